This design comes from an exercise in tuning for small area, a short achievable clock period and few clock cycles per item on the open sky130 flow, not from production work.
Function was checked by simulation only, so behaviour that the tests miss may differ from the original.
The runs stand in the order in which they began. Some may have run side by side, so a run need not build on the results above it, and the first need not be the original design.
Not every run is shown, and edits may drop behaviour that the tests do not exercise.

==> design.v <==
`timescale 1ns / 1ps
module evaluate(input wire [2:0]state,output reg [31:0]score);
integer i;
always @ (*)
begin
	for(i=0;i<32;i=i+1)
	begin
		if(state==7&&i==25)score[i]<=1;
		else if(state==6&&i==20)score[i]<=1;
		else if(state==5&&i==17)score[i]<=1;
		else if(state==4&&(i==16||i==17))score[i]<=1;
		else if(state==3&&i==15)score[i]<=1;
		else if(state==2&&i==13)score[i]<=1;
		else if(state==1&&i==12)score[i]<=1;
		else score[i]<=0;
	end
end
endmodule
`timescale 1ns / 1ps
module judgeChessForm(input wire clk,input wire	[8:0]A,input wire [8:0]B,output wire [2:0]typeOut);
integer cnt,addLeft,addRight,zeroLeft,zeroRight,zeroComplementLeft,zeroComplementRight,mark;
integer i;
reg [2:0] form;
reg [2:0] realType;
assign typeOut=realType;
always @ (*)
begin
	form=0;
	cnt=1;
	addLeft=0;
	addRight=0;
	zeroLeft=0;
	zeroRight=0;
	zeroComplementLeft=0;
	zeroComplementRight=0;
	mark=0;
	for(i=3;i>=0;i=i-1)
	begin
		if(mark==0)
			begin
				if(A[i]==0)
					begin
						if(B[i]==0)
							begin
								mark=1;
								zeroLeft=1;
							end
						else mark=3;
					end
				else cnt=cnt+1;
			end
		else if(mark==1)
			begin
				if(A[i]==0&&B[i]==0)zeroLeft=zeroLeft+1;
				else if(A[i]==1)
					begin
						addLeft=1;
						mark=2;
					end
				else mark=3;
			end
		else if(mark==2)
			begin
				if(A[i]==1)addLeft=addLeft+1;				
				else 
					begin
						if(B[i]==0)
							begin
								zeroComplementLeft=1;
								mark=4;
							end
						else mark=3;
					end
			end
		else if(mark==4)
			begin
				if(A[i]==0&&B[i]==0)zeroComplementLeft=zeroComplementLeft+1;
				else mark=3;
			end
	end
	mark=0;
	for(i=5;i<=8;i=i+1)
	begin
		if(mark==0)
			begin
				if(A[i]==0)
					begin
						if(B[i]==0)
							begin
								mark=1;
								zeroRight=1;
							end
						else mark=3;
					end
				else cnt=cnt+1;
			end
		else if(mark==1)
			begin
				if(A[i]==0&&B[i]==0)zeroRight=zeroRight+1;
				else if(A[i]==1)
					begin
						addRight=1;
						mark=2;
					end
				else mark=3;
			end
		else if(mark==2)
			begin
				if(A[i]==1)addRight=addRight+1;				
				else 
					begin
						if(B[i]==0)
							begin
								zeroComplementRight=1;
								mark=4;
							end
						else mark=3;
					end
			end
		else if(mark==4)
			begin
				if(A[i]==0&&B[i]==0)zeroComplementRight=zeroComplementRight+1;
				else mark=3;
			end
	end
	if(cnt>=5)form=7;
	else if(cnt==4)
		begin
			if(zeroLeft>=1&&zeroRight>=1)form=6;
			else if(zeroLeft+zeroRight>=1)form=5;
			else form=0;
		end	
	else if(cnt==3)
		begin
			if((zeroLeft==1&&addLeft>=1)||(zeroRight==1&&addRight>=1))form=5;
			else if(zeroLeft+zeroRight<=1)form=0;
			else if(zeroLeft==0||zeroRight==0)form=3;
			else if(zeroLeft+zeroRight==2)form=3;
			else if(zeroLeft+zeroRight>=3)form=4;
		end
	else if(cnt==2)
		begin
			if((zeroLeft==1&&addLeft>=2)||(zeroRight==1&&addRight>=2))form=5;
			else if(zeroLeft==1&&addLeft==1)
				begin
					if(zeroRight+zeroComplementLeft==0)form=0;
					else if(zeroRight==0||zeroComplementLeft==0)form=3;
					else if(zeroRight+zeroComplementLeft>=2)form=4;
				end
			else if(zeroRight==1&&addRight==1)
				begin
					if(zeroLeft+zeroComplementRight==0)form=0;
					else if(zeroLeft==0||zeroComplementRight==0)form=3;
					else if(zeroLeft+zeroComplementRight>=2)form=4;
				end
			else if((zeroLeft==2&&addLeft>=1)||(zeroRight==2&&addRight>=1))form=3;
			else if(zeroLeft==0||zeroRight==0)form=1;
			else if(zeroLeft+zeroRight>=4)form=2;
			else if(zeroLeft+zeroRight<3)form=0;
			else if(zeroLeft+zeroRight==3)form=1;
		end
	else if(cnt==1)
		begin
			if((zeroLeft==1&&addLeft>=3)||(zeroRight==1&&addRight>=3))form=5;
			else if(zeroLeft==1&&addLeft>=2)
				begin
					if(zeroRight+zeroComplementLeft==0)form=0;
					else if(zeroRight==0||zeroComplementLeft==0)form=3;
					else form=4;
				end
			else if(zeroRight==1&&addRight>=2)
				begin
					if(zeroLeft+zeroComplementRight==0)form=0;
					else if(zeroLeft==0||zeroComplementRight==0)form=3;
					else form=4;
				end
			else if((zeroLeft==2&&addLeft>=2)||(zeroRight==2&&addRight>=2))form=3;
			else if(zeroLeft==1&&zeroRight==1&&addLeft>=1&&addRight>=1)form=3;
			else if((A[4:0]==21&&B[4:0]==0)||(A[8:4]==21&&B[8:4]==0))form=3;
			else if(zeroLeft==1&&addLeft==1)
				begin
					if(zeroComplementLeft+zeroRight<2)form=0;
					else if(zeroComplementLeft==0||zeroRight==0)form=1;
					else if(zeroComplementLeft+zeroRight==2)form=1;
					else form=2;
				end
			else if(zeroRight==1&&addRight==1)
				begin
					if(zeroComplementRight+zeroLeft<2)form=0;
					else if(zeroComplementRight==0||zeroLeft==0)form=1;
					else if(zeroComplementRight+zeroLeft==2)form=1;
					else form=2;
				end
			else if(zeroLeft==2&&addLeft==1)
				begin
					if(zeroComplementLeft+zeroRight==0)form=0;
					else if(zeroComplementLeft==0||zeroRight==0)form=1;
					else form=2;
				end
			else if(zeroRight==2&&addRight==1)
				begin
					if(zeroComplementRight+zeroLeft==0)form=0;
					else if(zeroComplementRight==0||zeroLeft==0)form=1;
					else form=2;
				end
			else if((zeroLeft==3&&addLeft==1)||(zeroRight==3&&addRight==1))form=1;
			else form=0;
		end
	realType=form;
end
endmodule
`timescale 1ns / 1ps
module aiGo(reset,clk,humanIn,enable,AIOut,finish,x,y); 
input wire clk,enable;
input wire reset;
input wire [224:0] humanIn; 
output wire [224:0] AIOut;
output wire finish;
output reg[3:0]x,y;
reg isFinished;
reg [224:0]AI;
reg [9:0] target;
reg empty;
reg [9:0] humanPos;
reg [9:0] aiPos;
reg state;
reg [31:0] maxAi,maxHm,maxHmForAi,maxAiForHm;
reg [31:0] sumAi,sumHm;
reg [8:0] aAi,aHm,bAi,bHm,cAi,cHm,dAi,dHm,aAit,aHmt,bAit,bHmt,cAit,cHmt,dAit,dHmt;
wire [2:0] aTypeAi,aTypeHm,bTypeAi,bTypeHm,cTypeAi,cTypeHm,dTypeAi,dTypeHm;
wire [31:0] aValueAi,aValueHm,bValueAi,bValueHm,cValueAi,cValueHm,dValueAi,dValueHm;
reg firstIn;
reg firstValid;
reg jgClk;
assign AIOut[224:0]=AI[224:0];
assign finish=isFinished;
judgeChessForm aAiJudge(jgClk,aAi,aHmt,aTypeAi);
judgeChessForm aHmJudge(jgClk,aHm,aAit,aTypeHm);
judgeChessForm bAiJudge(jgClk,bAi,bHmt,bTypeAi);
judgeChessForm bHmJudge(jgClk,bHm,bAit,bTypeHm);
judgeChessForm cAiJudge(jgClk,cAi,cHmt,cTypeAi);
judgeChessForm cHmJudge(jgClk,cHm,cAit,cTypeHm);
judgeChessForm dAiJudge(jgClk,dAi,dHmt,dTypeAi);
judgeChessForm dHmJudge(jgClk,dHm,dAit,dTypeHm);
evaluate aAiEva(aTypeAi,aValueAi);
evaluate aHmEva(aTypeHm,aValueHm);
evaluate bAiEva(bTypeAi,bValueAi);
evaluate bHmEva(bTypeHm,bValueHm);
evaluate cAiEva(cTypeAi,cValueAi);
evaluate cHmEva(cTypeHm,cValueHm);
evaluate dAiEva(dTypeAi,dValueAi);
evaluate dHmEva(dTypeHm,dValueHm);
integer row,col;
integer i,j,k;
always @(posedge clk or negedge reset)
begin
	if(!reset)
		begin 
			firstIn<=1;
			AI<=0;
			AI[112]<=1;
			isFinished<=0;
		end 
	else if(enable)
		begin 
			if(firstIn==1)
				begin 
					x<=7;
					y<=7;
					isFinished<=1;
					firstIn<=0;
				end 
			else
				begin 
					if(isFinished)
						begin
							target<=0;
							isFinished<=0;
							state<=0;
							firstValid<=1;
							jgClk<=0;
						end
					else
						begin 
							if(state==0)
								begin 
									if(target==225)
										begin
											if(maxAi>maxHm)
												begin
													AI[aiPos]<=1;
													x<=aiPos/15;
													y<=aiPos%15;
												end
											else
												begin
													AI[humanPos]<=1;
													x<=humanPos/15;
													y<=humanPos%15;
												end
											 isFinished<=1;
											 target<=0;
										end
									else 
										begin 
											empty<=0;
											if(humanIn[target]==0&&AI[target]==0)
												begin 
													empty<=1;
													row=target/15;
													col=target%15;
														for(i=-4;i<=4;i=i+1)
														if(col+i<0||col+i>14)
															begin
																aHmt[i+4]<=1;
																aAit[i+4]<=1;
																aHm[i+4]<=0;
																aAi[i+4]<=0;
															end
														else 
															begin
																if(i==0)
																	begin
																		aHm[i+4]<=1;
																		aAi[i+4]<=1;
																		aHmt[i+4]<=0;
																		aAit[i+4]<=0;
																	end
																else
																	begin
																		aHm[i+4]<=humanIn[target+i];
																		aHmt[i+4]<=humanIn[target+i];
																		aAi[i+4]<=AI[target+i];
																		aAit[i+4]<=AI[target+i];
																	end
															end
														for(i=-4;i<=4;i=i+1)
														if(row+i<0||row+i>14)
															begin
																bHmt[i+4]<=1;
																bAit[i+4]<=1;
																bHm[i+4]<=0;
																bAi[i+4]<=0;
															end
														else 
															begin
																if(i==0)
																	begin
																		bHm[i+4]<=1;
																		bAi[i+4]<=1;
																		bHmt[i+4]<=0;
																		bAit[i+4]<=0;
																	end
																else
																	begin
																		bHm[i+4]<=humanIn[target+i*15];
																		bHmt[i+4]<=humanIn[target+i*15];
																		bAi[i+4]<=AI[target+i*15];
																		bAit[i+4]<=AI[target+i*15];
																	end
															end
														for(i=-4;i<=4;i=i+1)
														if(row+i<0||row+i>14||col+i<0||col+i>14)
															begin
																cHmt[i+4]<=1;
																cAit[i+4]<=1;
																cHm[i+4]<=0;
																cAi[i+4]<=0;
															end
														else 
															begin
																if(i==0)
																	begin
																		cHm[i+4]<=1;
																		cAi[i+4]<=1;
																		cHmt[i+4]<=0;
																		cAit[i+4]<=0;
																	end
																else
																	begin
																		cHm[i+4]<=humanIn[target+i*15+i];
																		cHmt[i+4]<=humanIn[target+i*15+i];
																		cAi[i+4]<=AI[target+i*15+i];
																		cAit[i+4]<=AI[target+i*15+i];
																	end
															end
														for(i=-4;i<=4;i=i+1)
														if(row+i<0||row+i>14||col-i<0||col-i>14)
															begin
																dHmt[i+4]<=1;
																dAit[i+4]<=1;
																dHm[i+4]<=0;
																dAi[i+4]<=0;
															end
														else 
															begin
																if(i==0)
																	begin
																		dHm[i+4]<=1;
																		dAi[i+4]<=1;
																		dHmt[i+4]<=0;
																		dAit[i+4]<=0;
																	end
																else
																	begin
																		dHm[i+4]<=humanIn[target+i*15-i];
																		dHmt[i+4]<=humanIn[target+i*15-i];
																		dAi[i+4]<=AI[target+i*15-i];
																		dAit[i+4]<=AI[target+i*15-i];
																	end
															end
														jgClk<=1;
												end 
												state<=~state;
												target<=target+1;
										end 
									end 
								else 
									begin 
										if(empty==1)
												begin
													sumAi=aValueAi+bValueAi+cValueAi+dValueAi;
													sumHm=aValueHm+bValueHm+cValueHm+dValueHm;
													if(firstValid)
														begin
															maxAi<=sumAi;
															maxAiForHm<=sumAi;
															maxHm<=sumHm;
															maxHmForAi<=sumHm;
															aiPos<=target-1;
															humanPos<=target-1;
															firstValid<=0;
														end
													else 
														begin
															if(sumAi>maxAi||(sumAi==maxAi&&sumHm>maxHmForAi))
																begin
																	maxAi<=sumAi;
																	maxHmForAi<=sumHm;
																	aiPos<=target-1;
																end
															if(sumHm>maxHm||(sumHm==maxHm&&sumAi>maxAiForHm))
																begin
																	maxHm<=sumHm;
																	maxAiForHm<=sumAi;
																	humanPos<=target-1;
																end
														end
												end
												jgClk<=0;
												state<=~state;
									end 
						end 
				end 
		end 
end
endmodule 
==> run.sh <==
#!/bin/bash
# synth_recipe.tcl (not shown) runs the flow's synth.tcl, then flattens the netlist and writes it again
# the make line also repeats each setting of config.mk as NAME=value (left out here)
make -C /OpenROAD-flow-scripts/flow DESIGN_CONFIG=/design/flow/config.mk WORK_HOME=/design/flow/orfs CLKGATE_MAP_FILE= SYNTH_SCRIPT=/design/flow/synth_recipe.tcl finish
==> config.mk <==
export PLATFORM = sky130hd
export DESIGN_NAME = aiGo
export DESIGN_NICKNAME = aiGo
export VERILOG_FILES = /design/flow/design.v
export SDC_FILE = /design/flow/constraint.sdc
export NUM_CORES = 4
export LEC_CHECK = 0
export CAP_MARGIN = 20
export CORE_MARGIN = 2
export CORE_UTILIZATION = 22
export PLACE_DENSITY = 0.45
export SLEW_MARGIN = 20
==> constraint.sdc <==
create_clock -name core_clock -period 14.0 [get_ports {clk}]
set_input_delay 2.8000 -clock core_clock [delete_from_list [all_inputs] [get_ports {clk}]]
set_output_delay 2.8000 -clock core_clock [all_outputs]
set_load 0.01 [all_outputs]
==> qor.yml, run 1 <==
synth.avg_cell_area_um2: 8.32
period_needed_ns: 11.61
crit_path_start: "target[2]"
slowest_stage: "o311ai_2"
worst_slack_ns: 2.39
critPathMaxFanout: 45
synth_top_cell_area_share_pct: 22.2
drcViolationCount: 0
gp_congestion: 1.05
yosysTopAreaCell: "mux4_2"
portBuffers: 461
io_pins: 462
cp_slowest_stage_delay_ns: 0.91
status: "no timing/DRC/antenna violations"
start_util_pct: 22.1
nNetsFinal: 12700
worst_r2r_startpoint: "target[2]"
synth.most_common_cell: "nand2_1"
grt_pass1_vias: 101000
rsz0062_at_grt: "no"
cts_tree: "built"
gr-total-overflow: 0
cts_root_buf: "clkbuf_16"
worstPathRequired_ns: 14.37
slew_viol_final: 0
yosys-top-cells-count: "nand2_1, nor2_1, mux4_2, a21oi_1, clkbuf_1"
rows: 245
hpwl_mm: 480
path_class: "flip-flop to flip-flop"
relSlewSlack_pct: 10.9
layout-drive-gt1-share_pct: 17.4
grt.total_usage_pct: 25.8
netlist_area_um2: 98500
firstDrtPassIters: 7
timing.fmax_ghz: 0.0861
hp-start: "AI[224]"
ys_warn_count: 3
setup_viol: 0
grt_max_degree: 144
ys_seq_area_share_pct: 12.8
min_path_type: "flip-flop to flip-flop"
worstPathArrival_ns: 11.98
initialDrtViolationCount: 15700
clock-sinks: 458
period_share_pct: 83.0
synth_flop_cell: "edfxtp_1"
place_ws_ns: 2.52
start_kind: "flip-flop"
grt_pass1_wl_mm: 835
fp.dieArea_um2: 453000
cts_resized: 0
area_growth_pct: 15.9
insertion_delay_ns: 0.74
synthDistinctLibCells: 141
clkTransAtPathRegs_ns: 0.07
die_x_um: 673
vias_per_cell: 6.11
cts_hold_buf: 0
crit_path_end_kind: "flip-flop"
post-cts-setup-buffers: 0
synth-seq-cells: 458
antenna_found_initial: 99
vias: 110000
async_reset_ff_share_pct: 49.6
totalWireLength_mm: 612
synth_edf_count: 231
cts_made_buffers: 57
r2r_setup_slack_ns: 2.39
coreArea_um2: 445000
fin_skew_ns: 0.0346
maxCapViolations: 0
tightest_slew_ns: 1.34
wl_per_cell_um: 33.9
timing.setup.tns_ns: 0
cts_max_path_buffers: 3
finalHoldViolations: 0
fp.dieH_um: 673
netlist_instances: 11800
synthTopCellsByArea: "mux4_2, edfxtp_1, mux2i_1"
detail-route-antenna-nets: 0
crit_top_cell: "nand2_1"
h-tree-depth: 2
[registers in the layout (all words and copies together) (netlist names), 10 cells and up]
signal	count
humanPos	10
maxHmForAi	14
target	10
AI	225
maxAiForHm	14
maxHm	14
maxAi	14
aiPos	10
[layout by cell type (no fill, tap or decap), types with 231 or more instances in the layout]
cell and instances:
o21ai_0 611, nor3_1 294, and2_1 244, a21oi_1 813, mux4_2 969, inv_1 355
clkdlybuf4s50_1 460, a211oi_1 303, nor2_1 1078, ha_1 418, mux2i_1 551, buf_4 485
edfxtp_1 231, nand2_1 1372, nand3_1 313
[cells by family after synthesis]
group / Yosys count / share of synthesized area (%)
mux: 1721 / 30.1
fa+ha+maj: 469 / 6.31
buf+inv: 1247 / 4.86
flops: 458 / 12.8
compound gates: 3312 / 22.1
other cells: 1 / 0.00381
simple gates: 4257 / 20.6
xor+xnor: 367 / 3.31
[critical path, delay by kind of cell, from the launching register on]
family | cells | cell delay [ns]
AOI/OAI and AO/OA | 6 | 2.67
and+or+nand+nor | 18 | 4.63
xor gates and xnor gates | 3 | 0.54
adders and majority gates | 4 | 1.56
buffers and inverters | 7 | 1.33
DFF | 1 | 0.47
[layout make-up]
| class | instances | area [um2] |
|---|---|---|
| sequential | 458 | 12600 |
| fill | 48500 | 331000 |
| timing repair buffer | 957 | 8450 |
| inverter | 368 | 1410 |
| antenna | 63 | 158 |
| tap | 5928 | 7420 |
| clock buffer | 70 | 1540 |
| clock inverter | 32 | 397 |
| multi-input combinational | 10200 | 82100 |
[worst paths after layout]
check                           to  depth (start not counted)
hold / removal             AI[224]                          1
setup reg to reg           cAit[3]                         38
setup / recovery           cAit[3]                         38
min in group asynchronous   AI[28]                          1
hold reg to reg            AI[224]                          1
max in group asynchronous  AI[217]                          3
[routing by layer]
layer | part of all wire (%) | vias to the layer above | GRT usage, %
met5 | 0.051 | - | 0.0638
met4 | 7.5 | 44 | 15.8
met3 | 12 | 1673 | 8.70
met2 | 42 | 7369 | 37.7
met1 | 39 | 55200 | 32.6
li1 | - | 45900 | -
[per-stage QoR]
step	std cells	hold WS (ns)	cell area [um2]	util, %
floorplan	11900	0.536	98600	-
finish	18000	0.480	114000	25.6
CTS	18000	0.480	114000	25.5
detailed placement	17900	0.463	112000	25.1
global route	18000	0.494	114000	25.6
global placement	17900	0.462	112000	25.1
Testbench counts, summed over its fixed seeds: cycles 650,912, moves 1,472.
Power of run 1 is not shown: the default activity estimate is doubtful for this run.
## Run 2: large edit since run 1, in outline
design.v: 457 -> 3104 lines; modules unchanged: 0
  evaluate: edited, 17 -> 138 lines
  judgeChessForm: edited, 192 -> 192 lines
  aiGo: edited, 245 -> 2774 lines, shown in part
  code outside the modules changed too, not shown
==> module evaluate as of run 2 <==
module evaluate(input [2:0] f0, input [2:0] f1, input [2:0] f2, input [2:0] f3, output [13:0] s);
  wire new_n27, new_n28, new_n29, new_n30, new_n31, new_n32, new_n33, new_n34, new_n35, new_n36, new_n37, new_n38, new_n39, new_n40, new_n41, new_n42, new_n44, new_n45, new_n46, new_n47, new_n48, new_n49, new_n50, new_n51, new_n52, new_n53, new_n54, new_n55, new_n56, new_n57, new_n58, new_n59, new_n60, new_n61, new_n62, new_n64, new_n65, new_n66, new_n68, new_n69, new_n70, new_n71, new_n72, new_n73, new_n74, new_n75, new_n76, new_n77, new_n78, new_n79, new_n80, new_n82, new_n83, new_n84, new_n85, new_n86, new_n87, new_n88, new_n89, new_n90, new_n91, new_n92, new_n93, new_n94, new_n95, new_n96, new_n97, new_n98, new_n99, new_n100, new_n102, new_n103, new_n104, new_n105, new_n106, new_n107, new_n108, new_n109, new_n110, new_n111, new_n112, new_n113, new_n114, new_n115, new_n116, new_n118, new_n119, new_n120, new_n122, new_n124, new_n125, new_n126, new_n127, new_n128, new_n129, new_n130, new_n131, new_n132, new_n133, new_n134, new_n135, new_n136, new_n137, new_n140, new_n141, new_n143, new_n144, new_n145, new_n146, new_n147, new_n148, new_n149, new_n150, new_n151, new_n152, new_n153, new_n154, new_n155, new_n156, new_n159, new_n160;
  assign new_n27 = f0[0] & ~f0[2];
  assign new_n28 = ~f0[1] & new_n27;
  assign new_n29 = f2[0] & ~f2[1];
  assign new_n30 = ~f2[2] & new_n29;
  assign new_n31 = f1[0] & ~f1[2];
  assign new_n32 = ~f1[1] & new_n31;
  assign new_n33 = new_n30 & new_n32;
  assign new_n34 = ~new_n30 & ~new_n32;
  assign new_n35 = ~new_n33 & ~new_n34;
  assign new_n36 = new_n28 & new_n35;
  assign new_n37 = ~new_n28 & ~new_n35;
  assign new_n38 = ~new_n36 & ~new_n37;
  assign new_n39 = f3[0] & ~f3[2];
  assign new_n40 = ~f3[1] & new_n39;
  assign new_n41 = new_n38 & new_n40;
  assign new_n42 = ~new_n38 & ~new_n40;
  assign s[0] = ~new_n41 & ~new_n42;
  assign new_n44 = ~f3[0] & f3[1];
  assign new_n45 = ~f3[2] & new_n44;
  assign new_n46 = ~new_n41 & ~new_n45;
  assign new_n47 = f2[1] & ~f2[2];
  assign new_n48 = ~f2[0] & new_n47;
  assign new_n49 = ~f1[0] & f1[1];
  assign new_n50 = ~f1[2] & new_n49;
  assign new_n51 = new_n48 & new_n50;
  assign new_n52 = ~new_n48 & ~new_n50;
  assign new_n53 = ~new_n51 & ~new_n52;
  assign new_n54 = ~new_n33 & ~new_n53;
  assign new_n55 = ~f0[0] & f0[1];
  assign new_n56 = ~f0[2] & new_n55;
  assign new_n57 = ~new_n36 & ~new_n56;
  assign new_n58 = new_n54 & new_n57;
  assign new_n59 = ~new_n54 & ~new_n57;
  assign new_n60 = ~new_n58 & ~new_n59;
  assign new_n61 = new_n46 & ~new_n60;
  assign new_n62 = ~new_n46 & new_n60;
  assign s[1] = ~new_n61 & ~new_n62;
  assign new_n64 = ~new_n59 & ~new_n62;
  assign new_n65 = new_n51 & ~new_n64;
  assign new_n66 = ~new_n51 & new_n64;
  assign s[2] = ~new_n65 & ~new_n66;
  assign new_n68 = f2[0] & new_n47;
  assign new_n69 = f0[1] & new_n27;
  assign new_n70 = f1[1] & new_n31;
  assign new_n71 = new_n69 & new_n70;
  assign new_n72 = ~new_n69 & ~new_n70;
  assign new_n73 = ~new_n71 & ~new_n72;
  assign new_n74 = new_n68 & new_n73;
  assign new_n75 = ~new_n68 & ~new_n73;
  assign new_n76 = ~new_n74 & ~new_n75;
  assign new_n77 = f3[1] & new_n39;
  assign new_n78 = new_n76 & new_n77;
  assign new_n79 = ~new_n76 & ~new_n77;
  assign new_n80 = ~new_n78 & ~new_n79;
  assign s[3] = ~(~new_n65 & ~new_n80);
  assign new_n82 = ~f3[1] & f3[2];
  assign new_n83 = ~f3[0] & new_n82;
  assign new_n84 = ~new_n78 & ~new_n83;
  assign new_n85 = ~f0[1] & f0[2];
  assign new_n86 = ~f0[0] & new_n85;
  assign new_n87 = ~f1[1] & f1[2];
  assign new_n88 = ~f1[0] & new_n87;
  assign new_n89 = new_n86 & new_n88;
  assign new_n90 = ~new_n86 & ~new_n88;
  assign new_n91 = ~new_n89 & ~new_n90;
  assign new_n92 = ~new_n71 & ~new_n91;
  assign new_n93 = ~f2[1] & f2[2];
  assign new_n94 = ~f2[0] & new_n93;
  assign new_n95 = ~new_n74 & ~new_n94;
  assign new_n96 = ~new_n92 & ~new_n95;
  assign new_n97 = new_n92 & new_n95;
  assign new_n98 = ~new_n96 & ~new_n97;
  assign new_n99 = ~new_n84 & new_n98;
  assign new_n100 = new_n84 & ~new_n98;
  assign s[4] = ~new_n99 & ~new_n100;
  assign new_n102 = new_n89 & new_n99;
  assign new_n103 = ~new_n89 & ~new_n96;
  assign new_n104 = ~new_n99 & new_n103;
  assign new_n105 = ~new_n102 & ~new_n104;
  assign new_n106 = new_n87 & new_n93;
  assign new_n107 = ~new_n87 & ~new_n93;
  assign new_n108 = ~new_n106 & ~new_n107;
  assign new_n109 = new_n85 & ~new_n108;
  assign new_n110 = ~new_n85 & new_n108;
  assign new_n111 = ~new_n109 & ~new_n110;
  assign new_n112 = new_n82 & ~new_n111;
  assign new_n113 = ~new_n82 & new_n111;
  assign new_n114 = ~new_n112 & ~new_n113;
  assign new_n115 = new_n105 & new_n114;
  assign new_n116 = ~new_n105 & ~new_n114;
  assign s[5] = ~new_n115 & ~new_n116;
  assign new_n118 = ~new_n107 & ~new_n110;
  assign new_n119 = ~new_n112 & ~new_n115;
  assign new_n120 = ~new_n118 & new_n119;
  assign s[7] = new_n118 & ~new_n119;
  assign new_n122 = ~new_n102 & s[7];
  assign s[6] = ~new_n120 & ~new_n122;
  assign new_n124 = f2[1] & f2[2];
  assign new_n125 = ~f2[0] & new_n124;
  assign new_n126 = f1[2] & new_n49;
  assign new_n127 = new_n125 & new_n126;
  assign new_n128 = ~new_n125 & ~new_n126;
  assign new_n129 = ~new_n127 & ~new_n128;
  assign new_n130 = f3[2] & new_n44;
  assign new_n131 = f0[1] & f0[2];
  assign new_n132 = ~f0[0] & new_n131;
  assign new_n133 = new_n130 & new_n132;
  assign new_n134 = ~new_n130 & ~new_n132;
  assign new_n135 = ~new_n133 & ~new_n134;
  assign new_n136 = new_n129 & ~new_n135;
  assign new_n137 = ~new_n129 & new_n135;
  assign s[8] = ~(~new_n136 & ~new_n137);
  assign s[10] = new_n127 & new_n133;
  assign new_n140 = ~new_n134 & ~new_n137;
  assign new_n141 = ~new_n127 & ~new_n140;
  assign s[9] = ~s[10] & ~new_n141;
  assign new_n143 = f2[0] & new_n124;
  assign new_n144 = f3[0] & f3[1];
  assign new_n145 = f3[2] & new_n144;
  assign new_n146 = new_n143 & new_n145;
  assign new_n147 = ~new_n143 & ~new_n145;
  assign new_n148 = ~new_n146 & ~new_n147;
  assign new_n149 = f1[0] & f1[1];
  assign new_n150 = f1[2] & new_n149;
  assign new_n151 = f0[0] & new_n131;
  assign new_n152 = new_n150 & new_n151;
  assign new_n153 = ~new_n150 & ~new_n151;
  assign new_n154 = ~new_n152 & ~new_n153;
  assign new_n155 = new_n148 & ~new_n154;
  assign new_n156 = ~new_n148 & new_n154;
  assign s[11] = ~(~new_n155 & ~new_n156);
  assign s[13] = new_n146 & new_n152;
  assign new_n159 = ~new_n153 & ~new_n156;
  assign new_n160 = ~new_n146 & ~new_n159;
  assign s[12] = ~s[13] & ~new_n160;
endmodule
==> module judgeChessForm as of run 2 <==
module judgeChessForm(input [7:0] o, input [7:0] e, output [2:0] t);
  wire new_n20, new_n21, new_n22, new_n23, new_n24, new_n25, new_n26, new_n27, new_n28, new_n29, new_n30, new_n31, new_n32, new_n33, new_n34, new_n35, new_n36, new_n37, new_n38, new_n39, new_n40, new_n41, new_n42, new_n43, new_n44, new_n45, new_n46, new_n47, new_n48, new_n49, new_n50, new_n51, new_n52, new_n53, new_n54, new_n55, new_n56, new_n57, new_n58, new_n59, new_n60, new_n61, new_n62, new_n63, new_n64, new_n65, new_n66, new_n67, new_n68, new_n69, new_n70, new_n71, new_n72, new_n73, new_n74, new_n75, new_n76, new_n77, new_n78, new_n79, new_n80, new_n81, new_n82, new_n83, new_n84, new_n85, new_n86, new_n87, new_n88, new_n89, new_n90, new_n91, new_n92, new_n93, new_n94, new_n95, new_n96, new_n97, new_n98, new_n99, new_n100, new_n101, new_n102, new_n103, new_n104, new_n105, new_n106, new_n107, new_n108, new_n109, new_n110, new_n111, new_n112, new_n113, new_n114, new_n115, new_n116, new_n117, new_n118, new_n119, new_n120, new_n121, new_n122, new_n123, new_n124, new_n125, new_n126, new_n127, new_n128, new_n129, new_n130, new_n131, new_n132, new_n133, new_n134, new_n135, new_n136, new_n137, new_n138, new_n139, new_n140, new_n141, new_n142, new_n143, new_n144, new_n145, new_n146, new_n147, new_n148, new_n149, new_n150, new_n151, new_n152, new_n153, new_n154, new_n155, new_n156, new_n157, new_n158, new_n159, new_n160, new_n161, new_n162, new_n163, new_n164, new_n165, new_n166, new_n167, new_n168, new_n169, new_n170, new_n171, new_n172, new_n173, new_n174, new_n175, new_n176, new_n177, new_n178, new_n179, new_n180, new_n181, new_n183, new_n184, new_n185, new_n186, new_n187, new_n188, new_n189, new_n190, new_n191, new_n192, new_n193, new_n194, new_n196, new_n197, new_n198, new_n199, new_n200, new_n201, new_n202, new_n203, new_n204, new_n205, new_n206, new_n207;
  assign new_n20 = ~o[3] & ~o[4];
  assign new_n21 = ~o[1] & e[1];
  assign new_n22 = ~o[3] & e[2];
  assign new_n23 = ~new_n21 & ~new_n22;
  assign new_n24 = ~o[2] & ~new_n23;
  assign new_n25 = ~o[3] & ~e[3];
  assign new_n26 = ~o[2] & ~e[2];
  assign new_n27 = ~new_n25 & ~new_n26;
  assign new_n28 = o[0] & e[1];
  assign new_n29 = o[2] & ~o[3];
  assign new_n30 = ~o[1] & ~new_n29;
  assign new_n31 = ~new_n28 & new_n30;
  assign new_n32 = new_n27 & ~new_n31;
  assign new_n33 = ~new_n24 & new_n32;
  assign new_n34 = o[7] & e[6];
  assign new_n35 = ~o[6] & ~new_n34;
  assign new_n36 = o[4] & o[5];
  assign new_n37 = ~new_n35 & new_n36;
  assign new_n38 = o[4] & e[5];
  assign new_n39 = o[6] & new_n38;
  assign new_n40 = ~o[4] & e[4];
  assign new_n41 = o[5] & new_n40;
  assign new_n42 = ~new_n39 & ~new_n41;
  assign new_n43 = ~new_n37 & new_n42;
  assign new_n44 = ~new_n28 & new_n43;
  assign new_n45 = new_n33 & ~new_n44;
  assign new_n46 = e[4] & e[5];
  assign new_n47 = o[6] & new_n46;
  assign new_n48 = o[7] & new_n47;
  assign new_n49 = o[5] & e[4];
  assign new_n50 = ~new_n35 & new_n49;
  assign new_n51 = o[0] & e[2];
  assign new_n52 = ~o[2] & ~new_n51;
  assign new_n53 = o[1] & e[3];
  assign new_n54 = ~new_n52 & new_n53;
  assign new_n55 = ~new_n50 & ~new_n54;
  assign new_n56 = ~new_n48 & new_n55;
  assign new_n57 = ~new_n45 & new_n56;
  assign new_n58 = o[1] & e[0];
  assign new_n59 = ~new_n21 & ~new_n58;
  assign new_n60 = ~new_n36 & ~new_n38;
  assign new_n61 = o[6] & e[7];
  assign new_n62 = ~o[6] & e[6];
  assign new_n63 = ~new_n61 & ~new_n62;
  assign new_n64 = o[5] & new_n63;
  assign new_n65 = ~new_n60 & ~new_n64;
  assign new_n66 = ~new_n40 & ~new_n65;
  assign new_n67 = ~new_n59 & ~new_n66;
  assign new_n68 = new_n59 & new_n66;
  assign new_n69 = ~new_n67 & ~new_n68;
  assign new_n70 = o[2] & new_n53;
  assign new_n71 = ~new_n69 & new_n70;
  assign new_n72 = o[2] & o[3];
  assign new_n73 = new_n59 & new_n72;
  assign new_n74 = ~o[3] & e[3];
  assign new_n75 = ~new_n27 & ~new_n74;
  assign new_n76 = ~new_n73 & ~new_n75;
  assign new_n77 = ~new_n63 & new_n76;
  assign new_n78 = new_n63 & ~new_n76;
  assign new_n79 = ~new_n77 & ~new_n78;
  assign new_n80 = ~new_n43 & ~new_n79;
  assign new_n81 = o[6] & ~new_n70;
  assign new_n82 = new_n80 & new_n81;
  assign new_n83 = ~new_n71 & ~new_n82;
  assign new_n84 = ~new_n57 & new_n83;
  assign new_n85 = e[7] & ~new_n76;
  assign new_n86 = ~e[7] & new_n76;
  assign new_n87 = ~new_n85 & ~new_n86;
  assign new_n88 = o[6] & ~new_n87;
  assign new_n89 = ~new_n27 & ~new_n87;
  assign new_n90 = e[6] & ~new_n89;
  assign new_n91 = ~e[6] & ~new_n27;
  assign new_n92 = ~new_n90 & ~new_n91;
  assign new_n93 = ~new_n43 & ~new_n92;
  assign new_n94 = ~o[3] & new_n21;
  assign new_n95 = new_n24 & ~new_n94;
  assign new_n96 = new_n76 & ~new_n95;
  assign new_n97 = new_n32 & ~new_n96;
  assign new_n98 = ~new_n33 & new_n47;
  assign new_n99 = ~new_n97 & new_n98;
  assign new_n100 = ~new_n93 & ~new_n99;
  assign new_n101 = ~new_n88 & ~new_n100;
  assign new_n102 = new_n43 & new_n97;
  assign new_n103 = e[0] & e[1];
  assign new_n104 = ~new_n46 & ~new_n103;
  assign new_n105 = ~o[4] & ~new_n104;
  assign new_n106 = o[5] & ~e[7];
  assign new_n107 = e[6] & ~new_n106;
  assign new_n108 = ~new_n60 & new_n107;
  assign new_n109 = ~new_n105 & ~new_n108;
  assign new_n110 = new_n33 & ~new_n109;
  assign new_n111 = ~new_n102 & ~new_n110;
  assign new_n112 = ~new_n69 & ~new_n111;
  assign new_n113 = ~new_n101 & ~new_n112;
  assign new_n114 = new_n33 & ~new_n67;
  assign new_n115 = new_n111 & new_n114;
  assign new_n116 = ~new_n35 & new_n46;
  assign new_n117 = ~new_n49 & ~new_n116;
  assign new_n118 = ~new_n32 & new_n117;
  assign new_n119 = new_n57 & ~new_n118;
  assign new_n120 = ~new_n115 & new_n119;
  assign new_n121 = new_n113 & new_n120;
  assign new_n122 = ~new_n84 & ~new_n121;
  assign new_n123 = new_n20 & ~new_n122;
  assign new_n124 = o[3] & ~e[1];
  assign new_n125 = e[2] & ~new_n25;
  assign new_n126 = ~new_n124 & new_n125;
  assign new_n127 = ~new_n109 & new_n126;
  assign new_n128 = new_n92 & ~new_n109;
  assign new_n129 = new_n96 & ~new_n128;
  assign new_n130 = ~new_n127 & ~new_n129;
  assign new_n131 = ~new_n38 & ~new_n40;
  assign new_n132 = ~new_n130 & ~new_n131;
  assign new_n133 = ~new_n35 & new_n38;
  assign new_n134 = ~new_n47 & ~new_n133;
  assign new_n135 = ~new_n97 & new_n134;
  assign new_n136 = ~o[5] & new_n135;
  assign new_n137 = new_n132 & new_n136;
  assign new_n138 = ~o[3] & ~o[5];
  assign new_n139 = o[4] & ~new_n138;
  assign new_n140 = ~new_n72 & ~new_n139;
  assign new_n141 = ~new_n20 & new_n140;
  assign new_n142 = ~new_n80 & new_n141;
  assign new_n143 = ~new_n33 & new_n142;
  assign new_n144 = ~new_n137 & new_n143;
  assign new_n145 = ~new_n66 & new_n76;
  assign new_n146 = ~o[2] & new_n126;
  assign new_n147 = new_n109 & ~new_n146;
  assign new_n148 = ~new_n145 & new_n147;
  assign new_n149 = ~o[1] & ~o[4];
  assign new_n150 = new_n72 & ~new_n149;
  assign new_n151 = ~o[3] & ~o[6];
  assign new_n152 = new_n36 & ~new_n151;
  assign new_n153 = ~new_n150 & ~new_n152;
  assign new_n154 = ~new_n140 & new_n153;
  assign new_n155 = new_n145 & ~new_n147;
  assign new_n156 = new_n154 & ~new_n155;
  assign new_n157 = ~new_n148 & new_n156;
  assign new_n158 = ~new_n20 & ~new_n36;
  assign new_n159 = ~new_n68 & new_n158;
  assign new_n160 = new_n114 & new_n159;
  assign new_n161 = ~new_n157 & ~new_n160;
  assign new_n162 = new_n66 & ~new_n76;
  assign new_n163 = ~new_n153 & ~new_n162;
  assign new_n164 = ~new_n145 & new_n163;
  assign new_n165 = ~o[3] & ~o[7];
  assign new_n166 = o[6] & ~new_n72;
  assign new_n167 = ~new_n165 & new_n166;
  assign new_n168 = ~new_n154 & ~new_n167;
  assign new_n169 = ~new_n43 & ~new_n168;
  assign new_n170 = ~o[0] & ~o[4];
  assign new_n171 = o[1] & ~new_n170;
  assign new_n172 = ~new_n36 & ~new_n171;
  assign new_n173 = new_n72 & ~new_n172;
  assign new_n174 = ~new_n169 & ~new_n173;
  assign new_n175 = ~new_n72 & new_n172;
  assign new_n176 = new_n153 & ~new_n175;
  assign new_n177 = new_n33 & new_n176;
  assign new_n178 = new_n174 & ~new_n177;
  assign new_n179 = ~new_n164 & new_n178;
  assign new_n180 = new_n161 & new_n179;
  assign new_n181 = ~new_n144 & new_n180;
  assign t[0] = ~(~new_n123 & new_n181);
  assign new_n183 = ~new_n145 & new_n174;
  assign new_n184 = ~new_n153 & ~new_n183;
  assign new_n185 = new_n40 & new_n76;
  assign new_n186 = ~new_n83 & new_n185;
  assign new_n187 = ~new_n43 & new_n77;
  assign new_n188 = ~new_n33 & ~new_n187;
  assign new_n189 = ~new_n20 & ~new_n114;
  assign new_n190 = ~new_n188 & new_n189;
  assign new_n191 = ~new_n140 & new_n155;
  assign new_n192 = ~new_n163 & new_n178;
  assign new_n193 = ~new_n191 & new_n192;
  assign new_n194 = ~new_n190 & new_n193;
  assign t[2] = ~(~new_n186 & new_n194);
  assign new_n196 = new_n132 & ~new_n147;
  assign new_n197 = ~new_n49 & new_n135;
  assign new_n198 = ~new_n196 & new_n197;
  assign new_n199 = new_n142 & ~new_n198;
  assign new_n200 = ~new_n66 & ~new_n111;
  assign new_n201 = ~new_n113 & new_n200;
  assign new_n202 = new_n77 & ~new_n100;
  assign new_n203 = ~new_n84 & new_n161;
  assign new_n204 = ~new_n202 & new_n203;
  assign new_n205 = ~new_n201 & new_n204;
  assign new_n206 = ~new_n199 & new_n205;
  assign new_n207 = ~t[2] & ~new_n206;
  assign t[1] = ~(~new_n184 & ~new_n207);
endmodule
==> module aiGo as of run 2, first 41 of 2774 lines <==
module aiGo(reset,clk,humanIn,enable,AIOut,finish,x,y);
input wire clk,enable;
input wire reset;
input wire [224:0] humanIn;
output wire [224:0] AIOut;
output wire finish;
output reg [3:0] x,y;
reg [224:0] AI;
reg fin, firstIn;
reg [4:0] ph;             
assign AIOut = AI;
assign finish = fin;
reg [134:0] Wh, Wa;       
reg [8:0] Wv;             
reg [14:0] nh, na;
integer k;
always @* begin
  nh = 15'd0; na = 15'd0;
  for (k = 5; k < 15; k = k + 1)
    if (ph + 5'd4 == k) begin
      nh = humanIn[k*15 +: 15];
      na = AI[k*15 +: 15];
    end
end
wire nv = (ph <= 5'd10);
reg [3:0] krow;
wire [134:0] E;
genvar gj;
generate for (gj = 0; gj < 135; gj = gj + 1) begin : gE
  assign E[gj] = ~Wh[gj] & ~Wa[gj] & Wv[gj/15];
end endgenerate
wire [2:0] fAa0, fHa0;
judgeChessForm jAa0(.o({Wa[64], Wa[63], Wa[62], Wa[61], 1'b0, 1'b0, 1'b0, 1'b0}), .e({E[64], E[63], E[62], E[61], 1'b0, 1'b0, 1'b0, 1'b0}), .t(fAa0));
judgeChessForm jHa0(.o({Wh[64], Wh[63], Wh[62], Wh[61], 1'b0, 1'b0, 1'b0, 1'b0}), .e({E[64], E[63], E[62], E[61], 1'b0, 1'b0, 1'b0, 1'b0}), .t(fHa0));
wire [2:0] fAb0, fHb0;
judgeChessForm jAb0(.o({Wa[120], Wa[105], Wa[90], Wa[75], Wa[45], Wa[30], Wa[15], Wa[0]}), .e({E[120], E[105], E[90], E[75], E[45], E[30], E[15], E[0]}), .t(fAb0));
judgeChessForm jHb0(.o({Wh[120], Wh[105], Wh[90], Wh[75], Wh[45], Wh[30], Wh[15], Wh[0]}), .e({E[120], E[105], E[90], E[75], E[45], E[30], E[15], E[0]}), .t(fHb0));
wire [2:0] fAc0, fHc0;
judgeChessForm jAc0(.o({Wa[124], Wa[108], Wa[92], Wa[76], 1'b0, 1'b0, 1'b0, 1'b0}), .e({E[124], E[108], E[92], E[76], 1'b0, 1'b0, 1'b0, 1'b0}), .t(fAc0));
judgeChessForm jHc0(.o({Wh[124], Wh[108], Wh[92], Wh[76], 1'b0, 1'b0, 1'b0, 1'b0}), .e({E[124], E[108], E[92], E[76], 1'b0, 1'b0, 1'b0, 1'b0}), .t(fHc0));
wire [2:0] fAd0, fHd0;
removed: run.sh
==> flow/run.sh (new file) <==
#!/bin/bash
# Layout flow: the standard ORFS flow (standard.sh) with two changes.
#  1. Synthesis is the standard flow's synthesis script unchanged, except that Yosys's final
#     technology mapping call (abc) uses flow/abc.script, an area-oriented ABC
#     script, in place of ORFS's. Registers are untouched: abc maps only the
#     combinational logic, after dfflibmap.
#  2. Timing repair (repair_timing, in floorplan, CTS and global routing) aims
#     for SETUP_SLACK_MARGIN ns of setup slack at the design's clock period.
# The SDC, the clock period and every other setting are the standard flow's.
# Each tool's full output: orfs/logs/... (per ORFS step) and flow_make.log here.
set -euo pipefail
W=$(pwd)
MARGIN=$(cat "$W/flow/margin.txt")
{
  echo 'proc abc {args} {'
  echo '  set i [lsearch -exact $args -script]'
  echo "  if {\$i >= 0} { lset args [expr {\$i + 1}] {$W/flow/abc.script} }"
  echo '  yosys abc {*}$args'
  echo '}'
  cat "$W/synth_recipe.tcl"
} > "$W/flow_synth.tcl"
bash "$W/standard.sh" SYNTH_SCRIPT="$W/flow_synth.tcl" SETUP_SLACK_MARGIN="$MARGIN" finish > "$W/flow_make.log" 2>&1
==> flow/abc.script (new file) <==
strash
dch -f
amap
topo
==> flow/margin.txt (new file) <==
8
==> standard.sh (new file) <==
#!/bin/bash
# synth_recipe.tcl (not shown) runs the flow's synth.tcl, then flattens the netlist and writes it again
# the make line also repeats each setting of config.mk as NAME=value (left out here)
make -C /OpenROAD-flow-scripts/flow DESIGN_CONFIG=/design/flow/config.mk WORK_HOME=/design/flow/orfs CLKGATE_MAP_FILE= SYNTH_SCRIPT=/design/flow/synth_recipe.tcl "${@:-finish}"
--- a/config.mk
+++ b/config.mk
@@ -7,6 +7,6 @@
 export LEC_CHECK = 0
 export CAP_MARGIN = 20
 export CORE_MARGIN = 2
-export CORE_UTILIZATION = 22
-export PLACE_DENSITY = 0.45
+export CORE_UTILIZATION = 35
+export PLACE_DENSITY = 0.55
 export SLEW_MARGIN = 20
==> qor.yml, run 2 <==
status: "no timing/DRC/antenna violations"  # unchanged
insertion_delay_ns: 1.02  # was 0.74 ns
async_reset_ff_share_pct: 18.5  # was 49.6%
cts_made_buffers: 170  # was 57
rsz0062_at_grt: "yes"  # was no
synth_top_cell_area_share_pct: 20.5  # was 22.2%
synthTopCellsByArea: "edfxtp_1, nor2_1, clkinv_1"  # was mux4_2, edfxtp_1, mux2i_1
yosys-top-cells-count: "nor2_1, clkinv_1, o21ai_0, nor3_1, nand2_1"  # was nand2_1, nor2_1, mux4_2, a21oi_1, clkbuf_1
start_kind: "flip-flop"  # unchanged
start_util_pct: 35.1  # was 22.1%
grt_max_degree: 159  # was 144
die_x_um: 650  # was 673 um
reg_top3: "AI: 225 flops, kfA: 180 flops, kfH: 180 flops"
vias: 193000  # was 110000
netlist_area_um2: 146000  # was 98500 um2
synth_compound_area_share_pct: 35.8  # was 22.1%
layout-drive-gt1-share_pct: 5.78  # was 17.4%
crit_path_end_kind: "flip-flop"  # unchanged
worstPathArrival_ns: 6.93  # was 11.98 ns
clkTransAtPathRegs_ns: 0.06  # was 0.07 ns
cp_slowest_stage_delay_ns: 0.79  # was 0.91 ns
path_buf_inv: 8  # was 7
firstDrtPassIters: 11  # was 7
cts_tree: "built"  # unchanged
synth_top_family_by_area: "compound AO/OA/AOI/OAI gates"  # was multiplexers
vias_per_cell: 6.76  # was 6.11
synth.avg_cell_area_um2: 6.89  # was 8.32 um2
synth_xor_area_share_pct: 0  # was 3.31%
muxShareOfSynthArea_pct: 0  # was 30.1%
fin_skew_ns: 0.112  # was 0.0346 ns
antenna_found_initial: 214  # was 99
worstPathRequired_ns: 14.62  # was 14.37 ns
synth_flop_cell: "edfxtp_1"  # unchanged
period_needed_ns: 6.31  # was 11.61 ns
grt.total_usage_pct: 47.8  # was 25.8%
clock-sinks: 1224  # was 458
cts_hold_buf: 0  # unchanged
nNetsFinal: 23700  # was 12700
synth_simple_gate_area_share_pct: 23.2  # was 20.6%
drcViolationCount: 0  # unchanged
path_class: "flip-flop to flip-flop"  # unchanged
setup_viol: 0  # unchanged
synth.most_common_cell: "nor2_1"  # was nand2_1
hpwl_mm: 849  # was 480 mm
fp.dieH_um: 650  # was 673 um
detail-route-antenna-nets: 0  # unchanged
relSlewSlack_pct: 6.80  # was 10.9%
h-tree-depth: 4  # was 2
regMostFlops: "AI"  # unchanged
yosysTopAreaCell: "edfxtp_1"  # was mux4_2
ys_warn_count: 1  # was 3
slowest_stage: "o21ai_4"  # was o311ai_2
netlist_instances: 21200  # was 11800
synthDistinctLibCells: 64  # was 141
timing.fmax_ghz: 0.158  # was 0.0861 GHz
io_pins: 462  # unchanged
finalHoldViolations: 0  # unchanged
area_growth_pct: 17.7  # was 15.9%
synth-seq-cells: 1224  # was 458
crit_family: "buffers and inverters"  # was simple AND/OR/NAND/NOR gates
cts_max_path_buffers: 4  # was 3
gr-total-overflow: 0  # unchanged
wl_per_cell_um: 37.2  # was 33.9 um
coreArea_um2: 416000  # was 445000 um2
rows: 237  # was 245
tightest_slew_ns: 1.38  # was 1.34 ns
layout_commonest_cell: "nor2_1"  # was nand2_1
slew_viol_final: 0  # unchanged
critPathMaxFanout: 29  # was 45
grt_pass1_vias: 174000  # was 101000
synth_edf_count: 997  # was 231
crit_chain: "buf_4 -> clkinv_1 -> buf_4 -> o21ai_0 -> clkinv_1 -> nor2_2 -> clkinv_1 -> buf_4 -> nor2_1 -> buf_4 -> clkinv_1 -> a21oi_1 -> o21ai_0 -> o21a_1 -> o211a_1 -> o21ai_4"
fp.dieArea_um2: 422000  # was 453000 um2
period_share_pct: 45.1  # was 83.0%
grt_pass1_wl_mm: 1420  # was 835 mm
ys_seq_area_share_pct: 24.4  # was 12.8%
initialDrtViolationCount: 29800  # was 15700
largest_register_ffs: 225  # unchanged
synth_fa_ha_area_share_pct: 8.43  # was 6.31%
min_path_type: "flip-flop to flip-flop"  # unchanged
maxCapViolations: 0  # unchanged
portBuffers: 461  # unchanged
gp_congestion: 1.13  # was 1.05
totalWireLength_mm: 1060  # was 612 mm
cts_root_buf: "clkbuf_16"  # unchanged
timing.setup.tns_ns: 0  # unchanged
final_cell_mix: "nor2_1, clkinv_1, o21ai_0"  # was nand2_1, nor2_1, mux4_2
[run 2: changes by cell type after synthesis, moves of 442 or more]
cell | previous run | this run
clkbuf_1 | 651 | 0
clkinv_1 | 3 | 3135
edfxtp_1 | 231 | 997
mux2i_1 | 567 | 0
mux4_2 | 969 | 0
nor2_1 | 1092 | 4372
nor3_1 | 297 | 1485
o21a_1 | 43 | 485
o21ai_0 | 625 | 2035
o22ai_1 | 196 | 919
[run 2: kinds of logic (layout without fill, tap and decap cells)]
logic type,after synthesis,count (layout)
simple gates,7964,7966
compound gates,7945,7945
buf+inv,3158,4652
flops,1224,1224
fa+ha+maj,893,893
other cells,0,353
[run 2: repair_timing]
action	CTS	global route
setup endpoints to repair	193	465
buffers inserted	15	27
pin swaps	2	9
gates resized for setup	25	136
cloned	0	3
[run 2: final timing paths]
path                          from        to  slack (ns)  depth (start not counted)
min in group asynchronous    reset   AI[180]        1.94                          1
max                         Wh[71]  kfA[157]        7.69                         16
max in group asynchronous    reset       fin       10.70                          2
max reg2reg                 Wh[71]  kfA[157]        7.69                         16
min                        krow[2]   prow[2]        0.42                          0
min reg2reg                krow[2]   prow[2]        0.42                          0
[run 2: metal layers]
| layer | part of all wire [%] | global-route usage (%) | up-vias |
|---|---|---|---|
| met2 | 38 | 64.1 | 14900 |
| met1 | 37 | 57.2 | 92100 |
| li1 | - | - | 82300 |
| met4 | 11 | 41.7 | 110 |
| met3 | 14 | 21.2 | 3508 |
| met5 | 0.11 | 0.521 | - |
[run 2: layout make-up]
class	count	area [um2]
tap	5497	6880
antenna	353	883
clock inverter	110	1350
timing repair buffer	1204	10600
fill	44300	244000
sequential	1224	35600
timing repair inverter	1	5.00
multi-input combinational	16800	100000
clock buffer	202	4480
inverter	3135	11900
[run 2: stage by stage]
stage / utilization [%] / setup WS [ns] / area (um2) / instances / hold slack, ns
6_report: 41.3 / 7.69 / 172000 / 28500 / 0.423
5_1_grt: 41.2 / 7.81 / 171000 / 28400 / 0.425
4_1_cts: 40.8 / 7.98 / 170000 / 28100 / 0.421
3_5_place_dp: 39.3 / 6.95 / 164000 / 27800 / 0.407
3_3_place_gp: 39.3 / 6.77 / 164000 / 27800 / 0.406
2_1_floorplan: - / 0.394 / 146000 / 21200 / 0.400
Testbench counts for the RTL of run 2, summed over its fixed seeds: cycles 27,392, moves 1,472.
Power of run 2 is not shown: the default activity estimate is doubtful for this run.
==> run 3: too many edits to list; what changed since run 2 <==
design.v: 3104 -> 2785 lines; modules unchanged: 0
  evaluate: edited, 138 -> 146 lines
  judgeChessForm: edited, 192 -> 189 lines
  aiGo: edited, 2774 -> 2450 lines, shown in part
==> module evaluate as of run 3 <==
module evaluate(input [2:0] f0, input [2:0] f1, input [2:0] f2, input [2:0] f3, output [11:0] s);
  wire new_n25, new_n26, new_n27, new_n28, new_n29, new_n30, new_n31, new_n32, new_n33, new_n34, new_n35, new_n36, new_n37, new_n38, new_n39, new_n40, new_n42, new_n43, new_n44, new_n45, new_n46, new_n47, new_n48, new_n49, new_n50, new_n51, new_n52, new_n53, new_n54, new_n55, new_n56, new_n57, new_n58, new_n59, new_n60, new_n62, new_n63, new_n64, new_n66, new_n67, new_n68, new_n69, new_n70, new_n71, new_n72, new_n73, new_n74, new_n75, new_n76, new_n77, new_n78, new_n79, new_n81, new_n82, new_n83, new_n84, new_n85, new_n86, new_n87, new_n88, new_n89, new_n90, new_n91, new_n92, new_n93, new_n94, new_n95, new_n96, new_n97, new_n98, new_n99, new_n101, new_n102, new_n103, new_n104, new_n105, new_n106, new_n107, new_n108, new_n109, new_n110, new_n111, new_n112, new_n113, new_n114, new_n115, new_n117, new_n118, new_n119, new_n121, new_n123, new_n124, new_n125, new_n126, new_n127, new_n128, new_n129, new_n130, new_n131, new_n132, new_n133, new_n134, new_n135, new_n136, new_n137, new_n138, new_n139, new_n140, new_n141, new_n142, new_n143, new_n144, new_n145, new_n146, new_n147, new_n148, new_n149, new_n150, new_n151, new_n152, new_n153, new_n154, new_n156, new_n157, new_n158, new_n159, new_n160, new_n161, new_n163, new_n164, new_n165;
  assign new_n25 = f1[0] & ~f1[2];
  assign new_n26 = ~f1[1] & new_n25;
  assign new_n27 = f2[0] & ~f2[1];
  assign new_n28 = ~f2[2] & new_n27;
  assign new_n29 = f0[0] & ~f0[2];
  assign new_n30 = ~f0[1] & new_n29;
  assign new_n31 = new_n28 & new_n30;
  assign new_n32 = ~new_n28 & ~new_n30;
  assign new_n33 = ~new_n31 & ~new_n32;
  assign new_n34 = new_n26 & new_n33;
  assign new_n35 = ~new_n26 & ~new_n33;
  assign new_n36 = ~new_n34 & ~new_n35;
  assign new_n37 = f3[0] & ~f3[2];
  assign new_n38 = ~f3[1] & new_n37;
  assign new_n39 = new_n36 & new_n38;
  assign new_n40 = ~new_n36 & ~new_n38;
  assign s[0] = ~new_n39 & ~new_n40;
  assign new_n42 = ~f2[0] & f2[1];
  assign new_n43 = ~f2[2] & new_n42;
  assign new_n44 = ~f0[0] & f0[1];
  assign new_n45 = ~f0[2] & new_n44;
  assign new_n46 = new_n43 & new_n45;
  assign new_n47 = ~new_n43 & ~new_n45;
  assign new_n48 = ~new_n46 & ~new_n47;
  assign new_n49 = ~new_n31 & ~new_n48;
  assign new_n50 = ~f1[0] & f1[1];
  assign new_n51 = ~f1[2] & new_n50;
  assign new_n52 = ~new_n34 & ~new_n51;
  assign new_n53 = new_n49 & new_n52;
  assign new_n54 = ~new_n49 & ~new_n52;
  assign new_n55 = ~new_n53 & ~new_n54;
  assign new_n56 = ~f3[0] & f3[1];
  assign new_n57 = ~f3[2] & new_n56;
  assign new_n58 = ~new_n39 & ~new_n57;
  assign new_n59 = ~new_n55 & new_n58;
  assign new_n60 = new_n55 & ~new_n58;
  assign s[1] = ~new_n59 & ~new_n60;
  assign new_n62 = ~new_n54 & ~new_n60;
  assign new_n63 = new_n46 & ~new_n62;
  assign new_n64 = ~new_n46 & new_n62;
  assign s[2] = ~new_n63 & ~new_n64;
  assign new_n66 = f2[0] & f2[1];
  assign new_n67 = ~f2[2] & new_n66;
  assign new_n68 = f0[1] & new_n29;
  assign new_n69 = f1[1] & new_n25;
  assign new_n70 = new_n68 & new_n69;
  assign new_n71 = ~new_n68 & ~new_n69;
  assign new_n72 = ~new_n70 & ~new_n71;
  assign new_n73 = new_n67 & new_n72;
  assign new_n74 = ~new_n67 & ~new_n72;
  assign new_n75 = ~new_n73 & ~new_n74;
  assign new_n76 = f3[1] & new_n37;
  assign new_n77 = new_n75 & new_n76;
  assign new_n78 = ~new_n75 & ~new_n76;
  assign new_n79 = ~new_n77 & ~new_n78;
  assign s[3] = ~(~new_n63 & ~new_n79);
  assign new_n81 = ~f0[1] & f0[2];
  assign new_n82 = ~f0[0] & new_n81;
  assign new_n83 = ~f1[1] & f1[2];
  assign new_n84 = ~f1[0] & new_n83;
  assign new_n85 = new_n82 & new_n84;
  assign new_n86 = ~new_n82 & ~new_n84;
  assign new_n87 = ~new_n85 & ~new_n86;
  assign new_n88 = ~new_n70 & ~new_n87;
  assign new_n89 = ~f3[1] & f3[2];
  assign new_n90 = ~f3[0] & new_n89;
  assign new_n91 = ~new_n77 & ~new_n90;
  assign new_n92 = ~f2[1] & f2[2];
  assign new_n93 = ~f2[0] & new_n92;
  assign new_n94 = ~new_n73 & ~new_n93;
  assign new_n95 = ~new_n91 & ~new_n94;
  assign new_n96 = new_n91 & new_n94;
  assign new_n97 = ~new_n95 & ~new_n96;
  assign new_n98 = ~new_n88 & new_n97;
  assign new_n99 = new_n88 & ~new_n97;
  assign s[4] = ~new_n98 & ~new_n99;
  assign new_n101 = new_n83 & new_n92;
  assign new_n102 = ~new_n83 & ~new_n92;
  assign new_n103 = ~new_n101 & ~new_n102;
  assign new_n104 = new_n81 & new_n103;
  assign new_n105 = ~new_n81 & ~new_n103;
  assign new_n106 = ~new_n104 & ~new_n105;
  assign new_n107 = ~new_n89 & ~new_n106;
  assign new_n108 = new_n89 & new_n106;
  assign new_n109 = ~new_n107 & ~new_n108;
  assign new_n110 = new_n85 & new_n95;
  assign new_n111 = ~new_n85 & ~new_n95;
  assign new_n112 = ~new_n110 & ~new_n111;
  assign new_n113 = ~new_n98 & ~new_n112;
  assign new_n114 = ~new_n109 & ~new_n113;
  assign new_n115 = new_n109 & new_n113;
  assign s[5] = ~(~new_n114 & ~new_n115);
  assign new_n117 = ~new_n101 & ~new_n104;
  assign new_n118 = ~new_n107 & ~new_n115;
  assign new_n119 = new_n117 & ~new_n118;
  assign s[7] = ~new_n117 & new_n118;
  assign new_n121 = ~new_n110 & s[7];
  assign s[6] = ~new_n119 & ~new_n121;
  assign new_n123 = f0[2] & new_n44;
  assign new_n124 = f3[1] & f3[2];
  assign new_n125 = ~f3[0] & new_n124;
  assign new_n126 = new_n123 & new_n125;
  assign new_n127 = ~new_n123 & ~new_n125;
  assign new_n128 = ~new_n126 & ~new_n127;
  assign new_n129 = f1[1] & f1[2];
  assign new_n130 = ~f1[0] & new_n129;
  assign new_n131 = ~new_n128 & new_n130;
  assign new_n132 = new_n128 & ~new_n130;
  assign new_n133 = ~new_n131 & ~new_n132;
  assign new_n134 = f2[2] & new_n42;
  assign new_n135 = f2[2] & new_n66;
  assign new_n136 = f3[0] & new_n124;
  assign new_n137 = ~new_n135 & ~new_n136;
  assign new_n138 = f0[0] & f0[1];
  assign new_n139 = f0[2] & new_n138;
  assign new_n140 = f1[0] & new_n129;
  assign new_n141 = ~new_n139 & ~new_n140;
  assign new_n142 = ~new_n137 & ~new_n141;
  assign new_n143 = new_n137 & new_n141;
  assign new_n144 = ~new_n142 & ~new_n143;
  assign new_n145 = new_n135 & new_n136;
  assign new_n146 = new_n139 & new_n140;
  assign new_n147 = ~new_n145 & ~new_n146;
  assign new_n148 = ~new_n137 & new_n147;
  assign new_n149 = ~new_n144 & ~new_n148;
  assign new_n150 = ~new_n134 & new_n149;
  assign new_n151 = new_n134 & ~new_n149;
  assign new_n152 = ~new_n150 & ~new_n151;
  assign new_n153 = new_n133 & new_n152;
  assign new_n154 = ~new_n133 & ~new_n152;
  assign s[8] = ~(~new_n153 & ~new_n154);
  assign new_n156 = ~new_n127 & ~new_n132;
  assign new_n157 = ~new_n150 & ~new_n153;
  assign new_n158 = new_n156 & new_n157;
  assign new_n159 = new_n145 & new_n146;
  assign new_n160 = ~new_n156 & ~new_n159;
  assign new_n161 = ~new_n157 & new_n160;
  assign s[9] = ~new_n158 & ~new_n161;
  assign new_n163 = new_n147 & ~new_n158;
  assign new_n164 = ~new_n144 & ~new_n163;
  assign new_n165 = new_n144 & new_n163;
  assign s[10] = ~(~new_n164 & ~new_n165);
  assign s[11] = ~new_n143 & ~new_n165;
endmodule
==> module judgeChessForm as of run 3 <==
module judgeChessForm(input [7:0] o, input [7:0] e, output [2:0] t);
  wire new_n20, new_n21, new_n22, new_n23, new_n24, new_n25, new_n26, new_n27, new_n28, new_n29, new_n30, new_n31, new_n32, new_n33, new_n34, new_n35, new_n36, new_n37, new_n38, new_n39, new_n40, new_n41, new_n42, new_n43, new_n44, new_n45, new_n46, new_n47, new_n48, new_n49, new_n50, new_n51, new_n52, new_n53, new_n54, new_n55, new_n56, new_n57, new_n58, new_n59, new_n60, new_n61, new_n62, new_n63, new_n64, new_n65, new_n66, new_n67, new_n68, new_n69, new_n70, new_n71, new_n72, new_n73, new_n74, new_n75, new_n76, new_n77, new_n78, new_n79, new_n80, new_n81, new_n82, new_n83, new_n84, new_n85, new_n86, new_n87, new_n88, new_n89, new_n90, new_n91, new_n92, new_n93, new_n94, new_n95, new_n96, new_n97, new_n98, new_n99, new_n100, new_n101, new_n102, new_n103, new_n104, new_n105, new_n106, new_n107, new_n108, new_n109, new_n110, new_n111, new_n112, new_n113, new_n114, new_n115, new_n116, new_n117, new_n118, new_n119, new_n120, new_n121, new_n122, new_n123, new_n124, new_n125, new_n126, new_n127, new_n128, new_n129, new_n130, new_n131, new_n132, new_n133, new_n134, new_n135, new_n136, new_n137, new_n138, new_n139, new_n140, new_n141, new_n142, new_n143, new_n144, new_n145, new_n146, new_n147, new_n148, new_n149, new_n150, new_n151, new_n152, new_n153, new_n154, new_n155, new_n156, new_n157, new_n158, new_n159, new_n160, new_n161, new_n162, new_n163, new_n164, new_n165, new_n166, new_n167, new_n168, new_n169, new_n170, new_n171, new_n172, new_n173, new_n174, new_n175, new_n176, new_n177, new_n178, new_n179, new_n180, new_n182, new_n183, new_n184, new_n185, new_n186, new_n187, new_n188, new_n189, new_n190, new_n191, new_n192, new_n194, new_n195, new_n196, new_n197, new_n198, new_n199, new_n200, new_n201, new_n202, new_n203, new_n204;
  assign new_n20 = ~o[3] & ~o[4];
  assign new_n21 = o[0] & e[1];
  assign new_n22 = o[4] & e[5];
  assign new_n23 = o[6] & new_n22;
  assign new_n24 = ~o[4] & e[4];
  assign new_n25 = o[7] & e[6];
  assign new_n26 = ~o[6] & ~new_n25;
  assign new_n27 = o[4] & ~new_n26;
  assign new_n28 = ~new_n24 & ~new_n27;
  assign new_n29 = o[5] & ~new_n28;
  assign new_n30 = ~new_n23 & ~new_n29;
  assign new_n31 = ~new_n21 & new_n30;
  assign new_n32 = ~o[1] & e[1];
  assign new_n33 = ~o[3] & e[2];
  assign new_n34 = ~new_n32 & ~new_n33;
  assign new_n35 = ~o[2] & ~new_n34;
  assign new_n36 = o[2] & ~o[3];
  assign new_n37 = ~o[1] & ~new_n21;
  assign new_n38 = ~new_n36 & new_n37;
  assign new_n39 = ~o[3] & ~e[3];
  assign new_n40 = ~o[2] & ~e[2];
  assign new_n41 = ~new_n39 & ~new_n40;
  assign new_n42 = ~new_n38 & new_n41;
  assign new_n43 = ~new_n35 & new_n42;
  assign new_n44 = ~new_n31 & new_n43;
  assign new_n45 = o[5] & e[4];
  assign new_n46 = ~new_n26 & new_n45;
  assign new_n47 = e[4] & e[5];
  assign new_n48 = o[6] & new_n47;
  assign new_n49 = o[7] & new_n48;
  assign new_n50 = o[0] & e[2];
  assign new_n51 = ~o[2] & ~new_n50;
  assign new_n52 = o[1] & e[3];
  assign new_n53 = ~new_n51 & new_n52;
  assign new_n54 = ~new_n49 & ~new_n53;
  assign new_n55 = ~new_n46 & new_n54;
  assign new_n56 = ~new_n44 & new_n55;
  assign new_n57 = o[2] & new_n52;
  assign new_n58 = o[1] & e[0];
  assign new_n59 = ~new_n32 & ~new_n58;
  assign new_n60 = ~o[5] & new_n22;
  assign new_n61 = ~new_n24 & ~new_n60;
  assign new_n62 = o[4] & o[5];
  assign new_n63 = o[6] & ~e[7];
  assign new_n64 = ~o[6] & ~e[6];
  assign new_n65 = ~new_n63 & ~new_n64;
  assign new_n66 = new_n62 & new_n65;
  assign new_n67 = new_n61 & ~new_n66;
  assign new_n68 = ~new_n59 & ~new_n67;
  assign new_n69 = new_n59 & new_n67;
  assign new_n70 = ~new_n68 & ~new_n69;
  assign new_n71 = new_n57 & ~new_n70;
  assign new_n72 = o[2] & new_n59;
  assign new_n73 = ~new_n40 & ~new_n72;
  assign new_n74 = o[3] & ~new_n73;
  assign new_n75 = ~new_n39 & ~new_n74;
  assign new_n76 = new_n65 & new_n75;
  assign new_n77 = ~new_n65 & ~new_n75;
  assign new_n78 = ~new_n76 & ~new_n77;
  assign new_n79 = ~new_n30 & ~new_n78;
  assign new_n80 = o[6] & ~new_n57;
  assign new_n81 = new_n79 & new_n80;
  assign new_n82 = ~new_n71 & ~new_n81;
  assign new_n83 = ~new_n56 & new_n82;
  assign new_n84 = ~o[3] & new_n32;
  assign new_n85 = new_n35 & ~new_n84;
  assign new_n86 = new_n75 & ~new_n85;
  assign new_n87 = new_n42 & ~new_n86;
  assign new_n88 = new_n30 & new_n87;
  assign new_n89 = e[0] & e[1];
  assign new_n90 = ~new_n47 & ~new_n89;
  assign new_n91 = ~o[4] & ~new_n90;
  assign new_n92 = e[7] & new_n62;
  assign new_n93 = ~new_n60 & ~new_n92;
  assign new_n94 = e[6] & ~new_n93;
  assign new_n95 = ~new_n91 & ~new_n94;
  assign new_n96 = new_n43 & ~new_n95;
  assign new_n97 = ~new_n88 & ~new_n96;
  assign new_n98 = ~new_n70 & ~new_n97;
  assign new_n99 = e[2] & ~new_n39;
  assign new_n100 = e[7] & ~new_n75;
  assign new_n101 = ~e[7] & new_n75;
  assign new_n102 = ~new_n100 & ~new_n101;
  assign new_n103 = e[6] & ~new_n102;
  assign new_n104 = ~new_n99 & ~new_n103;
  assign new_n105 = e[6] & new_n99;
  assign new_n106 = ~new_n104 & ~new_n105;
  assign new_n107 = ~new_n30 & ~new_n106;
  assign new_n108 = ~new_n43 & new_n48;
  assign new_n109 = new_n102 & new_n108;
  assign new_n110 = ~new_n107 & ~new_n109;
  assign new_n111 = ~new_n88 & ~new_n110;
  assign new_n112 = ~new_n98 & ~new_n111;
  assign new_n113 = new_n43 & ~new_n68;
  assign new_n114 = ~new_n26 & new_n47;
  assign new_n115 = ~new_n45 & ~new_n114;
  assign new_n116 = ~new_n42 & new_n115;
  assign new_n117 = ~new_n113 & ~new_n116;
  assign new_n118 = new_n97 & ~new_n117;
  assign new_n119 = new_n56 & ~new_n118;
  assign new_n120 = new_n112 & new_n119;
  assign new_n121 = ~new_n83 & ~new_n120;
  assign new_n122 = new_n20 & ~new_n121;
  assign new_n123 = ~new_n95 & new_n106;
  assign new_n124 = new_n86 & ~new_n123;
  assign new_n125 = o[3] & ~e[1];
  assign new_n126 = new_n99 & ~new_n125;
  assign new_n127 = ~new_n95 & new_n126;
  assign new_n128 = ~new_n124 & ~new_n127;
  assign new_n129 = ~new_n61 & ~new_n128;
  assign new_n130 = new_n22 & ~new_n26;
  assign new_n131 = ~new_n48 & ~new_n130;
  assign new_n132 = ~new_n87 & new_n131;
  assign new_n133 = ~o[5] & new_n132;
  assign new_n134 = new_n129 & new_n133;
  assign new_n135 = o[2] & o[3];
  assign new_n136 = ~o[3] & ~o[5];
  assign new_n137 = o[4] & ~new_n136;
  assign new_n138 = ~new_n135 & ~new_n137;
  assign new_n139 = ~new_n20 & new_n138;
  assign new_n140 = ~new_n79 & new_n139;
  assign new_n141 = ~new_n43 & new_n140;
  assign new_n142 = ~new_n134 & new_n141;
  assign new_n143 = ~new_n67 & new_n75;
  assign new_n144 = ~o[2] & new_n126;
  assign new_n145 = new_n95 & ~new_n144;
  assign new_n146 = ~new_n138 & ~new_n145;
  assign new_n147 = new_n143 & new_n146;
  assign new_n148 = ~o[3] & ~o[6];
  assign new_n149 = new_n62 & ~new_n148;
  assign new_n150 = ~o[1] & ~o[4];
  assign new_n151 = new_n135 & ~new_n150;
  assign new_n152 = ~new_n149 & ~new_n151;
  assign new_n153 = ~new_n138 & new_n152;
  assign new_n154 = new_n143 & new_n153;
  assign new_n155 = ~new_n146 & ~new_n154;
  assign new_n156 = ~new_n147 & ~new_n155;
  assign new_n157 = ~new_n20 & ~new_n62;
  assign new_n158 = ~new_n69 & new_n157;
  assign new_n159 = new_n113 & new_n158;
  assign new_n160 = ~new_n156 & ~new_n159;
  assign new_n161 = new_n67 & ~new_n75;
  assign new_n162 = ~new_n152 & ~new_n161;
  assign new_n163 = ~new_n143 & new_n162;
  assign new_n164 = ~o[3] & ~o[7];
  assign new_n165 = o[6] & ~new_n135;
  assign new_n166 = ~new_n164 & new_n165;
  assign new_n167 = ~new_n153 & ~new_n166;
  assign new_n168 = ~new_n30 & ~new_n167;
  assign new_n169 = ~o[0] & ~o[4];
  assign new_n170 = o[1] & ~new_n169;
  assign new_n171 = ~new_n62 & ~new_n170;
  assign new_n172 = new_n135 & ~new_n171;
  assign new_n173 = ~new_n168 & ~new_n172;
  assign new_n174 = new_n138 & ~new_n170;
  assign new_n175 = new_n152 & ~new_n174;
  assign new_n176 = new_n43 & new_n175;
  assign new_n177 = new_n173 & ~new_n176;
  assign new_n178 = ~new_n163 & new_n177;
  assign new_n179 = new_n160 & new_n178;
  assign new_n180 = ~new_n142 & new_n179;
  assign t[0] = ~(~new_n122 & new_n180);
  assign new_n182 = ~new_n143 & new_n173;
  assign new_n183 = ~new_n152 & ~new_n182;
  assign new_n184 = new_n24 & new_n75;
  assign new_n185 = ~new_n82 & new_n184;
  assign new_n186 = ~new_n30 & new_n76;
  assign new_n187 = ~new_n43 & ~new_n186;
  assign new_n188 = ~new_n20 & ~new_n113;
  assign new_n189 = ~new_n187 & new_n188;
  assign new_n190 = ~new_n147 & ~new_n162;
  assign new_n191 = new_n177 & new_n190;
  assign new_n192 = ~new_n189 & new_n191;
  assign t[2] = ~(~new_n185 & new_n192);
  assign new_n194 = new_n129 & ~new_n145;
  assign new_n195 = ~new_n45 & new_n132;
  assign new_n196 = ~new_n194 & new_n195;
  assign new_n197 = new_n140 & ~new_n196;
  assign new_n198 = ~new_n76 & new_n97;
  assign new_n199 = ~new_n67 & ~new_n198;
  assign new_n200 = ~new_n112 & new_n199;
  assign new_n201 = ~new_n83 & new_n160;
  assign new_n202 = ~new_n200 & new_n201;
  assign new_n203 = ~new_n197 & new_n202;
  assign new_n204 = ~t[2] & ~new_n203;
  assign t[1] = ~(~new_n183 & ~new_n204);
endmodule
==> module aiGo, changes in run 3, first 47 of 4534 lines <==
@@ -6,10 +6,11 @@
 output wire finish;
 output reg [3:0] x,y;
 reg [224:0] AI;
-reg fin, firstIn;
+reg fin, fin_o, firstIn;    
 reg [4:0] ph;             
+reg [4:0] wc;             
 assign AIOut = AI;
-assign finish = fin;
+assign finish = fin_o;
 reg [134:0] Wh, Wa;       
 reg [8:0] Wv;             
 reg [14:0] nh, na;
@@ -211,2502 +212,2170 @@
 judgeChessForm jHd14(.o({Wh[130], Wh[116], Wh[102], Wh[88], 1'b0, 1'b0, 1'b0, 1'b0}), .e({E[130], E[116], E[102], E[88], 1'b0, 1'b0, 1'b0, 1'b0}), .t(fHd14));
 reg [14:0] kv;
 reg [179:0] kfA, kfH;    
-wire [13:0] sA0, sH0;
+wire [11:0] sA0, sH0;
 evaluate eA0(kfA[2:0], kfA[5:3], kfA[8:6], kfA[11:9], sA0);
 evaluate eH0(kfH[2:0], kfH[5:3], kfH[8:6], kfH[11:9], sH0);
-wire [28:0] kA0 = {kv[0], sA0, sH0};
-wire [28:0] kD0 = {kv[0], sH0, sA0};
-wire [13:0] sA1, sH1;
+wire [24:0] kA0 = {kv[0], sA0, sH0};
+wire [24:0] kD0 = {kv[0], sH0, sA0};
+wire [11:0] sA1, sH1;
 evaluate eA1(kfA[14:12], kfA[17:15], kfA[20:18], kfA[23:21], sA1);
 evaluate eH1(kfH[14:12], kfH[17:15], kfH[20:18], kfH[23:21], sH1);
-wire [28:0] kA1 = {kv[1], sA1, sH1};
-wire [28:0] kD1 = {kv[1], sH1, sA1};
-wire [13:0] sA2, sH2;
+wire [24:0] kA1 = {kv[1], sA1, sH1};
+wire [24:0] kD1 = {kv[1], sH1, sA1};
+wire [11:0] sA2, sH2;
 evaluate eA2(kfA[26:24], kfA[29:27], kfA[32:30], kfA[35:33], sA2);
 evaluate eH2(kfH[26:24], kfH[29:27], kfH[32:30], kfH[35:33], sH2);
-wire [28:0] kA2 = {kv[2], sA2, sH2};
-wire [28:0] kD2 = {kv[2], sH2, sA2};
-wire [13:0] sA3, sH3;
+wire [24:0] kA2 = {kv[2], sA2, sH2};
+wire [24:0] kD2 = {kv[2], sH2, sA2};
+wire [11:0] sA3, sH3;
 evaluate eA3(kfA[38:36], kfA[41:39], kfA[44:42], kfA[47:45], sA3);
 evaluate eH3(kfH[38:36], kfH[41:39], kfH[44:42], kfH[47:45], sH3);
-wire [28:0] kA3 = {kv[3], sA3, sH3};
--- a/flow/run.sh
+++ b/flow/run.sh
@@ -3,7 +3,8 @@
 #  1. Synthesis is the standard flow's synthesis script unchanged, except that Yosys's final
 #     technology mapping call (abc) uses flow/abc.script, an area-oriented ABC
 #     script, in place of ORFS's. Registers are untouched: abc maps only the
-#     combinational logic, after dfflibmap.
+#     combinational logic, after dfflibmap. ADDER_MAP_FILE is left empty, so
+#     adders stay plain gates for ABC instead of being extracted into adder cells.
 #  2. Timing repair (repair_timing, in floorplan, CTS and global routing) aims
 #     for SETUP_SLACK_MARGIN ns of setup slack at the design's clock period.
 # The SDC, the clock period and every other setting are the standard flow's.
@@ -19,4 +20,4 @@
   echo '}'
   cat "$W/synth_recipe.tcl"
 } > "$W/flow_synth.tcl"
-bash "$W/standard.sh" SYNTH_SCRIPT="$W/flow_synth.tcl" SETUP_SLACK_MARGIN="$MARGIN" finish > "$W/flow_make.log" 2>&1
+bash "$W/standard.sh" SYNTH_SCRIPT="$W/flow_synth.tcl" ADDER_MAP_FILE= SETUP_SLACK_MARGIN="$MARGIN" finish > "$W/flow_make.log" 2>&1
==> flow/margin.txt (replaced) <==
8.0
--- a/config.mk
+++ b/config.mk
@@ -7,6 +7,6 @@
 export LEC_CHECK = 0
 export CAP_MARGIN = 20
 export CORE_MARGIN = 2
-export CORE_UTILIZATION = 35
-export PLACE_DENSITY = 0.55
+export CORE_UTILIZATION = 45
+export PLACE_DENSITY = 0.6
 export SLEW_MARGIN = 20
==> qor.yml, run 3 <==
timing.setup.tns_ns: 0  # unchanged
clock-sinks: 1190  # was 1224
synth_edf_count: 21  # was 997
slew_viol_final: 95  # was 0
so.violations: "max-capacitance violations, max-slew violations"
synth_compound_area_share_pct: 41.9  # was 35.8%
final_cell_mix: "nor2_1, clkinv_1, o21ai_0"  # unchanged
r2r_setup_slack_ns: 7.52  # was 7.69 ns
holdWs_ns: 0.328  # was 0.423 ns
hpwl_mm: 679  # was 849 mm
r2r_cells: 14  # was 16
worst_r2r_startpoint: "Wv[6]"  # was Wh[71]
grt_pass1_wl_mm: 1220  # was 1420 mm
yosys-top-cells-count: "nor2_1, clkinv_1, o21ai_0, a21oi_1, nand2_1"  # was nor2_1, clkinv_1, o21ai_0, nor3_1, nand2_1
crit_chain: "buf_4 -> clkinv_1 -> nor3_1 -> clkinv_1 -> nor2_1 -> clkinv_1 -> o32ai_1 -> buf_4 -> clkinv_1 -> nor2_1 -> a31oi_1 -> o32ai_1 -> a311o_1 -> o21ai_1"  # was buf_4 -> clkinv_1 -> buf_4 -> o21ai_0 -> clkinv_1 -> nor2_2 -> clkinv_1 -> buf_4 -> nor2_1 -> buf_4 -> clkinv_1 -> a21oi_1 -> o21ai_0 -> o21a_1 -> o211a_1 -> o21ai_4
ys_seq_area_share_pct: 19.5  # was 24.4%
crit_top_cell: "clkinv_1"
r2r_end: "kfA[16]"  # was kfA[157]
yosysTopAreaCell: "dfxtp_1"  # was edfxtp_1
muxShareOfSynthArea_pct: 0  # unchanged
io_pins: 462  # unchanged
timing.fmax_ghz: 0.154  # was 0.158 GHz
synth.most_common_cell: "nor2_1"  # unchanged
drcViolationCount: 0  # unchanged
reg_top3: "AI: 225 flops, kfA: 180 flops, kfH: 180 flops"  # unchanged
path_class: "flip-flop to flip-flop"  # unchanged
h-tree-depth: 4  # unchanged
synth_fa_ha_area_share_pct: 0  # was 8.43%
start_util_pct: 45.2  # was 35.1%
firstDrtPassIters: 17  # was 11
setup_viol: 0  # unchanged
initialDrtViolationCount: 34700  # was 29800
vias_per_cell: 7.18  # was 6.76
grt.total_usage_pct: 57.3  # was 47.8%
status: "complete, but fails checks"  # was no timing/DRC/antenna violations
slowest_stage: "a311o_1"  # was o21ai_4
cts_root_buf: "clkbuf_16"  # unchanged
rsz0062_at_grt: "yes"  # unchanged
relSlewSlack_pct: -21.1  # was 6.80%
die_x_um: 539  # was 650 um
detail-route-antenna-nets: 0  # unchanged
cts_made_buffers: 155  # was 170
cts_max_path_buffers: 4  # unchanged
worstPathArrival_ns: 6.96  # was 6.93 ns
cp_slowest_stage_delay_ns: 0.90  # was 0.79 ns
start_kind: "flip-flop"  # unchanged
maxCapViolations: 9  # was 0
finalHoldViolations: 0  # unchanged
wl_per_cell_um: 32.6  # was 37.2 um
area_growth_pct: 17.1  # was 17.7%
netlist_instances: 21600  # was 21200
worstPathRequired_ns: 14.48  # was 14.62 ns
synth_top_cell_area_share_pct: 14.6  # was 20.5%
fp.dieH_um: 539  # was 650 um
rows: 196  # was 237
totalWireLength_mm: 885  # was 1060 mm
synth_top_family_by_area: "compound AO/OA/AOI/OAI gates"  # unchanged
ys_warn_count: 1  # unchanged
grt_max_degree: 131  # was 159
clkTransAtPathRegs_ns: 0.06  # about the same
synth.avg_cell_area_um2: 5.96  # was 6.89 um2
synthDistinctLibCells: 61  # was 64
synth_xor_area_share_pct: 0  # unchanged
gr-total-overflow: 0  # unchanged
period_needed_ns: 6.48  # was 6.31 ns
largest_register_ffs: 225  # unchanged
crit_path_end_kind: "flip-flop"  # unchanged
synth_flop_cell: "dfxtp_1"  # was edfxtp_1
grt_pass1_vias: 170000  # was 174000
antenna_found_initial: 193  # was 214
insertion_delay_ns: 0.96  # was 1.02 ns
layout_commonest_cell: "nor2_1"  # unchanged
fillers: 29000  # was 44300
critPathMaxFanout: 26  # was 29
nNetsFinal: 23100  # was 23700
async_reset_ff_share_pct: 19.2  # was 18.5%
crit_path_start: "Wv[6]"  # was Wh[71]
netlist_area_um2: 129000  # was 146000 um2
vias: 195000  # was 193000
layout-drive-gt1-share_pct: 5.23  # was 5.78%
min_path_type: "flip-flop to flip-flop"  # unchanged
portBuffers: 461  # unchanged
fp.dieArea_um2: 290000  # was 422000 um2
cts_tree: "built"  # unchanged
synth-seq-cells: 1190  # was 1224
synthTopCellsByArea: "dfxtp_1, nor2_1, o21ai_0"  # was edfxtp_1, nor2_1, clkinv_1
period_share_pct: 46.3  # was 45.1%
gp_congestion: 1.24  # was 1.13
fin_skew_ns: 0.102  # was 0.112 ns
endpoint: "kfA[16]"  # was kfA[157]
coreArea_um2: 285000  # was 416000 um2
regMostFlops: "AI"  # unchanged
cts_hold_buf: 0  # unchanged
tightest_slew_ns: 1.80  # was 1.38 ns
synth_simple_gate_area_share_pct: 29.1  # was 23.2%
run 3: changes by cell type in the layout (fill, tap and decap cells not counted), sizes merged, moves of 267 or more:
cell,before,now
a21oi,1197,1525
dfxtp,0,941
edfxtp,997,21
ha,743,0
nand2,1225,1492
nor2,4372,4770
o21ai,2035,2426
run 3: what timing repair did:
item,CTS,global route
resized for setup,32,204
endpoints found under the setup margin,184,289
buffers inserted,2,17
pin swaps,2,15
gates cloned,3,4
run 3: logic make-up after synthesis:
logic type      after synthesis
compound gates             8393
simple gates               8807
flops                      1190
buf+inv                    3228
run 3: worst max-delay path: cells and delay by family, from the launching register on:
kind | cells | cell delay, ns
AOI/OAI and AO/OA | 5 | 2.34
buffers and inverters | 6 | 2.32
and+or+nand+nor | 3 | 1.02
DFF | 1 | 0.31
run 3: area by class of cell:
type | instances | area, um2 | area share, %
diodes | 342 | 856 | 0.568
clock buffers | 187 | 4210 | 2.79
clock inverters | 93 | 1170 | 0.773
inverters | 3227 | 12200 | 8.07
multi-input cells | 17200 | 92900 | 61.6
flip-flops and latches | 1190 | 25200 | 16.7
well taps | 3762 | 4710 | 3.12
repair buffers | 1115 | 9570 | 6.35
repair inverters | 1 | 5.00 | 0.00332
run 3: how the worst min path moves through the flow:
stage / endpoint / start / slack [ns] / cells past startpoint
after global routing: prow[3] / krow[3] / 0.34 / 0
after detailed placement: prow[3] / krow[3] / 0.31 / 0
after floorplan: prow[0] / krow[0] / 0.31 / 0
after CTS: prow[3] / krow[3] / 0.33 / 0
after global placement: prow[3] / krow[3] / 0.31 / 0
final: prow[3] / krow[3] / 0.33 / 0
run 3: through the flow:
step	setup WS, ns	cells	cell area (um2)	util (%)
floorplan	3.68	21600	129000	-
global placement	7.31	26500	143000	50.3
detailed placement	7.30	26500	143000	50.3
CTS	8.00	26800	149000	52.3
global route	7.83	26900	150000	52.7
finish	7.52	27100	151000	52.9
run 3: routing by layer:
layer | vias to the layer above | part of all wire (%) | wire length (um) | track usage (%)
li1 | 82400 | - | - | -
met1 | 88500 | 33 | 294000 | 61.8
met2 | 18000 | 35 | 313000 | 73.3
met3 | 5654 | 19 | 168000 | 38.0
met4 | 144 | 12 | 106000 | 52.8
met5 | - | 0.37 | 3260 | 8.75
Testbench counts for the RTL of run 3, summed over its fixed seeds: cycles 27,392, moves 1,472.
Power of run 3 is left out: the tool's default activity adds up to more than one toggle a clock period on the data nets, which glitch-free logic cannot reach.
==> inputs of run 4 (changes only) <==
==> flow/abc.script (replaced) <==
strash
dch -f
amap
topo
stime -c
buffer -c
upsize -c
dnsize -c
stime -c
--- a/config.mk
+++ b/config.mk
@@ -5,8 +5,9 @@
 export SDC_FILE = /design/flow/constraint.sdc
 export NUM_CORES = 4
 export LEC_CHECK = 0
+export ABC_CLOCK_PERIOD_IN_PS = 4500
 export CAP_MARGIN = 20
 export CORE_MARGIN = 2
-export CORE_UTILIZATION = 45
-export PLACE_DENSITY = 0.6
+export CORE_UTILIZATION = 35
+export PLACE_DENSITY = 0.5
 export SLEW_MARGIN = 20
==> qor.yml, run 4 <==
async_reset_ff_share_pct: 19.2  # unchanged
synthDistinctLibCells: 96  # was 61
cts_made_buffers: 166  # was 155
worstPathArrival_ns: 6.55  # was 6.96 ns
endpoint: "kfA[82]"  # was kfA[16]
slew_viol_final: 0  # was 95
grt_pass1_wl_mm: 1290  # was 1220 mm
synth-seq-cells: 1190  # unchanged
layout_commonest_cell: "nor2_1"  # unchanged
clkTransAtPathRegs_ns: 0.06  # about the same
relSlewSlack_pct: 4.01  # was -21.1%
h-tree-depth: 4  # unchanged
regMostFlops: "AI"  # unchanged
path_class: "flip-flop to flip-flop"  # unchanged
r2r_cells: 10  # was 14
worst_r2r_startpoint: "Wa[10]"  # was Wv[6]
gp_congestion: 1.10  # was 1.24
start_util_pct: 35.1  # was 45.2%
reg_top3: "AI: 225 flops, kfA: 180 flops, kfH: 180 flops"  # unchanged
ys_seq_area_share_pct: 18.9  # was 19.5%
fp.dieH_um: 620  # was 539 um
detail-route-antenna-nets: 0  # unchanged
timing.fmax_ghz: 0.168  # was 0.154 GHz
maxCapViolations: 0  # was 9
gr-total-overflow: 0  # unchanged
clock-sinks: 1190  # unchanged
critPathMaxFanout: 7  # was 26
tightest_slew_ns: 1.44  # was 1.80 ns
netlist_area_um2: 133000  # was 129000 um2
fp.dieArea_um2: 385000  # was 290000 um2
cts_tree: "built"  # unchanged
yosys-top-cells-count: "nor2_1, inv_1, o21ai_0, a21oi_1, nand2_1"  # was nor2_1, clkinv_1, o21ai_0, a21oi_1, nand2_1
grt.total_usage_pct: 46.7  # was 57.3%
r2r_end: "kfA[82]"  # was kfA[16]
totalWireLength_mm: 946  # was 885 mm
crit_path_start: "Wa[10]"  # was Wv[6]
synth_top_cell_area_share_pct: 14.2  # was 14.6%
ys_warn_count: 1  # unchanged
hpwl_mm: 750  # was 679 mm
insertion_delay_ns: 0.98  # was 0.96 ns
grt_max_degree: 136  # was 131
min_path_type: "flip-flop to flip-flop"  # unchanged
vias_per_cell: 6.55  # was 7.18
timing.setup.tns_ns: 0  # unchanged
finalHoldViolations: 0  # unchanged
worstPathRequired_ns: 14.61  # was 14.48 ns
initialDrtViolationCount: 26900  # was 34700
coreArea_um2: 379000  # was 285000 um2
period_share_pct: 42.4  # was 46.3%
post-cts-setup-buffers: 0  # was 2
period_needed_ns: 5.94  # was 6.48 ns
io_pins: 462  # unchanged
rows: 226  # was 196
area_growth_pct: 15.3  # was 17.1%
cts_max_path_buffers: 4  # unchanged
synth.most_common_cell: "nor2_1"  # unchanged
layout-drive-gt1-share_pct: 7.55  # was 5.23%
start_kind: "flip-flop"  # unchanged
synth.avg_cell_area_um2: 5.93  # was 5.96 um2
setup_viol: 0  # unchanged
wl_per_cell_um: 33.3  # was 32.6 um
die_x_um: 620  # was 539 um
grt_pass1_vias: 167000  # was 170000
crit_path_end_kind: "flip-flop"  # unchanged
synth_flop_cell: "dfxtp_1"  # unchanged
status: "no timing/DRC/antenna violations"  # was complete, but fails checks
antenna_found_initial: 171  # was 193
yosysTopAreaCell: "dfxtp_1"  # unchanged
r2r_setup_slack_ns: 8.06  # was 7.52 ns
rsz0062_at_grt: "yes"  # unchanged
final_cell_mix: "nor2_1, inv_1, o21ai_0"  # was nor2_1, clkinv_1, o21ai_0
vias: 186000  # was 195000
portBuffers: 461  # unchanged
cts_root_buf: "clkbuf_16"  # unchanged
fin_skew_ns: 0.0875  # was 0.102 ns
synth_edf_count: 21  # unchanged
firstDrtPassIters: 10  # was 17
nNetsFinal: 23100  # about the same
largest_register_ffs: 225  # unchanged
synthTopCellsByArea: "dfxtp_1, nor2_1, inv_1"  # was dfxtp_1, nor2_1, o21ai_0
netlist_instances: 22400  # was 21600
drcViolationCount: 0  # unchanged
fillers: 41600  # was 29000
[run 4: changes by cell type in the layout (fill, tap and decap cells not counted), moves of 130 or more]
cell      change
o21ai_1     +240
inv_1      +2955
o21ai_0     -258
or2_2       +206
or2_0       -210
clkinv_1   -3081
inv_2       +130
[run 4: worst min path at each step]
stage	slack, ns	cells after the start	startpoint	end
after global routing	0.34	0	krow[1]	prow[1]
after global placement	0.31	0	krow[1]	prow[1]
after floorplan	0.31	0	krow[0]	prow[0]
after CTS	0.33	0	krow[1]	prow[1]
after detailed placement	0.31	0	krow[1]	prow[1]
final	0.33	0	krow[1]	prow[1]
[run 4: metrics by stage]
stage	hold slack, ns	setup WS [ns]	cell area (um2)	utilization (%)	std cells
after floorplan	0.310	9.41	133000	-	22400
after global placement	0.311	7.08	146000	38.6	27700
after detailed placement	0.315	7.80	146000	38.7	27700
after CTS	0.329	8.06	152000	40.1	28000
after global routing	0.341	7.86	153000	40.3	28200
final	0.328	8.06	153000	40.5	28400
[run 4: cell type report]
cell class                 count  area [um2]  share of cell area [%]
antenna                      375         938                   0.612
sequential                  1190       25200                    16.4
clock buffer                 214        4600                    3.01
multi-input combinational  17200       93400                    60.9
timing repair buffer        1120        9670                    6.31
clock inverter                87        1030                   0.674
tap                         5016        6280                    4.10
inverter                    3227       12100                    7.93
[run 4: timing repair]
action,CTS,global route
hold buffers,0,0
setup endpoints to repair,0,147
gates resized for setup,0,34
[run 4: cells by family after synthesis]
family	count (synthesis)	synth area share, %
buf+inv	4020	11.5
simple gates	8807	28.5
compound gates	8393	41.1
flops	1190	18.9
[run 4: per-layer routing]
layer	vias to the layer above	wire length, um	global-route usage [%]	share of wire (%)
met4	88	94700	39.8	10
met1	87400	353000	55.2	37
li1	81900	-	-	-
met2	13600	363000	63.9	38
met3	3280	135000	20.4	14
met5	-	670	0.985	0.071
[run 4: critical path, cell delays in order, from the launching register on]
cell and delay (ns):
dfxtp_1 0.51, inv_1 0.61, nand3_1 0.90, o21ai_0 0.63, o21ai_0 0.14, a21oi_1 0.49
inv_1 0.29, nor3_1 0.30, nor2_1 0.07, o311ai_1 0.96, o21ai_0 0.71
Power of run 4 is left out for the same reason.
==> inputs of run 5 (changes only) <==
--- a/design.v
+++ b/design.v
@@ -343,7 +343,6 @@
 reg [224:0] AI;
 reg fin, fin_o, firstIn;    
 reg [4:0] ph;             
-reg [4:0] wc;             
 assign AIOut = AI;
 assign finish = fin_o;
 reg [134:0] Wh, Wa;       
@@ -2734,7 +2733,7 @@
     end else if (fin) begin
       fin <= 1'b0;
       fin_o <= 1'b0;
-    end else if (wc == 5'd18) begin
+    end else if (ph == 5'd18) begin
       fin <= 1'b1;
       fin_o <= 1'b1;
       AI <= AI | setAI;
@@ -2746,40 +2745,37 @@
     if (firstIn) begin
       x <= 4'd7;
       y <= 4'd7;
-    end else if (!fin && wc == 5'd18) begin
-      x <= mr;
-      y <= mc;
+    end else if (fin) begin
+      ph <= 5'd1;
+      Wh <= {humanIn[74:0], 60'd0};
+      Wa <= {AI[74:0], 60'd0};
+      Wv <= 9'b111110000;
+    end else begin
+      ph <= ph + 5'd1;
+      Wh <= {nh, Wh[134:15]};
+      Wa <= {na, Wa[134:15]};
+      Wv <= {nv, Wv[8:1]};
+      kv <= E[74:60];
+      kfA <= {fAd14, fAc14, fAb14, fAa14, fAd13, fAc13, fAb13, fAa13, fAd12, fAc12, fAb12, fAa12, fAd11, fAc11, fAb11, fAa11, fAd10, fAc10, fAb10, fAa10, fAd9, fAc9, fAb9, fAa9, fAd8, fAc8, fAb8, fAa8, fAd7, fAc7, fAb7, fAa7, fAd6, fAc6, fAb6, fAa6, fAd5, fAc5, fAb5, fAa5, fAd4, fAc4, fAb4, fAa4, fAd3, fAc3, fAb3, fAa3, fAd2, fAc2, fAb2, fAa2, fAd1, fAc1, fAb1, fAa1, fAd0, fAc0, fAb0, fAa0};
+      kfH <= {fHd14, fHc14, fHb14, fHa14, fHd13, fHc13, fHb13, fHa13, fHd12, fHc12, fHb12, fHa12, fHd11, fHc11, fHb11, fHa11, fHd10, fHc10, fHb10, fHa10, fHd9, fHc9, fHb9, fHa9, fHd8, fHc8, fHb8, fHa8, fHd7, fHc7, fHb7, fHa7, fHd6, fHc6, fHb6, fHa6, fHd5, fHc5, fHb5, fHa5, fHd4, fHc4, fHb4, fHa4, fHd3, fHc3, fHb3, fHa3, fHd2, fHc2, fHb2, fHa2, fHd1, fHc1, fHb1, fHa1, fHd0, fHc0, fHb0, fHa0};
+      krow <= ph[3:0] - 4'd1;
+      pA <= {gA3, gA2, gA1, gA0};
+      pD <= {gD3, gD2, gD1, gD0};
+      piA <= {giA3, giA2, giA1, giA0};
+      piD <= {giD3, giD2, giD1, giD0};
+      prow <= krow;
+      if (ph <= 5'd2) begin
+        bA[24] <= 1'b0;
+        bD[24] <= 1'b0;
+      end else begin
+        bA <= nA; bAr <= nAr; bAc <= nAc;
+        bD <= nD; bDr <= nDr; bDc <= nDc;
+      end
+      if (ph == 5'd18) begin
+        x <= mr;
+        y <= mc;
+      end
     end
   end
 end
-always @(posedge clk) begin
-  if (enable) begin
-    if (fin) wc <= 5'd1;
-    else if (wc != 5'd18) wc <= wc + 5'd1;
-  end
-end
-always @(posedge clk) begin
-  if (enable && fin) begin
-    ph <= 5'd1;
-    Wh <= {humanIn[74:0], 60'd0};
-    Wa <= {AI[74:0], 60'd0};
-    Wv <= 9'b111110000;
-  end else begin
-    if (ph != 5'd18) ph <= ph + 5'd1;
-    Wh <= {nh, Wh[134:15]};
-    Wa <= {na, Wa[134:15]};
-    Wv <= {nv, Wv[8:1]};
-  end
-  kv <= E[74:60];
-  kfA <= {fAd14, fAc14, fAb14, fAa14, fAd13, fAc13, fAb13, fAa13, fAd12, fAc12, fAb12, fAa12, fAd11, fAc11, fAb11, fAa11, fAd10, fAc10, fAb10, fAa10, fAd9, fAc9, fAb9, fAa9, fAd8, fAc8, fAb8, fAa8, fAd7, fAc7, fAb7, fAa7, fAd6, fAc6, fAb6, fAa6, fAd5, fAc5, fAb5, fAa5, fAd4, fAc4, fAb4, fAa4, fAd3, fAc3, fAb3, fAa3, fAd2, fAc2, fAb2, fAa2, fAd1, fAc1, fAb1, fAa1, fAd0, fAc0, fAb0, fAa0};
-  kfH <= {fHd14, fHc14, fHb14, fHa14, fHd13, fHc13, fHb13, fHa13, fHd12, fHc12, fHb12, fHa12, fHd11, fHc11, fHb11, fHa11, fHd10, fHc10, fHb10, fHa10, fHd9, fHc9, fHb9, fHa9, fHd8, fHc8, fHb8, fHa8, fHd7, fHc7, fHb7, fHa7, fHd6, fHc6, fHb6, fHa6, fHd5, fHc5, fHb5, fHa5, fHd4, fHc4, fHb4, fHa4, fHd3, fHc3, fHb3, fHa3, fHd2, fHc2, fHb2, fHa2, fHd1, fHc1, fHb1, fHa1, fHd0, fHc0, fHb0, fHa0};
-  krow <= ph[3:0] - 4'd1;
-  pA <= {gA3, gA2, gA1, gA0};
-  pD <= {gD3, gD2, gD1, gD0};
-  piA <= {giA3, giA2, giA1, giA0};
-  piD <= {giD3, giD2, giD1, giD0};
-  prow <= krow;
-  bA <= {nA[24] & (ph > 5'd2), nA[23:0]}; bAr <= nAr; bAc <= nAc;
-  bD <= {nD[24] & (ph > 5'd2), nD[23:0]}; bDr <= nDr; bDc <= nDc;
-end
 endmodule
==> flow/abc.script (replaced) <==
strash
dch -f
amap
topo
--- a/config.mk
+++ b/config.mk
@@ -5,7 +5,6 @@
 export SDC_FILE = /design/flow/constraint.sdc
 export NUM_CORES = 4
 export LEC_CHECK = 0
-export ABC_CLOCK_PERIOD_IN_PS = 4500
 export CAP_MARGIN = 20
 export CORE_MARGIN = 2
 export CORE_UTILIZATION = 35
==> qor.yml, run 5 <==
status: "no timing/DRC/antenna violations"  # unchanged
crit_family: "compound AO/OA/AOI/OAI gates"  # unchanged
worstPathRequired_ns: 14.48  # was 14.61 ns
die_x_um: 632  # was 620 um
synthDistinctLibCells: 64  # was 96
initialDrtViolationCount: 27600  # was 26900
crit_chain: "clkinv_1 -> buf_4 -> nor3_1 -> buf_4 -> clkinvlp_4 -> nand2_1 -> o21ai_0 -> a21oi_1 -> clkinv_1 -> nor3_1 -> nor2_1 -> o311ai_1 -> o21ai_0"  # was inv_1 -> nand3_1 -> o21ai_0 -> o21ai_0 -> a21oi_1 -> inv_1 -> nor3_1 -> nor2_1 -> o311ai_1 -> o21ai_0
cts_tree: "built"  # unchanged
ys_warn_count: 1  # unchanged
vias: 191000  # was 186000
grt.total_usage_pct: 46.7  # about the same
synth.most_common_cell: "nor2_1"  # unchanged
muxShareOfSynthArea_pct: 0  # unchanged
yosys-top-cells-count: "nor2_1, clkinv_1, o21ai_0, a21oi_1, nand2_1"  # was nor2_1, inv_1, o21ai_0, a21oi_1, nand2_1
slew_viol_final: 0  # unchanged
cts_max_path_buffers: 4  # unchanged
synthTopCellsByArea: "edfxtp_1, nor2_1, clkinv_1"  # was dfxtp_1, nor2_1, inv_1
fin_skew_ns: 0.134  # was 0.0875 ns
synth_fa_ha_area_share_pct: 0  # unchanged
maxCapViolations: 0  # unchanged
slowest_stage: "o311ai_1"  # unchanged
layout-drive-gt1-share_pct: 5.98  # was 7.55%
synth_simple_gate_area_share_pct: 27.3  # was 28.5%
cts_root_buf: "clkbuf_16"  # unchanged
cts_made_buffers: 164  # was 166
detail-route-antenna-nets: 0  # unchanged
fp.dieH_um: 632  # was 620 um
netlist_area_um2: 138000  # was 133000 um2
yosysTopAreaCell: "edfxtp_1"  # was dfxtp_1
relSlewSlack_pct: 6.82  # was 4.01%
h-tree-depth: 4  # unchanged
synth_edf_count: 957  # was 21
start_kind: "flip-flop"  # unchanged
insertion_delay_ns: 1.01  # was 0.98 ns
clkTransAtPathRegs_ns: 0.07  # was 0.06 ns
fp.dieArea_um2: 400000  # was 385000 um2
antenna_found_initial: 177  # was 171
synth_compound_area_share_pct: 39.1  # was 41.1%
gp_congestion: 1.12  # was 1.10
clock-sinks: 1185  # was 1190
gr-total-overflow: 0  # unchanged
final_area_um2: 163000  # was 153000 um2
min_path_type: "flip-flop to flip-flop"  # unchanged
drcViolationCount: 0  # unchanged
reg_top3: "AI: 225 flops, kfA: 180 flops, kfH: 180 flops"  # unchanged
synth_flop_cell: "edfxtp_1"  # was dfxtp_1
period_needed_ns: 6.34  # was 5.94 ns
rsz0062_at_grt: "yes"  # unchanged
regMostFlops: "AI"  # unchanged
synth-seq-cells: 1185  # was 1190
grt_max_degree: 154  # was 136
start_util_pct: 35.2  # was 35.1%
wl_per_cell_um: 34.4  # was 33.3 um
hpwl_mm: 774  # was 750 mm
async_reset_ff_share_pct: 19.2  # about the same
synth.avg_cell_area_um2: 6.38  # was 5.93 um2
ys_seq_area_share_pct: 24.9  # was 18.9%
path_class: "flip-flop to flip-flop"  # unchanged
synth_top_cell_area_share_pct: 20.8  # was 14.2%
netlist_instances: 21600  # was 22400
vias_per_cell: 6.69  # was 6.55
totalWireLength_mm: 983  # was 946 mm
rows: 230  # was 226
timing.setup.tns_ns: 0  # unchanged
io_pins: 462  # unchanged
timing.fmax_ghz: 0.158  # was 0.168 GHz
path_buf_inv: 5  # was 2
finalHoldViolations: 0  # unchanged
synth_xor_area_share_pct: 0  # unchanged
layout_commonest_cell: "nor2_1"  # unchanged
portBuffers: 461  # unchanged
worst_slack_ns: 7.66  # was 8.06 ns
place_ws_ns: 7.32  # was 7.80 ns
fillers: 42100  # was 41600
coreArea_um2: 393000  # was 379000 um2
cts_hold_buf: 0  # unchanged
grt_pass1_vias: 169000  # was 167000
crit_path_end_kind: "flip-flop"  # unchanged
tightest_slew_ns: 1.38  # was 1.44 ns
area_growth_pct: 18.2  # was 15.3%
period_share_pct: 45.3  # was 42.4%
cp_slowest_stage_delay_ns: 1.08  # was 0.96 ns
grt_pass1_wl_mm: 1330  # was 1290 mm
place_area_um2: 156000  # was 146000 um2
firstDrtPassIters: 11  # was 10
critPathMaxFanout: 14  # was 7
holdWs_ns: 0.328  # about the same
largest_register_ffs: 225  # unchanged
worstPathArrival_ns: 6.82  # was 6.55 ns
final_cell_mix: "nor2_1, clkinv_1, o21ai_0"  # was nor2_1, inv_1, o21ai_0
nNetsFinal: 23300  # was 23100
setup_viol: 0  # unchanged
synth_top_family_by_area: "compound AO/OA/AOI/OAI gates"  # unchanged
==> run 5: metrics by stage <==
step / utilization [%] / instances
final: 41.6 / 28600
after global routing: 41.5 / 28400
after CTS: 41.1 / 28400
after detailed placement: 39.7 / 28000
after global placement: 39.6 / 28000
after floorplan: - / 21600
==> run 5: path summary, 6_finish.rpt <==
path / from / to / slack (ns) / depth (start not counted)
worst max-delay path: Wv[2] / kfA[106] / 7.66 / 13
worst min-delay path: krow[1] / prow[1] / 0.33 / 0
worst max register to register: Wv[2] / kfA[106] / 7.66 / 13
worst min register to register: krow[1] / prow[1] / 0.33 / 0
max in group asynchronous: reset / AI[16] / 10.69 / 2
min in group asynchronous: reset / AI[13] / 1.86 / 1
==> run 5: cell families after synthesis <==
| family | after synthesis |
|---|---|
| AOI/OAI and AO/OA | 8393 |
| buffers and inverters | 3195 |
| and+or+nand+nor | 8871 |
| DFF | 1185 |
==> run 5: area by class of cell <==
class	count	area [um2]	share of cell area, %
Timing Repair inverter	1	5.00	0.00307
Clock buffer	189	4300	2.63
Antenna cell	172	430	0.264
Sequential cell	1185	34400	21.1
Multi-Input combinational cell	17300	93600	57.3
Inverter	3194	12000	7.38
Tap cell	5220	6530	4.00
Timing Repair Buffer	1236	10700	6.55
Clock inverter	107	1260	0.774
==> run 5: repair_timing <==
item / in CTS / in global routing
pin swaps: 2 / 16
cloned: 1 / 6
setup endpoints to repair: 356 / 458
gates resized for setup: 45 / 242
buffers inserted: 9 / 36
==> run 5: layer usage <==
metal	up-vias	GRT usage, %	wire length, um
met5	-	0.338	1040
met4	110	38.7	97800
met3	3484	23.2	150000
met2	14200	62.7	371000
met1	89900	55.1	363000
li1	83500	-	-
Testbench counts for the RTL of run 5, summed over its fixed seeds: cycles 27,392, moves 1,472.
Power of run 5 is not shown: the default activity estimate is doubtful for this run.
==> inputs of run 6 (changes only) <==
==> design.v: back to that of run 3 <==
--- a/config.mk
+++ b/config.mk
@@ -5,8 +5,8 @@
 export SDC_FILE = /design/flow/constraint.sdc
 export NUM_CORES = 4
 export LEC_CHECK = 0
-export CAP_MARGIN = 20
+export CAP_MARGIN = 35
 export CORE_MARGIN = 2
 export CORE_UTILIZATION = 35
 export PLACE_DENSITY = 0.5
-export SLEW_MARGIN = 20
+export SLEW_MARGIN = 35
==> qor.yml, run 6 <==
yosys-top-cells-count: "nor2_1, clkinv_1, o21ai_0, a21oi_1, nand2_1"  # unchanged
crit_path_end_kind: "flip-flop"  # unchanged
holdWs_ns: 0.325  # was 0.328 ns
maxCapViolations: 0  # unchanged
vias: 189000  # was 191000
r2r_cells: 16  # was 13
synth.avg_cell_area_um2: 5.96  # was 6.38 um2
synthTopCellsByArea: "dfxtp_1, nor2_1, o21ai_0"  # was edfxtp_1, nor2_1, clkinv_1
critPathMaxFanout: 12  # was 14
detail-route-antenna-nets: 0  # unchanged
grt_pass1_wl_mm: 1290  # was 1330 mm
layout_commonest_cell: "nor2_1"  # unchanged
crit_path_start: "Wv[5]"  # was Wv[2]
dp_cells: 27600  # was 28000
grt.total_usage_pct: 48.0  # was 46.7%
cts_hold_buf: 0  # unchanged
h-tree-depth: 4  # unchanged
tightest_slew_ns: 1.21  # was 1.38 ns
cp_slowest_stage_delay_ns: 0.78  # was 1.08 ns
totalWireLength_mm: 947  # was 983 mm
initialDrtViolationCount: 26600  # was 27600
die_x_um: 611  # was 632 um
grt_max_degree: 134  # was 154
portBuffers: 461  # unchanged
insertion_delay_ns: 0.95  # was 1.01 ns
slowest_stage: "nor3_2"  # was o311ai_1
rsz0062_at_grt: "yes"  # unchanged
slew_viol_final: 0  # unchanged
grt_pass1_vias: 167000  # was 169000
timing.setup.tns_ns: 0  # unchanged
synth_flop_cell: "dfxtp_1"  # was edfxtp_1
cts_made_buffers: 167  # was 164
hp-start: "krow[3]"  # was krow[1]
cts_tree: "built"  # unchanged
antenna_found_initial: 186  # was 177
finalHoldViolations: 0  # unchanged
worstPathRequired_ns: 14.60  # was 14.48 ns
hpwl_mm: 749  # was 774 mm
rows: 222  # was 230
period_needed_ns: 6.28  # was 6.34 ns
setup_viol: 0  # unchanged
fp.dieH_um: 611  # was 632 um
cts_max_path_buffers: 4  # unchanged
synth_edf_count: 21  # was 957
ys_warn_count: 1  # unchanged
fp.dieArea_um2: 373000  # was 400000 um2
clock-sinks: 1190  # was 1185
min_path_type: "flip-flop to flip-flop"  # unchanged
synth.most_common_cell: "nor2_1"  # unchanged
gr-total-overflow: 0  # unchanged
met2_usage_pct: 64.0  # was 62.7%
regMostFlops: "AI"  # unchanged
largest_register_ffs: 225  # unchanged
nNetsFinal: 23200  # was 23300
crit_top_cell: "clkinv_1"
reg_top3: "AI: 225 flops, kfA: 180 flops, kfH: 180 flops"  # unchanged
synth_top_cell_area_share_pct: 14.6  # was 20.8%
start_util_pct: 35.2  # about the same
utilization_pct: 42.0  # was 41.6%
wl_per_cell_um: 33.6  # was 34.4 um
grt_util_met3_pct: 24.9  # was 23.2%
area_growth_pct: 19.4  # was 18.2%
crit_chain: "clkinv_1 -> buf_4 -> buf_4 -> nor3_2 -> buf_4 -> clkinv_1 -> nor2_1 -> clkinv_1 -> o221ai_1 -> clkinv_1 -> nor3_1 -> a31oi_1 -> o32ai_1 -> nand3_1 -> o311ai_1 -> o21ai_0"  # was clkinv_1 -> buf_4 -> nor3_1 -> buf_4 -> clkinvlp_4 -> nand2_1 -> o21ai_0 -> a21oi_1 -> clkinv_1 -> nor3_1 -> nor2_1 -> o311ai_1 -> o21ai_0
async_reset_ff_share_pct: 19.2  # about the same
final_cell_mix: "nor2_1, clkinv_1, o21ai_0"  # unchanged
relSlewSlack_pct: 18.3  # was 6.82%
coreArea_um2: 366000  # was 393000 um2
netlist_instances: 21600  # about the same
status: "no timing/DRC/antenna violations"  # unchanged
netlist_area_um2: 129000  # was 138000 um2
grt-busiest-layer: "met2"  # unchanged
vias_per_cell: 6.69  # about the same
layout-drive-gt1-share_pct: 5.96  # was 5.98%
path_class: "flip-flop to flip-flop"  # unchanged
whs_path_depth: 0  # unchanged
drcViolationCount: 0  # unchanged
worstPathArrival_ns: 6.88  # was 6.82 ns
gp_congestion: 1.14  # was 1.12
io_pins: 462  # unchanged
met1_usage_pct: 56.2  # was 55.1%
start_kind: "flip-flop"  # unchanged
firstDrtPassIters: 8  # was 11
final_cells: 28200  # was 28600
cts_root_buf: "clkbuf_16"  # unchanged
synthDistinctLibCells: 61  # was 64
worst_r2r_startpoint: "Wv[5]"  # was Wv[2]
clkTransAtPathRegs_ns: 0.06  # was 0.07 ns
fin_skew_ns: 0.0930  # was 0.134 ns
synth-seq-cells: 1190  # was 1185
timing.fmax_ghz: 0.159  # was 0.158 GHz
ys_seq_area_share_pct: 19.5  # was 24.9%
period_share_pct: 44.9  # was 45.3%
yosysTopAreaCell: "dfxtp_1"  # was edfxtp_1
## run 6: worst max-delay path, delay by kind of cell, from the launching register on
family	cells	cell delay (ns)
compound gates	5	1.71
flops	1	0.32
simple gates	4	1.65
buf+inv	7	2.29
## run 6: final timing paths
kind                             to  slack [ns]
setup / recovery           kfH[172]        7.72
hold / removal              prow[3]        0.33
setup reg to reg           kfH[172]        7.72
hold reg to reg             prow[3]        0.33
max in group asynchronous    AI[49]       10.65
min in group asynchronous    AI[12]        1.88
## run 6: timing repair
action,in CTS,in global routing
resized for setup,33,169
buffers inserted,1,12
cloned,0,4
setup endpoints to repair,194,246
pin swaps,0,9
## run 6: cells by family (layout without fill, tap and decap cells)
family	count (synthesis)	count (layout)	share of synthesized area, %
compound gates	8393	8393	41.9
flops	1190	1190	19.5
buf+inv	3228	4733	9.41
simple gates	8807	8811	29.1
other cells	0	276	0
## run 6: through the flow
step / setup slack [ns] / area, um2
final: 7.72 / 154000
after global routing: 7.97 / 153000
after CTS: 8.00 / 152000
after detailed placement: 7.57 / 146000
after global placement: 7.29 / 146000
after floorplan: 3.68 / 129000
## run 6: area by class of cell
class / count / area (um2)
diodes: 276 / 691
clock buffers: 209 / 4690
clock inverters: 94 / 1310
fillers: 40000 / 212000
inverters: 3227 / 12200
multi-input cells: 17200 / 93300
flip-flops and latches: 1190 / 25200
well taps: 4816 / 6030
repair buffers: 1203 / 10400
## run 6: routing by layer
layer / up-vias / part of all wire, %
met1: 87800 / 37
met3: 3656 / 16
met4: 150 / 9.9
li1: 82600 / -
met5: - / 0.20
met2: 14500 / 37
Testbench counts for the RTL of run 6, summed over its fixed seeds: cycles 27,392, moves 1,472.
Power of run 6 is left out: the tool's default activity adds up to more than one toggle a clock period on the data nets, which glitch-free logic cannot reach.
==> inputs of run 7 (changes only) <==
==> flow/abc.script (replaced) <==
strash
dch -f
amap
topo
stime -c
buffer -c
upsize -c
dnsize -c
stime -c
==> flow/margin.txt (replaced) <==
8.3
--- a/config.mk
+++ b/config.mk
@@ -5,6 +5,7 @@
 export SDC_FILE = /design/flow/constraint.sdc
 export NUM_CORES = 4
 export LEC_CHECK = 0
+export ABC_CLOCK_PERIOD_IN_PS = 3500
 export CAP_MARGIN = 35
 export CORE_MARGIN = 2
 export CORE_UTILIZATION = 35
==> qor.yml, run 7 <==
insertion_delay_ns: 0.99  # was 0.95 ns
portBuffers: 461  # unchanged
ys_warn_count: 1  # unchanged
start_kind: "flip-flop"  # unchanged
rsz0062_at_grt: "no"  # was yes
min_path_type: "flip-flop to flip-flop"  # unchanged
antenna_found_initial: 159  # was 186
slew_viol_final: 0  # unchanged
period_needed_ns: 5.68  # was 6.28 ns
layout-drive-gt1-share_pct: 8.13  # was 5.96%
cts_hold_buf: 0  # unchanged
netlist_instances: 22400  # was 21600
tightest_slew_ns: 1.17  # was 1.21 ns
detail-route-antenna-nets: 0  # unchanged
critPathMaxFanout: 9  # was 12
period_share_pct: 40.6  # was 44.9%
vias: 187000  # was 189000
vias_per_cell: 6.57  # was 6.69
synth_fa_ha_area_share_pct: 0  # unchanged
timing.setup.tns_ns: 0  # unchanged
firstDrtPassIters: 11  # was 8
clock-sinks: 1190  # unchanged
initialDrtViolationCount: 26300  # was 26600
path_class: "flip-flop to flip-flop"  # unchanged
regMostFlops: "AI"  # unchanged
muxShareOfSynthArea_pct: 0  # unchanged
netlist_area_um2: 133000  # was 129000 um2
synth.most_common_cell: "nor2_1"  # unchanged
synth_compound_area_share_pct: 41.1  # was 41.9%
worstPathArrival_ns: 6.35  # was 6.88 ns
totalWireLength_mm: 949  # was 947 mm
grt_pass1_wl_mm: 1290  # about the same
synth_top_cell_area_share_pct: 14.2  # was 14.6%
synth_simple_gate_area_share_pct: 28.5  # was 29.1%
h-tree-depth: 4  # unchanged
maxCapViolations: 0  # unchanged
yosys-top-cells-count: "nor2_1, inv_1, o21ai_0, a21oi_1, nand2_1"  # was nor2_1, clkinv_1, o21ai_0, a21oi_1, nand2_1
status: "no timing/DRC/antenna violations"  # unchanged
reg_top3: "AI: 225 flops, kfA: 180 flops, kfH: 180 flops"  # unchanged
die_x_um: 620  # was 611 um
worst_slack_ns: 8.32  # was 7.72 ns
synth_xor_area_share_pct: 0  # unchanged
final_area_um2: 154000  # about the same
nNetsFinal: 23200  # about the same
synth-seq-cells: 1190  # unchanged
gp_congestion: 1.10  # was 1.14
synth_top_family_by_area: "compound AO/OA/AOI/OAI gates"  # unchanged
fillers: 41400  # was 40000
synthDistinctLibCells: 96  # was 61
fp.dieH_um: 620  # was 611 um
layout_commonest_cell: "nor2_1"  # unchanged
cts_tree: "built"  # unchanged
synth.avg_cell_area_um2: 5.93  # was 5.96 um2
dp_cells: 27800  # was 27600
slowest_stage: "nand3_2"  # was nor3_2
largest_register_ffs: 225  # unchanged
crit_chain: "buf_4 -> inv_1 -> nand3_2 -> o21ai_0 -> o21ai_0 -> a21oi_1 -> inv_1 -> o22ai_1 -> a22oi_1 -> o21ai_0 -> o21ai_0 -> o21ai_0 -> or2_2 -> a31oi_1 -> nor4_1 -> o21ai_1"  # was clkinv_1 -> buf_4 -> buf_4 -> nor3_2 -> buf_4 -> clkinv_1 -> nor2_1 -> clkinv_1 -> o221ai_1 -> clkinv_1 -> nor3_1 -> a31oi_1 -> o32ai_1 -> nand3_1 -> o311ai_1 -> o21ai_0
worstPathRequired_ns: 14.68  # was 14.60 ns
crit_path_end_kind: "flip-flop"  # unchanged
grt_max_degree: 136  # was 134
hpwl_mm: 751  # was 749 mm
relSlewSlack_pct: 21.7  # was 18.3%
ys_seq_area_share_pct: 18.9  # was 19.5%
crit_top_cell: "o21ai_0"  # was clkinv_1
clkTransAtPathRegs_ns: 0.06  # about the same
gr-total-overflow: 0  # unchanged
place_area_um2: 147000  # was 146000 um2
finalHoldViolations: 0  # unchanged
coreArea_um2: 379000  # was 366000 um2
drcViolationCount: 0  # unchanged
synthTopCellsByArea: "dfxtp_1, nor2_1, inv_1"  # was dfxtp_1, nor2_1, o21ai_0
rows: 226  # was 222
final_cells: 28500  # was 28200
area_growth_pct: 16.0  # was 19.4%
grt.total_usage_pct: 46.7  # was 48.0%
cp_slowest_stage_delay_ns: 1.00  # was 0.78 ns
synth_edf_count: 21  # unchanged
start_util_pct: 35.1  # was 35.2%
cts_made_buffers: 168  # was 167
fin_skew_ns: 0.0839  # was 0.0930 ns
place_ws_ns: 8.00  # was 7.57 ns
cts_max_path_buffers: 4  # unchanged
cts_root_buf: "clkbuf_16"  # unchanged
setup_viol: 0  # unchanged
io_pins: 462  # unchanged
wl_per_cell_um: 33.3  # was 33.6 um
async_reset_ff_share_pct: 19.2  # unchanged
fp.dieArea_um2: 385000  # was 373000 um2
grt_pass1_vias: 167000  # about the same
synth_flop_cell: "dfxtp_1"  # unchanged
final_cell_mix: "nor2_1, inv_1, o21ai_0"  # was nor2_1, clkinv_1, o21ai_0
timing.fmax_ghz: 0.176  # was 0.159 GHz
yosysTopAreaCell: "dfxtp_1"  # unchanged
==> run 7: worst max-delay path: cells and delay by family, from the launching register on <==
| kind | cells | cell delay (ns) |
|---|---|---|
| flops | 1 | 0.29 |
| buf+inv | 3 | 1.04 |
| simple gates | 3 | 1.65 |
| compound gates | 10 | 2.36 |
==> run 7: layout make-up <==
cell class	instances	area, um2	area share [%]
Inverter	3227	12200	7.88
Antenna cell	369	923	0.599
Clock buffer	203	4530	2.94
Sequential cell	1190	25300	16.4
Clock inverter	102	1400	0.906
Timing Repair Buffer	1139	9870	6.40
Tap cell	5016	6280	4.07
Multi-Input combinational cell	17200	93800	60.8
==> run 7: final timing paths <==
| check | cells after the start | endpoint | slack [ns] | from |
|---|---|---|---|---|
| worst max-delay path | 16 | kfA[103] | 8.32 | Wa[4] |
| worst min register to register | 0 | prow[1] | 0.33 | krow[1] |
| max in group asynchronous | 2 | AI[67] | 10.75 | reset |
| worst min-delay path | 0 | prow[1] | 0.33 | krow[1] |
| worst max register to register | 16 | kfA[103] | 8.32 | Wa[4] |
| min in group asynchronous | 1 | AI[1] | 1.87 | reset |
==> run 7: logic make-up (layout without fill, tap and decap cells) <==
group,count (synthesis),count (layout)
buffers and inverters,4020,4671
and+or+nand+nor,8807,8812
AOI/OAI and AO/OA,8393,8393
DFF,1190,1190
other,0,369
==> run 7: timing repair <==
item / 4_1_cts / 5_1_grt
endpoints found under the setup margin: 12 / 241
setup buffers: 0 / 8
hold endpoints to repair: 0 / 0
pin swaps: 1 / 7
gates cloned: 0 / 5
resized for setup: 5 / 116
==> run 7: per-stage QoR <==
step | utilization (%) | hold slack [ns]
6_report | 40.7 | 0.334
5_1_grt | 40.6 | 0.342
4_1_cts | 40.3 | 0.333
3_5_place_dp | 38.7 | 0.312
3_3_place_gp | 38.6 | 0.311
2_1_floorplan | - | 0.310
==> run 7: metal layers <==
layer  global-route usage (%)  routed length [um]  share of wire, %  up-vias
met3                     20.3              135000                14     3375
met4                     39.6               94600                10      105
met1                     55.1              353000                37    87500
met5                    0.114                 883             0.093        -
li1                         -                   -                 -    82000
met2                     64.4              365000                38    13900
Power of run 7 is left out for the same reason.

==> static timing again, ports no longer ideal <==
How much do the figures lean on ideal ports? The routed layouts below were timed once more, with nothing changed but the port constraints.
Step 1 (the two cells are an assumption about what drives the block):
set clk [get_ports {clk}]
set_driving_cell -lib_cell sky130_fd_sc_hd__clkbuf_16 $clk
set_driving_cell -lib_cell sky130_fd_sc_hd__buf_2 [delete_from_list [all_inputs] $clk]
Step 2, shift: input delay + t, output delay - t, t = (earliest + latest rising clock arrival at the registers) / 2. This alone moves slack from input paths to output paths.
Slacks: ideal ports / drivers / drivers and shift; pairs: ideal ports / drivers.
| run | t, ns | setup WS [ns] | latest minus earliest clock arrival (ns) |
|---|---|---|---|
| run 1 | 0.822 | 2.387 / 2.387 / 2.387 | 0.035 / 0.035 |
| run 2 | 1.095 | 7.690 / 7.690 / 7.166 | 0.113 / 0.114 |
| run 3 | 1.031 | 7.516 / 7.516 / 7.340 | 0.102 / 0.103 |
| run 4 | 1.067 | 8.059 / 8.059 / 7.528 | 0.093 / 0.093 |
| run 5 | 1.077 | 7.657 / 7.657 / 7.124 | 0.142 / 0.141 |
| run 6 | 1.034 | 7.719 / 7.719 / 7.719 | 0.099 / 0.099 |
| run 7 | 1.083 | 8.323 / 8.323 / 7.873 | 0.102 / 0.102 |
The setup slack of run 5, which loses most, moves by 0.000 ns with the drivers and by -0.533 ns with both steps.
